Background: an optimization exercise with open tools, aiming at a short achievable clock period and few clock cycles. Do not read the settings as production practice. Function was checked by simulation only, so behaviour that the tests miss may differ from the original. The runs stand in the order in which they began. Some may have run side by side, so a run need not build on the results above it, and the first need not be the original design. Not every run is shown, and edits may drop behaviour that the tests do not exercise. Power and IR drop assume default switching activity.

==> design.v <==
`timescale 1ns / 1ps
module ALU(
    input [31:0] a,
    input [31:0] b,
    input [31:0] op,
    output [31:0] out
    );
    wire [31:0] sra_ans = $signed($signed(a) >>> b);
    wire [31:0] slt_ans = $signed(a) < $signed(b) ? 32'b1 : 32'b0;
  	assign out =  (op == 4'd0)  ? a + b    :
                  (op == 4'd1)  ? a - b    :
                  (op == 4'd2)  ? a & b    : 
                  (op == 4'd3)   ? a | b    :
                  (op == 4'd4)  ? a ^ b    :
                  (op == 4'd5)  ? ~(a | b) :
                  (op == 4'd6)  ? a << b   :
                  (op == 4'd7)  ? a >> b   :
                  (op == 4'd8)  ? sra_ans  :
                  (op == 4'd9)  ? slt_ans  :
                  (op == 4'd10) ? a < b    :
                  (op == 4'd11)  ? b << 16  :
                  (op == 4'd12) ? b - 4    :
                  0;
endmodule
`timescale 1ns / 1ps
module CU(
    input [31:0] instr,
    input [31:0] a,
    input [31:0] b,  
    input [31:0] DM_write_addr,
    output branch,
    output jump,
    output [31:0] jump_addr,
    output j_r,
    output clear_delay,  
    output bgezal,
    input bgezal_en_in,
    output bgezal_en_out,
    output [4:0] rs,
    output [4:0] rt,
    output [4:0] rd,
    output [15:0] imm,
    output [25:0] addr,
    output load,
    output store,
    output r_cal,
    output i_cal,
    output shift_s,
    output shift_v,
    output branch_ins,
    output jap,
    output lwmx,
    output md,
    output mt,
    output mf,
    output IMM_EXT_TYPE,
    output MemtoReg,
    output MemWrite,
    output [31:0] ALUControl,
    output [2:0] ALUSrcA,
    output [2:0] ALUSrcB,
    output [2:0] RF_data_sel,
    output [4:0] RF_write_addr,
    output RegWrite,
    output [3:0] MDU_type,
    output reg [3:0] DM_data_byteen,
    output reg [3:0] DM_rdata_byteen
	);
    wire [5:0] opcode = instr[31:26],
               func = instr[5:0];
    assign rs = instr[25:21],
           rt = (jap==0) ? instr[20:16] : 29,
           rd = instr[15:11],
           imm = instr[15:0],
           addr = instr[25:0];
    wire lb    = (opcode == 6'b100000   );
    wire lh    = (opcode == 6'b100001   );
    wire lw    = (opcode == 6'b100011   );
    assign lwmx    = (opcode == 6'b101010);
    wire sb    = (opcode == 6'b101000   );
    wire sh    = (opcode == 6'b101001   );
    wire sw    = (opcode == 6'b101011   );
    wire add   = (opcode == 6'b000000 && func == 6'b100000  );
    wire addu  = (opcode == 6'b000000 && func == 6'b100001 );
    wire sub   = (opcode == 6'b000000 && func == 6'b100010  );
    wire subu  = (opcode == 6'b000000 && func == 6'b100011 );
    wire slt   = (opcode == 6'b000000 && func == 6'b101010  );
    wire sltu  = (opcode == 6'b000000 && func == 6'b101011 );
    wire sll   = (opcode == 6'b000000 && func == 6'b000000  );
    wire srl   = (opcode == 6'b000000 && func == 6'b000010  );
    wire sra   = (opcode == 6'b000000 && func == 6'b000011  );
    wire sllv  = (opcode == 6'b000000 && func == 6'b000100 );
    wire srlv  = (opcode == 6'b000000 && func == 6'b000110 );
    wire srav  = (opcode == 6'b000000 && func == 6'b000111 );
    wire And   = (opcode == 6'b000000 && func == 6'b100100  );
    wire Or    = (opcode == 6'b000000 && func == 6'b100101   );
    wire Xor   = (opcode == 6'b000000 && func == 6'b100110  );
    wire Nor   = (opcode == 6'b000000 && func == 6'b100111  );
    wire addi  = (opcode == 6'b001000 );
    wire addiu = (opcode == 6'b001001);
    wire andi  = (opcode == 6'b001100 );
    wire ori   = (opcode == 6'b001101  );
    wire xori  = (opcode == 6'b001110 );
    wire lui   = (opcode == 6'b001111  );
    wire slti  = (opcode == 6'b001010 );
    wire sltiu = (opcode == 6'b001011);
    wire beq   = (opcode == 6'b000100  );
    wire bne   = (opcode == 6'b000101  );
    wire blez  = (opcode == 6'b000110 );
    wire bgtz  = (opcode == 6'b000111 );
    wire bltz  = (opcode == 6'b000001 && rt == 5'b00000);
    wire bgez  = (opcode == 6'b000001 && rt == 5'b00001);
    assign bgezal = (opcode == 6'b000001 && rt == 5'b10001);
    wire j     = (opcode == 6'b000010    );
    wire jal   = (opcode == 6'b000011  );
    wire jalr  = (opcode == 6'b000000 && func == 6'b001001 );
    wire jr    = (opcode == 6'b000000 && func == 6'b001000   );
    assign jap = (opcode == 6'b110110);
    wire mult  = (opcode == 6'b000000 && func == 6'b011000 );
    wire multu = (opcode == 6'b000000 && func == 6'b011001);
    wire div   = (opcode == 6'b000000 && func == 6'b011010  );
    wire divu  = (opcode == 6'b000000 && func == 6'b011011 );
    wire mfhi  = (opcode == 6'b000000 && func == 6'b010000 );
    wire mflo  = (opcode == 6'b000000 && func == 6'b010010 );
    wire mthi  = (opcode == 6'b000000 && func == 6'b010001 );
    wire mtlo  = (opcode == 6'b000000 && func == 6'b010011 );
    assign load   = lw | lh | lb | lwmx;
    assign store  = sw | sh | sb;
    assign r_cal  = add | addu | sub | subu | slt | sltu |
                    sll | sllv | srl | srlv | sra | srav |
                    And | Or | Xor | Nor;  
    assign i_cal = addi | addiu | andi | ori| xori | slti | sltiu | lui ;
    assign shift_s = sll | srl | sra;
    assign shift_v = sllv | srlv | srav;
    assign md = mult | multu | div | divu;
    assign mt = mtlo | mthi;
    assign mf = mflo | mfhi;
    assign branch_ins = beq | bne | blez | bgtz | bgez | bltz;
    assign jump = j | jal | jalr | jr | jap;
    assign j_r = jalr | jr;
    assign branch = beq  ? a==b :
                    bne  ? a!=b :
                    blez ? $signed(a)<=0 :
                    bgtz ? $signed(a)>0 :
                    bltz ? $signed(a)<0 :
                    bgez ? $signed(a)>=0 :
                    bgezal ? $signed(a)>=0 :
                    0;
    assign bgezal_en_out = bgezal && $signed(a)>=0;  
    assign jump_addr = (j|jal|jap) ?    {4'b0,instr[25:0],2'b0} :
                       (jr) ? a :
                       (jalr) ? a :
                       0;
    wire link = (jal | jalr | bgezal_en_in);
    wire [31:0] link_addr = (jal|bgezal_en_in)  ? 31 :
                            (jalr) ? rd :
                             0;
    assign clear_delay = 0;
    assign ALUSrcA = (shift_s | shift_v) ? 3'd1 : 3'd0; 
    assign ALUSrcB = shift_s ? 3'd3  :
                     shift_v ? 3'd4 :
                    (r_cal && !shift_s && !shift_v) ? 3'd1  : 
                    (i_cal | load | store)          ? 3'd2 :
                                                      3'd1  ;
    assign ALUControl = (sub | subu)   ? 4'd1  :
                        (And | andi)   ? 4'd2  :
                        (Or | ori)     ? 4'd3   :
                        (Xor | xori)   ? 4'd4  :
                        (Nor)          ? 4'd5  :
                        (sll | sllv)   ? 4'd6  :
                        (srl | srlv)   ? 4'd7  :
                        (sra | srav)   ? 4'd8  :
                        (slt | slti)   ? 4'd9  :
                        (sltu | sltiu) ? 4'd10 :
                        (lui)          ? 4'd11  :
                        (jap)          ? 4'd12 :
                                         4'd0;
    assign MDU_type  =  (mult)  ? 4'd1     :
                        (multu) ? 4'd2    :
                        (div)   ? 4'd3      :
                        (divu)  ? 4'd4     :
                        (mfhi)  ? 4'd5     :
                        (mflo)  ? 4'd6     :
                        (mthi)  ? 4'd7     :
                        (mtlo)  ? 4'd8     :
                         0;
    assign MemtoReg = load;
    assign MemWrite = store | jap;
    assign RegWrite = load | r_cal | i_cal | mf
                      | jal | jalr | jap;  
    assign RF_write_addr = (r_cal|jalr|mf) ? rd : 
                           (jal) ? 31 :
                           (i_cal|load) ? rt :
                           (jap) ? 29 :
                           0;
    assign RF_data_sel = (jal|jalr|bgezal_en_in) ? 3'd2 :
                         (load)  ?    3'd1 : 
                                      3'd0 ; 
    assign IMM_EXT_TYPE = (lui|ori|andi) ? 0 : 1;
    always @(*) begin
    	if(sw|jap)begin
        	DM_data_byteen <= 4'b1111;
   	 	end
    	else if(sh)begin
        	case(DM_write_addr[1:0])
				0 : DM_data_byteen <= 4'b0011;
				2 : DM_data_byteen <= 4'b1100;
				default : DM_data_byteen <= 4'b0000;
        	endcase
    	end
    	else if(sb)begin
			case(DM_write_addr[1:0])
				0 : DM_data_byteen <= 4'b0001;
				1 : DM_data_byteen <= 4'b0010;
				2 : DM_data_byteen <= 4'b0100;
				3 : DM_data_byteen <= 4'b1000;
				default : DM_data_byteen <= 4'b0000;
        	endcase
    	end
        else DM_data_byteen <= 4'b0000;
    end
    always @(*) begin
    	if(lw|lwmx)begin
        	DM_rdata_byteen <= 4'b1111;
   	 	end
    	else if(lh)begin
        	case(DM_write_addr[1:0])
				0 : DM_rdata_byteen <= 4'b0011;
				2 : DM_rdata_byteen <= 4'b1100;
				default : DM_rdata_byteen <= 4'b0000;
        	endcase
    	end
    	else if(lb)begin
			case(DM_write_addr[1:0])
				0 : DM_rdata_byteen <= 4'b0001;
				1 : DM_rdata_byteen <= 4'b0010;
				2 : DM_rdata_byteen <= 4'b0100;
				3 : DM_rdata_byteen <= 4'b1000;
				default : DM_rdata_byteen <= 4'b0000;
        	endcase
    	end
        else DM_rdata_byteen <= 4'b0000;
    end
endmodule
`timescale 1ns / 1ps
module GRF(
    input clk,
    input rst,
	  input WE,
    input [4:0] aAddr,
    input [4:0] bAddr,
	  input [4:0] wAddr,
    input [31:0] WD,
    input [31:0] PC,
    output [31:0] a,
    output [31:0] b
    );
	reg [31:0] grf[0:31];
  integer i;
  always @(posedge clk) begin
    if (rst)
        for(i=0;i<=31;i=i+1)
            grf[i] <= 0;
    else if(WE) begin
			if(wAddr!=0) begin
        grf[wAddr] <= WD;
      end
    end
  end
  assign a = (wAddr == aAddr && wAddr && WE) ? WD : grf[aAddr];  
  assign b = (wAddr == bAddr && wAddr && WE) ? WD : grf[bAddr];
endmodule
`timescale 1ns / 1ps
module IMM_EXT(
    input [15:0] in,
    input ext_type,
    output [31:0] out
);
    assign out = (ext_type==0) ? {16'h0000,in} :
                (in[15]==0)? {16'h0000,in} : {16'hffff,in};
endmodule
`timescale 1ns / 1ps
module MDU(
	input clk,
	input reset,
    input [31:0] rs_data,
    input [31:0] rt_data,
    input [3:0] MDU_type,
	output ALMD_sel,
    output MDUbusy,
    output [31:0] MDUout
);
	integer cycle;
	reg busy;
    reg [31:0] hi, lo, hi_tmp, lo_tmp;
	wire start = (MDU_type==4'd1) | (MDU_type==4'd2) | 
				 (MDU_type==4'd3)  | (MDU_type==4'd4)  ;
	assign MDUbusy = start | busy;
	assign MDUout = (MDU_type==4'd6) ? lo :
		   			(MDU_type==4'd5) ? hi :
		   							 	    0  ;
  	always @(posedge clk) begin
		if(reset)begin
			hi <= 0;
			lo <= 0;
			busy <= 0;
			cycle <= 0;
		end
		else if(cycle==0) begin
			case (MDU_type)
			4'd7 : hi <= rs_data;
			4'd8 : lo <= rs_data;
			4'd1 : begin
				cycle <= 5;
				busy <= 1;
				{hi_tmp,lo_tmp} <= $signed(rs_data) * $signed(rt_data);
			end
			4'd2: begin
				cycle <= 5;
				busy <= 1;
				{hi_tmp,lo_tmp} <= rs_data * rt_data;
			end
			4'd3  : begin
				cycle <= 10;
				busy <= 1;
				lo_tmp <= $signed(rs_data) / $signed(rt_data);
            	hi_tmp <= $signed(rs_data) % $signed(rt_data);
			end
			4'd4 : begin
				cycle <= 10;
				busy <= 1;
				lo_tmp <= rs_data / rt_data;
            	hi_tmp <= rs_data % rt_data;
			end
    		endcase
		end else if (cycle==1)begin
				busy <= 0;
				cycle <= 0;
				hi <= hi_tmp;
				lo <= lo_tmp;
		end else cycle = cycle - 1;
  	end
	assign ALMD_sel = ((MDU_type==4'd6)||(MDU_type==4'd5)) ? 
											1'd1 :																   
											1'd0 ;
endmodule
`timescale 1ns / 1ps
module PC(
    input clk,
    input rst,
    input branch,
    input jump,
    input stall,
    input [31:0] offset,
    input [31:0] jump_addr,
    output reg [31:0] npc
    );
  always @(posedge clk) begin
    if (rst) npc <= 32'h3000;
      else begin
            if(stall)       npc <= npc;
            else if(branch) npc <= npc + offset;
            else if(jump)   npc <= jump_addr;
            else            npc <= npc + 4;
        end
  end
endmodule
`timescale 1ns / 1ps
module IF2ID(
    input clk,
    input reset,
    input en,
    input [31:0] instr_F,
    output reg [31:0] instr_D,
    input [31:0] pc_in,
    output reg [31:0] pc_out
);
  always @(posedge clk) begin
    if(reset) begin
        instr_D <= 0;
        pc_out <= 16'h3000;
    end
    else if(en) begin
        instr_D <= instr_F;
        pc_out <= pc_in;
    end
  end
endmodule
module ID2EX(
    input clk,
    input reset,
    input en,
    input [31:0] regRD1_in,
    input [31:0] regRD2_in,
    input [31:0] imm_in,
    output reg [31:0] regRD1_out,
    output reg [31:0] regRD2_out,
    output reg [31:0] imm_out,
    input [31:0] instr_in,
    output reg [31:0] instr_out,
    input [31:0] pc_in,
    output reg [31:0] pc_out,
    input bgezal_en_in,
    output reg bgezal_en_out
);
  always @(posedge clk) begin
    if(reset) begin
        regRD1_out <= 0;
        regRD2_out <= 0;
        imm_out <= 0;
        instr_out <= 0;
        pc_out <= 16'h3000;
        bgezal_en_out <= 0;
    end
    else if(en) begin
        regRD1_out <= regRD1_in;
        regRD2_out = regRD2_in;
        imm_out = imm_in;
        instr_out <= instr_in;
        pc_out <= pc_in;
        bgezal_en_out <= bgezal_en_in;
    end
  end
endmodule
module EX2MEM(
    input clk,
    input reset,
    input en,
    input [31:0] regRD2_in,
    input [31:0] ALUout_in,
    output reg [31:0] regRD2_out,
    output reg [31:0] ALUout_out,
    input [31:0] instr_in,
    output reg [31:0] instr_out,
    input [31:0] pc_in,
    output reg [31:0] pc_out,
    input bgezal_en_in,
    output reg bgezal_en_out
);
always @(posedge clk) begin
    if(reset) begin
        regRD2_out <= 0;
        ALUout_out <= 0;
        instr_out <= 0;
        pc_out <= 16'h3000;
        bgezal_en_out <= 0;
    end
    else if(en) begin
        regRD2_out = regRD2_in;
        ALUout_out <= ALUout_in;
        instr_out <= instr_in;
        pc_out <= pc_in;
        bgezal_en_out <= bgezal_en_in;
    end
end
endmodule
module MEM2WB(
    input clk,
    input reset,
    input en,
    input [31:0] DM_out_in,
    input [31:0] ALUout_in,
    output reg [31:0] DM_out_out,
    output reg [31:0] ALUout_out,
    input [31:0] instr_in,
    output reg [31:0] instr_out,
    input [31:0] pc_in,
    output reg [31:0] pc_out,
    input bgezal_en_in,
    output reg bgezal_en_out,
    input lwmx_en_in,
    output reg lwmx_en_out
);
always @(posedge clk) begin
    if(reset) begin
        DM_out_out <= 0;
        ALUout_out <= 0;
        instr_out <= 0;
        pc_out <= 16'h3000;
        bgezal_en_out <= 0;
        lwmx_en_out <= 0;
    end
    else if(en) begin
        DM_out_out <= DM_out_in;
        ALUout_out <= ALUout_in;
        instr_out <= instr_in;
        pc_out <= pc_in;
        bgezal_en_out <= bgezal_en_in;
        lwmx_en_out <= lwmx_en_in;
    end
end
endmodule
`timescale 1ns / 1ps
module SU(
	input [31:0] instr_D,
    input [31:0] instr_E,
    input [31:0] instr_M,
    input busy,
    output stall
    );
    wire [4:0] rs_D, rt_D;
    CU SU_D(
        .instr(instr_D),
        .rs(rs_D),
        .rt(rt_D),
        .load(load_D),
        .store(store_D),
        .r_cal(r_cal_D),
        .i_cal(i_cal_D),
        .branch_ins(branch_D),
        .j_r(j_r_D),
        .md(md_D),
        .mt(mt_D),
        .mf(mf_D),
        .shift_s(shift_s_D),
        .jap(jap_D)
    );
    wire [2:0] rs_Tuse = (branch_D | j_r_D) ? 0 :
                         ((r_cal_D | !shift_s_D)| load_D | store_D | i_cal_D | md_D | mt_D) ? 1 :
                         3,
               rt_Tuse = (branch_D) ? 0 :
                         (r_cal_D|md_D|jap_D) ? 1 :
                         (store_D) ? 2 :
                         3;
    wire [4:0] RF_write_addr_E, RF_write_addr_M;
    CU SU_E(
        .instr(instr_E),
        .load(load_E),
        .r_cal(r_cal_E),
        .i_cal(i_cal_E),
        .branch_ins(branch_E),
        .j_r(j_r_E),
        .RF_write_addr(RF_write_addr_E),
        .mf(mf_E),
        .jap(jap_E),
        .lwmx(lwmx_E)
    );
    wire [2:0] Tnew_E = (load_E) ? 2 :
                        (r_cal_E | i_cal_E | mf_E | jap_E) ? 1:
                        0;
    CU SU_M(
        .instr(instr_M),
        .load(load_M),
        .RF_write_addr(RF_write_addr_M),
        .lwmx(lwmx_M)
    );
    wire [2:0] Tnew_M = (load_M) ? 1 : 0;
    wire rs_stall_e = (rs_Tuse < Tnew_E) && rs_D && (rs_D == RF_write_addr_E);
    wire rs_stall_m = (rs_Tuse < Tnew_M) && rs_D && (rs_D == RF_write_addr_M);
    wire rs_stall = rs_stall_e | rs_stall_m;
    wire rt_stall_e = (rt_Tuse < Tnew_E) && rt_D && (rt_D == RF_write_addr_E);
    wire rt_stall_m = (rt_Tuse < Tnew_M) && rt_D && (rt_D == RF_write_addr_M);
    wire rt_stall = rt_stall_e | rt_stall_m;
    wire MDU_stall = busy & (md_D | mt_D |mf_D);
    assign stall = rs_stall | rt_stall | busy |(lwmx_E|lwmx_M);  
endmodule
`timescale 1ns / 1ps
module mips(
	input clk,
    input reset,
    input [31:0] i_inst_rdata,  
    input [31:0] m_data_rdata,  
    output [31:0] i_inst_addr,  
    output [31:0] m_data_addr,  
    output [31:0] m_data_wdata,
    output [3:0] m_data_byteen,
    output [31:0] m_inst_addr,
    output w_grf_we,
    output [4:0] w_grf_addr,
    output [31:0] w_grf_wdata,
    output [31:0] w_inst_addr
    );
	wire en = 1;
    wire [31:0] offset;
    wire [31:0] PC_F, PC_D, PC_E, PC_M, PC_W;
    wire [31:0] instr_F, instr_D, instr_E, instr_M, instr_W;
    wire [4:0] rs_D, rs_E, rt_D, rt_E, rt_M, rd_D;
    wire [4:0] RF_write_addr_M, RF_write_addr_W;
    wire [31:0] RF_write_data_M, RF_write_data_W;
	wire [31:0] ALMDout_M, rt_data_M, DM_out_M;
	wire [31:0] DM_out_W, ALMDout_W;
	wire [3:0] m_rdata_byteen;
    assign i_inst_addr = PC_F;  
    assign m_data_addr = (jap_M==0) ? ALMDout_M : ALMDout_M + 4;  
    assign m_data_wdata = (m_data_byteen==4'b1111) ? DM_write_data_M        : 
                          (m_data_byteen==4'b0011) ? DM_write_data_M        : 
                          (m_data_byteen==4'b1100) ? DM_write_data_M << 16  : 
                          (m_data_byteen==4'b0001) ? DM_write_data_M        : 
                          (m_data_byteen==4'b0010) ? DM_write_data_M << 8   : 
                          (m_data_byteen==4'b0100) ? DM_write_data_M << 16  : 
                          (m_data_byteen==4'b1000) ? DM_write_data_M << 24  : 
                                                     0;  
    function [31:0] half_signed_ext;
    input [15:0] in;
        half_signed_ext = (in[15]) ? {16'hffff,in}:{16'h0000,in};
    endfunction
    function [31:0] byte_signed_ext;
    input [7:0] in;
        byte_signed_ext = (in[7]) ? {24'hffffff,in}:{24'h000000,in};
    endfunction
   assign DM_out_M = (m_rdata_byteen==4'b1111) ? m_data_rdata                           : 
                     (m_rdata_byteen==4'b0011) ? half_signed_ext(m_data_rdata[15:0])    : 
                     (m_rdata_byteen==4'b1100) ? half_signed_ext(m_data_rdata[31:16])   : 
                     (m_rdata_byteen==4'b0001) ? byte_signed_ext(m_data_rdata[7:0])     :  
                     (m_rdata_byteen==4'b0010) ? byte_signed_ext(m_data_rdata[15:8])    : 
                     (m_rdata_byteen==4'b0100) ? byte_signed_ext(m_data_rdata[23:16])   : 
                     (m_rdata_byteen==4'b1000) ? byte_signed_ext(m_data_rdata[31:24])   : 
                                                     0;  
    assign m_inst_addr = PC_M;
    assign w_grf_we = RegWrite_W;
    assign w_grf_addr = RF_write_addr_W;
    assign w_grf_wdata = RF_write_data_W;
    assign w_inst_addr = PC_W;
    assign instr_F = i_inst_rdata;
    assign RF_write_data_E = (RF_data_sel_E==3'd2) ? PC_E + 8    : 
                              0;
    assign RF_write_data_M = (RF_data_sel_M==3'd0) ? ALMDout_M :
                             (RF_data_sel_M==3'd2) ? PC_M + 8    : 
                              0;  
    assign RF_write_data_W = (RF_data_sel_W==3'd0) ? ALMDout_W :
                             (RF_data_sel_W==3'd1) ? DM_out_W    : 
                             (RF_data_sel_W==3'd2) ? PC_W + 8    :
                              0;  
    SU su(
	    .instr_D(instr_D),
        .instr_E(instr_E),
        .instr_M(instr_M),
        .busy(busy),
        .stall(stall)
    );
    wire [31:0] jump_addr;
    PC pc(
        .clk(clk),
        .rst(reset),
        .stall(stall),
        .branch(branch),
        .offset(offset),
        .jump(jump),
        .jump_addr(jump_addr),
        .npc(PC_F)
    );
    assign offset = (instr_D[15]==0) ? {14'h0000,instr_D[15:0],2'b0} : 
                                       {14'h3fff,instr_D[15:0],2'b0} ;
    IF2ID if2id(
        .clk(clk),
        .reset(reset | (~stall & clear_delay)),
        .en(~stall),
        .instr_F(instr_F),
        .instr_D(instr_D),
        .pc_in(PC_F),
        .pc_out(PC_D)
    );
    wire [31:0] rs_data_D, rt_data_D, IMM_D;
    wire IMM_EXT_TYPE;  
    wire [2:0] RF_data_sel_D;
    IMM_EXT imm_ext(
        .in(instr_D[15:0]),
        .ext_type(IMM_EXT_TYPE),
        .out(IMM_D)
    );
    wire [31:0] RS_FWD_D =  (rs_D==0) ? 0 : 
                            (rs_D==RF_write_addr_E) ? RF_write_data_E : 
                            (rs_D==RF_write_addr_M) ? RF_write_data_M : 
                            (rs_D==RF_write_addr_W) ? RF_write_data_W : 
                            rs_data_D;
    wire [31:0] RT_FWD_D =  (rt_D==0) ? 0 : 
                            (rt_D==RF_write_addr_E) ? RF_write_data_E : 
                            (rt_D==RF_write_addr_M) ? RF_write_data_M : 
                            (rt_D==RF_write_addr_W) ? RF_write_data_W : 
                            rt_data_D;
    CU cu_D(
        .instr(instr_D),
        .a(RS_FWD_D),
        .b(RT_FWD_D),
        .rs(rs_D),
        .rt(rt_D),
        .rd(rd_D),
        .IMM_EXT_TYPE(IMM_EXT_TYPE),
        .MemtoReg(MemtoReg_D),
        .MemWrite(MemWrite_D),
        .RF_data_sel(RF_data_sel_D),
        .RegWrite(RegWrite_D),
        .bgezal_en_out(bgezal_D),
        .bgezal_en_in(bgezal_D),
        .clear_delay(clear_delay),
        .branch(branch),
        .jump(jump),
        .jump_addr(jump_addr)
    );
    GRF grf(
        .clk(clk),
        .rst(reset),
	    .WE(RegWrite_W),
        .aAddr(rs_D),
        .bAddr(rt_D),
	    .wAddr(RF_write_addr_W),
        .WD(RF_write_data_W),
        .PC(PC_W),
        .a(rs_data_D),
        .b(rt_data_D)
    );
    wire [31:0] rs_data_E, rt_data_E, IMM_E, ALUResult_E, ALUControl_E;
    ID2EX id2ex(
        .clk(clk),
        .reset(reset | stall),
        .en(en),
        .regRD1_in(RS_FWD_D), 
        .regRD2_in(RT_FWD_D), 
        .imm_in(IMM_D),
        .regRD1_out(rs_data_E),
        .regRD2_out(rt_data_E),
        .imm_out(IMM_E),
        .instr_in(instr_D),
        .instr_out(instr_E),
        .pc_in(PC_D),
        .pc_out(PC_E),
        .bgezal_en_in(bgezal_D),
        .bgezal_en_out(bgezal_E)
    );
    wire [2:0] ALUSrcA, ALUSrcB;
    wire [31:0] RS_FWD_E =  (rs_E==0) ? 0 : 
                            (rs_E==RF_write_addr_M) ? RF_write_data_M : 
                            (rs_E==RF_write_addr_W) ? RF_write_data_W : 
                            rs_data_E;
    wire [31:0] RT_FWD_E =  (rt_E==0) ? 0 : 
                            (rt_E==RF_write_addr_M) ? RF_write_data_M : 
                            (rt_E==RF_write_addr_W) ? RF_write_data_W : 
                             rt_data_E;
    wire [31:0] ALMD_A = (ALUSrcA==3'd1) ? RT_FWD_E : RS_FWD_E;
    wire [31:0] ALMD_B = (ALUSrcB==3'd3)  ?  {27'b0, instr_E[10:6]} :
                         (ALUSrcB==3'd4) ?  {27'b0, RS_FWD_E[4:0]} :
                         (ALUSrcB==3'd2)    ?   IMM_E    : 
                         (ALUSrcB==3'd1)     ?   RT_FWD_E :
                         0;
	wire [4:0] RF_write_addr_E;
    wire [2:0] RF_data_sel_E;
    wire [3:0] MDU_type;
    CU cu_E(
        .instr(instr_E),
        .rs(rs_E),
        .rt(rt_E),
        .ALUSrcA(ALUSrcA),
        .ALUSrcB(ALUSrcB),
        .ALUControl(ALUControl_E),
        .MDU_type(MDU_type),
        .RF_data_sel(RF_data_sel_E),
        .RF_write_addr(RF_write_addr_E),
        .bgezal_en_in(bgezal_E)
    );
    ALU alu(
        .a(ALMD_A),
        .b(ALMD_B),
        .op(ALUControl_E),
        .out(ALUResult_E)
    );
    wire [31:0] MDUout_E;
    MDU mdu(
        .clk(clk),
        .reset(reset),
        .rs_data(RS_FWD_E),
        .rt_data(RT_FWD_E),
        .MDU_type(MDU_type),
        .ALMD_sel(ALMD_sel),
        .MDUbusy(busy),
        .MDUout(MDUout_E)
    );
    wire[31:0] ALMDout_E = (ALMD_sel==1'd0) ? ALUResult_E : MDUout_E;
    EX2MEM ex2mem(
        .clk(clk),
        .reset(reset),
        .en(en),
        .regRD2_in(RT_FWD_E),
        .ALUout_in(ALMDout_E),
        .regRD2_out(rt_data_M),
        .ALUout_out(ALMDout_M),
        .instr_in(instr_E),
        .instr_out(instr_M),
		.pc_in(PC_E),
        .pc_out(PC_M),
        .bgezal_en_in(bgezal_E),
        .bgezal_en_out(bgezal_M)
    );
    wire [2:0] RF_data_sel_M;
    CU cu_M(
        .instr(instr_M),
        .DM_write_addr(ALMDout_M),
        .rt(rt_M),
        .MemWrite(MemWrite_M),
        .RF_data_sel(RF_data_sel_M),
        .RF_write_addr(RF_write_addr_M),
        .DM_data_byteen(m_data_byteen),
        .DM_rdata_byteen(m_rdata_byteen),
        .bgezal_en_in(bgezal_M),
        .jap(jap_M)
    );
    wire [31:0] DM_write_data_M = 
                            (jap_M) ? PC_M + 8   :
                            (rt_M==0) ? 0 :
                            (rt_M==RF_write_addr_W) ? RF_write_data_W :
                             rt_data_M;
    wire lwmx_en_M = $signed(rt_data_M) < $signed(DM_out_M);
    MEM2WB mem2wb(
        .clk(clk),
        .reset(reset),
        .en(en),
        .DM_out_in(DM_out_M),
        .ALUout_in(ALMDout_M),
        .DM_out_out(DM_out_W),
        .ALUout_out(ALMDout_W),
        .instr_in(instr_M),
        .instr_out(instr_W),
		.pc_in(PC_M),
        .pc_out(PC_W),
        .bgezal_en_in(bgezal_M),
        .bgezal_en_out(bgezal_W),
        .lwmx_en_in(lwmx_en_M),
        .lwmx_en_out(lwmx_en_W)
    );
    wire [2:0] RF_data_sel_W;
    wire [4:0] RF_write_addr_W_;
    wire [4:0] lwmx_addr;
    assign lwmx_addr = (lwmx_en_W) ? 5 : 4;
    assign RF_write_addr_W = (lwmx_W) ? lwmx_addr : 
                              RF_write_addr_W_;
    CU cu_W(
        .instr(instr_W),
        .RF_data_sel(RF_data_sel_W),
        .RF_write_addr(RF_write_addr_W_),
        .RegWrite(RegWrite_W),
        .bgezal_en_in(bgezal_W),
        .lwmx(lwmx_W)
    );
endmodule
==> run.sh <==
#!/bin/bash
# synth_recipe.tcl (not shown) runs the flow's synth.tcl, then flattens the netlist and writes it again
# the make line also repeats each setting of config.mk as NAME=value (left out here)
make -C /OpenROAD-flow-scripts/flow DESIGN_CONFIG=/design/flow/config.mk WORK_HOME=/design/flow/orfs CLKGATE_MAP_FILE= SYNTH_SCRIPT=/design/flow/synth_recipe.tcl finish
==> config.mk <==
export PLATFORM = sky130hd
export DESIGN_NAME = mips
export DESIGN_NICKNAME = mips
export VERILOG_FILES = /design/flow/design.v
export SDC_FILE = /design/flow/constraint.sdc
export NUM_CORES = 8
export LEC_CHECK = 0
export CAP_MARGIN = 20
export CORE_MARGIN = 2
export CORE_UTILIZATION = 40
export SLEW_MARGIN = 20
==> constraint.sdc <==
create_clock -name core_clock -period 98.0 [get_ports {clk}]
set_input_delay 19.6000 -clock core_clock [delete_from_list [all_inputs] [get_ports {clk}]]
set_output_delay 19.6000 -clock core_clock [all_outputs]
set_load 0.01 [all_outputs]
==> metrics.md, run 1 <==
| Metric | Value |
|---|---|
| WP data required | `98.54 ns` |
| 1st-iter DRT viols | `33607` |
| Syn-to-layout area delta | `27.82%` |
| Setup violations, final | `0` |
| Max Slew Vio Count | `0` |
| Worst R2R Setup Slack | `3.39 ns` |
| Post-synth ARST share | `0%` |
| Num CTS Buffers | `189` |
| Mapped Avg Cell Area | `8.419 sq um` |
| Worst slack at placement | `-7.012 ns` |
| Actual slew at the worst max-slew pin | `1.449 ns` |
| Die height | `720.1 um` |
| Die width | `720.1 um` |
| Most instantiated library cell after synthesis | `nor2_1` |
| Slowest stage cell, crit path | `o21ai_0` |
| Area of the mapped netlist | `205100 sq um` |
| Min cycle time layout | `94.61 ns` |
| Total track usage | `44.80%` |
| Slew HR | `3.421%` |
| Worst hold path type | `flop to flop` |
| Core Area | `510100 sq um` |
| Clk buf depth | `4` |
| Share of cells above drive strength 1 | `25.28%` |
| Via/cell ratio | `6.289` |
| Startpoint types | `flop` |
| Worst Setup Slack, final | `3.388 ns` |
| Top delay family on crit path | `compound AO/OA/AOI/OAI gates` |
| Number of fill cells | `48730` |
| Overflow after GRT | `0` |
| Initial antenna violation count | `152` |
| Layout Nets | `31876` |
| Sequential area share after synthesis | `21.46%` |
| Multi-input logic area | `151800 sq um` |
| Finished Cell Area | `262200 sq um` |
| Clock Sinks | `1655` |
| FP Rows | `262` |
| Worst reg2reg path endpoint | `mdu.lo_tmp[19]$_DFFE_PP_` |
| Reg2reg start | `mem2wb.instr_out[29]$_SDFF_PP0_` |
| Vias | `224447` |
| Total routed wirelength | `1205 mm` |
| Number of synthesized flops with an enable pin | `1088` |
| Seq cells post-synth | `1655` |
| Hold Buf Count CTS | `0` |
| FMAX | `10.57 MHz` |
| Worst hold path endpoint | `ex2mem.pc_out[26]$_SDFF_PP0_` |
| Top FF cell, synth | `edfxtp_1` |
| Hold Crit Depth | `1` |
| Status | `complete, no violations` |
| Yosys cell types | `135` |
| Fin. Hold Viols | `0` |
| Worst hold start | `id2ex.pc_out[26]$_SDFF_PP0_` |
| Hpwl dp | `930.6 mm` |
| Clock latency (worst-skew pair) | `0.95 ns` |
| Root Buffer | `clkbuf_16` |
| Largest net degree at the start of global routing | `150` |
| Synth top cells by count | `3384 x nor2_1, 2483 x nand2_1, 2003 x inv_1, 1619 x ha_1, 1490 x a21oi_1` |
| Port Buffers | `267` |
| Drt drc | `0` |
| Critical path launch point | `mem2wb.instr_out[29]$_SDFF_PP0_` |
| CP max FO | `12` |
| Clock Pin Slew Worst Setup and Hold Paths | `0.07 ns` |
| Final ANT Viol Nets | `0` |
| CP Class | `flop to flop` |
| Reg area | `44060 sq um` |
| Area after DPL | `252300 sq um` |
| CP Buf/Inv Count | `73` |
| Vias in the first global route | `213873` |
| Max cap viols | `0` |
| Most repeated library cell on the critical path | `o21a_1` |
| Die ar. | `518500 sq um` |
| Routed WL per cell | `33.77 um` |
| Fin Clk Skew | `0.1128 ns` |
| Worst reg-to-reg path cell count | `500` |
| CTS H-tree lvls | `4` |
| First-pass GRT wire length | `1651 mm` |
| Final worst-path cycle share | `96.54%` |
| Top cell type's share of synthesized area | `15.93%` |
| Pre-Repair DR Iteration Count | `10` |
| Crit. path cell count | `500` |
| Initial Util | `40.21%` |
| GP Congestion | `1.169` |
| Setup crit end kind | `flop` |
| WP data arrival | `95.15 ns` |
| CTS tree | `built` |
| Crit path capture | `mdu.lo_tmp[19]$_DFFE_PP_` |
| Boundary Pins | `268` |
| Top post-synthesis cells by area | `edfxtp_1 16%, fa_1 14%, ha_1 9.9%` |
| Largest area contributor in the netlist | `edfxtp_1` |
| CP max stage delay | `0.88 ns` |
| Ys Warns | `49` |
| Post-synthesis cell count | `24361` |
-- layer usage --
layer | up-vias | part of all wire [%] | global-route usage, %
met1 | 109469 | 38 | 57.19
met2 | 16322 | 39 | 61.81
li1 | 94495 | - | -
met5 | - | 0.087 | 0.3421
met3 | 4082 | 14 | 16.80
met4 | 79 | 8.9 | 31.86
-- through the flow --
| stage | TNS [ns] | util (%) | hold WS [ns] | std cells |
|---|---|---|---|---|
| 2_1_floorplan | 0 | - | 0.3895 | 24393 |
| 3_3_place_gp | -192.84 | 49.45 | 0.4173 | 35124 |
| 3_5_place_dp | -172.77 | 49.46 | 0.4239 | 35125 |
| 4_1_cts | 0 | 50.79 | 0.4331 | 35487 |
| 5_1_grt | -10.45 | 51.35 | 0.4511 | 35595 |
| 6_report | 0 | 51.40 | 0.4295 | 35687 |
-- layout make-up --
class	count	area share, %
Clock buffer	230	1.925
Sequential cell	1655	16.81
Clock inverter	99	0.3837
Multi-Input combinational cell	19254	57.89
Timing Repair Buffer	5560	16.73
Tap cell	6732	3.213
Inverter	2054	2.946
Antenna cell	103	0.09831
-- placed cells by master, fill, tap and decap left out, types with 360 or more instances in the layout --
| master | instances |
|---|---|
| xnor2_1 | 660 |
| o21ai_0 | 961 |
| nor2_1 | 3341 |
| a21oi_1 | 1408 |
| buf_4 | 5161 |
| o21a_1 | 427 |
| inv_1 | 1984 |
| edfxtp_1 | 1088 |
| mux2_2 | 360 |
| dfxtp_1 | 549 |
| fa_1 | 1476 |
| nand3_1 | 374 |
| ha_1 | 1614 |
| nand2_1 | 2431 |
| nor3_1 | 639 |
-- worst min-delay path by stage --
stage,cells after the start,slack [ns],startpoint,endpoint
floorplan,1,0.39,id2ex.pc_out[12]$_SDFF_PP1_,ex2mem.pc_out[12]$_SDFF_PP1_
global placement,1,0.42,id2ex.pc_out[24]$_SDFF_PP0_,ex2mem.pc_out[24]$_SDFF_PP0_
detailed placement,1,0.42,id2ex.pc_out[29]$_SDFF_PP0_,ex2mem.pc_out[29]$_SDFF_PP0_
-- cell families after synthesis --
kind of cell	count (synthesis)	synth area share, %
adder cells (fa/ha/maj)	3096	24.29
XOR/XNOR	1006	4.300
flip-flops	1655	21.46
multiplexers	885	6.559
AO/OA/AOI/OAI	5730	18.45
buffers and inverters	3484	6.490
other	1	0.001828
AND/OR/NAND/NOR	8504	18.44
-- what timing repair did --
action / 4_1_cts / 5_1_grt
cloned: 2 / 2
setup endpoints to repair: 60 / 64
pin swaps: 27 / 251
setup buffers: 31 / 92
resized for setup: 131 / 536
-- state kept, by name, indices dropped and copies added, names as in the netlist, 22 cells and up, named ones only --
signal             cells
ex2mem.ALUout_out     32
ex2mem.instr_out      22
ex2mem.pc_out         32
ex2mem.regRD2_out     32
grf.grf             1024
id2ex.instr_out       32
id2ex.pc_out          32
id2ex.regRD1_out      32
id2ex.regRD2_out      32
if2id.instr_D         32
if2id.pc_out          32
mdu.cycle             32
mdu.hi                32
mdu.hi_tmp            32
mdu.lo                32
mdu.lo_tmp            32
mem2wb.ALUout_out     32
mem2wb.DM_out_out     32
mem2wb.instr_out      22
mem2wb.pc_out         32
pc.npc                32
Testbench counts, summed over its fixed seeds: cycles 93,704.
Power of run 1 is not shown: the default activity estimate is doubtful for this run.
==> run 2: changes to the inputs <==
==> design.v (replaced) <==
`timescale 1ns / 1ps
module ALU(
    input [31:0] a,
    input [31:0] b,
    input [3:0] op,
    output reg [31:0] out
    );
    wire [31:0] sum = a + b;
    wire [31:0] dif = a - b;
    wire lt  = ($signed(a) < $signed(b));
    wire ltu = (a < b);
    always @(*) begin
        case (op)
            4'd0:  out = sum;
            4'd1:  out = dif;
            4'd2:  out = a & b;
            4'd3:   out = a | b;
            4'd4:  out = a ^ b;
            4'd5:  out = ~(a | b);
            4'd6:  out = a << b[4:0];
            4'd7:  out = a >> b[4:0];
            4'd8:  out = $signed(a) >>> b[4:0];
            4'd9:  out = {31'd0, lt};
            4'd10: out = {31'd0, ltu};
            4'd11:  out = {b[15:0], 16'd0};
            default:   out = sum;
        endcase
    end
endmodule
`timescale 1ns / 1ps
module GRF(
    input clk,
    input rst,
    input we,
    input [4:0] waddr,
    input [31:0] wdata,
    input [4:0] raddr_a,
    input [4:0] raddr_b,
    output [31:0] rdata_a,
    output [31:0] rdata_b
    );
    reg [31:0] r [1:31];
    integer i;
    always @(posedge clk) begin
        if (rst) begin
            for (i = 1; i < 32; i = i + 1) r[i] <= 32'd0;
        end else if (we && waddr != 5'd0) begin
            r[waddr] <= wdata;
        end
    end
    assign rdata_a = (raddr_a == 5'd0) ? 32'd0 : r[raddr_a];
    assign rdata_b = (raddr_b == 5'd0) ? 32'd0 : r[raddr_b];
endmodule
`timescale 1ns / 1ps
module MDU(
    input clk,
    input reset,
    input do_mult,
    input do_multu,
    input do_div,
    input do_divu,
    input do_mthi,
    input do_mtlo,
    input [31:0] a,
    input [31:0] b,
    output busy,
    output reg [31:0] hi,
    output reg [31:0] lo
    );
    wire ms = do_mult;
    wire signed [32:0] ma = {ms & a[31], a};
    wire signed [32:0] mb = {ms & b[31], b};
    wire signed [65:0] prod = ma * mb;
    reg        dbusy;
    reg [1:0]  dcnt;
    reg [31:0] drem, dsr, dden;
    reg        dnegq, dnegr;
    wire sa = do_div & a[31];
    wire sb = do_div & b[31];
    wire [31:0] ua = sa ? -a : a;
    wire [31:0] ub = sb ? -b : b;
    wire [1:0] c0 = (ub[31:8]  == 24'd0) ? 2'd3 :
                    (ub[31:16] == 16'd0) ? 2'd2 :
                    (ub[31:24] ==  8'd0) ? 2'd1 : 2'd0;
    reg [31:0] rem_init, sr_init;
    always @(*) begin
        case (c0)
            2'd0: begin rem_init = {8'd0,  ua[31:8]};  sr_init = {ua[7:0],  24'd0}; end
            2'd1: begin rem_init = {16'd0, ua[31:16]}; sr_init = {ua[15:0], 16'd0}; end
            2'd2: begin rem_init = {24'd0, ua[31:24]}; sr_init = {ua[23:0], 8'd0};  end
            default: begin rem_init = 32'd0;           sr_init = ua;            end
        endcase
    end
    reg [31:0] r_s, q_s;
    reg [32:0] t, d;
    integer k;
    always @(*) begin
        r_s = drem;
        q_s = dsr;
        for (k = 0; k < 8; k = k + 1) begin
            t = {r_s, q_s[31]};
            d = t - {1'b0, dden};
            if (!d[32]) begin
                r_s = d[31:0];
                q_s = {q_s[30:0], 1'b1};
            end else begin
                r_s = t[31:0];
                q_s = {q_s[30:0], 1'b0};
            end
        end
    end
    wire [31:0] q_fin = dnegq ? -q_s : q_s;
    wire [31:0] r_fin = dnegr ? -r_s : r_s;
    assign busy = dbusy;
    always @(posedge clk) begin
        if (reset) begin
            hi <= 32'd0;
            lo <= 32'd0;
            dbusy <= 1'b0;
            dcnt <= 2'd0;
        end else begin
            if (dbusy) begin
                drem <= r_s;
                dsr <= q_s;
                dcnt <= dcnt - 2'd1;
                if (dcnt == 2'd0) begin
                    dbusy <= 1'b0;
                    hi <= r_fin;
                    lo <= q_fin;
                end
            end
            if (do_mult | do_multu) begin
                hi <= prod[63:32];
                lo <= prod[31:0];
            end
            if (do_mthi) hi <= a;
            if (do_mtlo) lo <= a;
            if (do_div | do_divu) begin
                dbusy <= 1'b1;
                dcnt <= c0;
                drem <= rem_init;
                dsr <= sr_init;
                dden <= ub;
                dnegq <= sa ^ sb;
                dnegr <= sa;
            end
        end
    end
endmodule
`timescale 1ns / 1ps
module mips(
    input clk,
    input reset,
    input [31:0] i_inst_rdata,
    input [31:0] m_data_rdata,
    output [31:0] i_inst_addr,
    output [31:0] m_data_addr,
    output [31:0] m_data_wdata,
    output [3:0] m_data_byteen,
    output [31:0] m_inst_addr,
    output w_grf_we,
    output [4:0] w_grf_addr,
    output [31:0] w_grf_wdata,
    output [31:0] w_inst_addr
    );
    reg [31:0] pc_f;
    reg [31:0] ir, pc_x;
    reg        v_x;
    reg [31:0] m_addr, m_wdata, m_pc, m_res;
    reg [3:0]  m_be;
    reg        m_we, m_lw, m_lh, m_lb;
    reg [4:0]  m_waddr;
    reg [31:0] w_data, w_pc;
    reg        w_we;
    reg [4:0]  w_addr;
    assign i_inst_addr   = pc_f;
    assign m_data_addr   = m_addr;
    assign m_data_wdata  = m_wdata;
    assign m_data_byteen = m_be;
    assign m_inst_addr   = m_pc;
    assign w_grf_we      = w_we;
    assign w_grf_addr    = w_addr;
    assign w_grf_wdata   = w_data;
    assign w_inst_addr   = w_pc;
    wire [5:0] op = ir[31:26];
    wire [5:0] fn = ir[5:0];
    wire [4:0] rs = ir[25:21];
    wire [4:0] rt = ir[20:16];
    wire [4:0] rd = ir[15:11];
    wire [15:0] imm = ir[15:0];
    wire rtype = (op == 6'b000000);
    wire i_sll  = rtype & (fn == 6'b000000);
    wire i_srl  = rtype & (fn == 6'b000010);
    wire i_sra  = rtype & (fn == 6'b000011);
    wire i_sllv = rtype & (fn == 6'b000100);
    wire i_srlv = rtype & (fn == 6'b000110);
    wire i_srav = rtype & (fn == 6'b000111);
    wire i_jr   = rtype & (fn == 6'b001000);
    wire i_jalr = rtype & (fn == 6'b001001);
    wire i_mfhi = rtype & (fn == 6'b010000);
    wire i_mthi = rtype & (fn == 6'b010001);
    wire i_mflo = rtype & (fn == 6'b010010);
    wire i_mtlo = rtype & (fn == 6'b010011);
    wire i_mult = rtype & (fn == 6'b011000);
    wire i_multu= rtype & (fn == 6'b011001);
    wire i_div  = rtype & (fn == 6'b011010);
    wire i_divu = rtype & (fn == 6'b011011);
    wire i_add  = rtype & (fn == 6'b100000);
    wire i_addu = rtype & (fn == 6'b100001);
    wire i_sub  = rtype & (fn == 6'b100010);
    wire i_subu = rtype & (fn == 6'b100011);
    wire i_and  = rtype & (fn == 6'b100100);
    wire i_or   = rtype & (fn == 6'b100101);
    wire i_xor  = rtype & (fn == 6'b100110);
    wire i_nor  = rtype & (fn == 6'b100111);
    wire i_slt  = rtype & (fn == 6'b101010);
    wire i_sltu = rtype & (fn == 6'b101011);
    wire i_regimm = (op == 6'b000001);
    wire i_bltz = i_regimm & (rt == 5'b00000);
    wire i_bgez = i_regimm & (rt == 5'b00001);
    wire i_beq  = (op == 6'b000100);
    wire i_bne  = (op == 6'b000101);
    wire i_blez = (op == 6'b000110);
    wire i_bgtz = (op == 6'b000111);
    wire i_j    = (op == 6'b000010);
    wire i_jal  = (op == 6'b000011);
    wire i_addi = (op == 6'b001000);
    wire i_addiu= (op == 6'b001001);
    wire i_andi = (op == 6'b001100);
    wire i_ori  = (op == 6'b001101);
    wire i_xori = (op == 6'b001110);
    wire i_lui  = (op == 6'b001111);
    wire i_slti = (op == 6'b001010);
    wire i_sltiu= (op == 6'b001011);
    wire i_lw = (op == 6'b100011);
    wire i_lh = (op == 6'b100001);
    wire i_lb = (op == 6'b100000);
    wire i_sw = (op == 6'b101011);
    wire i_sh = (op == 6'b101001);
    wire i_sb = (op == 6'b101000);
    wire shift_s = i_sll | i_srl | i_sra;
    wire shift_v = i_sllv | i_srlv | i_srav;
    wire r_cal = i_add | i_addu | i_sub | i_subu | i_and | i_or | i_xor | i_nor |
                 i_slt | i_sltu | shift_s | shift_v;
    wire i_cal = i_addi | i_addiu | i_andi | i_ori | i_xori | i_lui | i_slti | i_sltiu;
    wire load  = i_lw | i_lh | i_lb;
    wire store = i_sw | i_sh | i_sb;
    wire md    = i_mult | i_multu | i_div | i_divu;
    wire mdu_op = md | i_mfhi | i_mflo | i_mthi | i_mtlo;
    wire use_rs = ~(i_lui | shift_s | i_mfhi | i_mflo | i_j | i_jal);
    wire use_rt = r_cal | md | i_beq | i_bne | store;
    wire        wr_x = v_x & (r_cal | i_cal | load | i_mfhi | i_mflo | i_jal | i_jalr);
    wire [4:0]  wa_x = (r_cal | i_jalr | i_mfhi | i_mflo) ? rd :
                       i_jal ? 5'd31 : rt;
    wire [31:0] rf_a, rf_b;
    GRF grf(
        .clk(clk), .rst(reset),
        .we(w_we), .waddr(w_addr), .wdata(w_data),
        .raddr_a(rs), .raddr_b(rt),
        .rdata_a(rf_a), .rdata_b(rf_b)
    );
    wire [31:0] va = (rs == 5'd0) ? 32'd0 :
                     (m_we && m_waddr == rs) ? m_res :
                     (w_we && w_addr == rs) ? w_data : rf_a;
    wire [31:0] vb = (rt == 5'd0) ? 32'd0 :
                     (m_we && m_waddr == rt) ? m_res :
                     (w_we && w_addr == rt) ? w_data : rf_b;
    wire mload = m_we & (m_lw | m_lh | m_lb);
    wire load_use = mload & ((use_rs & (m_waddr == rs)) | (use_rt & (m_waddr == rt)));
    wire mdu_busy;
    wire stall = v_x & (load_use | (mdu_op & mdu_busy));
    wire go = v_x & ~stall;
    wire sext = ~(i_andi | i_ori | i_lui);
    wire [31:0] immx = {{16{sext & imm[15]}}, imm};
    reg [3:0] aluop;
    always @(*) begin
        if (i_sub | i_subu)            aluop = 4'd1;
        else if (i_and | i_andi)       aluop = 4'd2;
        else if (i_or | i_ori)         aluop = 4'd3;
        else if (i_xor | i_xori)       aluop = 4'd4;
        else if (i_nor)                aluop = 4'd5;
        else if (i_sll | i_sllv)       aluop = 4'd6;
        else if (i_srl | i_srlv)       aluop = 4'd7;
        else if (i_sra | i_srav)       aluop = 4'd8;
        else if (i_slt | i_slti)       aluop = 4'd9;
        else if (i_sltu | i_sltiu)     aluop = 4'd10;
        else if (i_lui)                aluop = 4'd11;
        else                           aluop = 4'd0;
    end
    wire [31:0] alu_a = (shift_s | shift_v) ? vb : va;
    wire [31:0] alu_b = shift_s ? {27'd0, ir[10:6]} :
                        shift_v ? {27'd0, va[4:0]} :
                        (r_cal) ? vb : immx;
    wire [31:0] alu_out;
    ALU alu(.a(alu_a), .b(alu_b), .op(aluop), .out(alu_out));
    wire [31:0] hi, lo;
    MDU mdu(
        .clk(clk), .reset(reset),
        .do_mult(go & i_mult), .do_multu(go & i_multu),
        .do_div(go & i_div), .do_divu(go & i_divu),
        .do_mthi(go & i_mthi), .do_mtlo(go & i_mtlo),
        .a(va), .b(vb),
        .busy(mdu_busy), .hi(hi), .lo(lo)
    );
    wire [31:0] pc8 = pc_x + 32'd8;
    wire [31:0] res_x = (i_jal | i_jalr) ? pc8 :
                        i_mfhi ? hi :
                        i_mflo ? lo : alu_out;
    wire eq = (va == vb);
    wire taken = i_beq & eq | i_bne & ~eq |
                 i_blez & (va[31] | (va == 32'd0)) |
                 i_bgtz & ~va[31] & (va != 32'd0) |
                 i_bltz & va[31] | i_bgez & ~va[31];
    wire [31:0] br_target = pc_f + {{14{imm[15]}}, imm, 2'b00};
    wire [31:0] pc_next = stall ? pc_f :
                          taken ? br_target :
                          (i_j | i_jal) ? {4'b0, ir[25:0], 2'b00} :
                          (i_jr | i_jalr) ? va :
                          pc_f + 32'd4;
    wire [31:0] maddr = va + immx;
    reg [3:0] be_x;
    reg [31:0] wd_x;
    always @(*) begin
        be_x = 4'b0000;
        wd_x = vb;
        if (i_sw) be_x = 4'b1111;
        else if (i_sh) begin
            case (maddr[1:0])
                2'd0: be_x = 4'b0011;
                2'd2: begin be_x = 4'b1100; wd_x = vb << 16; end
                default: be_x = 4'b0000;
            endcase
        end else if (i_sb) begin
            case (maddr[1:0])
                2'd0: be_x = 4'b0001;
                2'd1: begin be_x = 4'b0010; wd_x = vb << 8; end
                2'd2: begin be_x = 4'b0100; wd_x = vb << 16; end
                default: begin be_x = 4'b1000; wd_x = vb << 24; end
            endcase
        end
    end
    reg [31:0] ld_data;
    always @(*) begin
        if (m_lw) ld_data = m_data_rdata;
        else if (m_lh) ld_data = m_addr[1] ? {{16{m_data_rdata[31]}}, m_data_rdata[31:16]}
                                           : {{16{m_data_rdata[15]}}, m_data_rdata[15:0]};
        else case (m_addr[1:0])
            2'd0: ld_data = {{24{m_data_rdata[7]}},  m_data_rdata[7:0]};
            2'd1: ld_data = {{24{m_data_rdata[15]}}, m_data_rdata[15:8]};
            2'd2: ld_data = {{24{m_data_rdata[23]}}, m_data_rdata[23:16]};
            default: ld_data = {{24{m_data_rdata[31]}}, m_data_rdata[31:24]};
        endcase
    end
    always @(posedge clk) begin
        if (reset) begin
            pc_f <= 32'h3000;
            v_x <= 1'b0;
            ir <= 32'd0;
            pc_x <= 32'd0;
            m_be <= 4'd0;
            m_we <= 1'b0;
            m_lw <= 1'b0; m_lh <= 1'b0; m_lb <= 1'b0;
            m_waddr <= 5'd0;
            m_addr <= 32'd0; m_wdata <= 32'd0; m_pc <= 32'd0; m_res <= 32'd0;
            w_we <= 1'b0;
            w_addr <= 5'd0;
            w_data <= 32'd0;
            w_pc <= 32'd0;
        end else begin
            pc_f <= pc_next;
            if (~stall) begin
                ir <= i_inst_rdata;
                pc_x <= pc_f;
                v_x <= 1'b1;
            end
            m_we <= go & wr_x & (wa_x != 5'd0);
            m_waddr <= wa_x;
            m_lw <= i_lw; m_lh <= i_lh; m_lb <= i_lb;
            m_be <= go ? be_x : 4'd0;
            m_addr <= maddr;
            m_wdata <= wd_x;
            m_pc <= pc_x;
            m_res <= res_x;
            w_we <= m_we;
            w_addr <= m_waddr;
            w_data <= (m_lw | m_lh | m_lb) ? ld_data : m_res;
            w_pc <= m_pc;
        end
    end
endmodule
==> run 2 against run 1 <==
Net effect:
- global-route usage is 12 points lower
- fmax rose to 2.7 times the previous value
- register-to-register slack gained 59 ns
- core utilization decreased by 6.8 points
- clock-buffer cell count down 2
- critical endpoint is now mdu.lo[28]$_SDFFE_PP0P_
- design area decreased by 40%
- non-clock buffer count is 4873 lower
- sequential share of layout area increased by 9.4 points
==> metrics.md, run 2 <==
| Metric | Value |
|---|---|
| Status | `complete, no violations` |
| Post-synth ARST share | `0% (unchanged)` |
| Layout Nets | `16148 (-49%)` |
| Die ar. | `360500 sq um (-30%)` |
| Max Slew Vio Count | `0 (unchanged)` |
| CTS tree | `built` |
| Max cap viols | `0 (unchanged)` |
| GP Congestion | `1.059 (-9.4%)` |
| Clock latency (worst-skew pair) | `0.94 ns (about the same)` |
| Setup TNS Final | `0 ns (unchanged)` |
| FP Rows | `219 (-16%)` |
| Actual slew at the worst max-slew pin | `1.364 ns (-0.08472 ns)` |
| Vias | `118397 (-47%)` |
| Area of the mapped netlist | `142300 sq um (-31%)` |
| Top delay family on crit path | `compound AO/OA/AOI/OAI gates` |
| FMAX | `28.32 MHz (+170%)` |
| Post-synthesis cell count | `14379 (-41%)` |
| RSZ-0062 raised after global routing | `false` |
| Pre-Repair DR Iteration Count | `7 (-3)` |
| Final worst-path cycle share | `36.03% (-61 points)` |
| 1st-iter DRT viols | `15047 (-55%)` |
| Syn-to-layout area delta | `11.12%` |
| Vias in the first global route | `115355 (-46%)` |
| Final ANT Viol Nets | `0 (unchanged)` |
| CP max FO | `45 (+33)` |
| Fin Clk Skew | `0.1091 ns (-0.003641 ns)` |
| Largest net degree at the start of global routing | `107 (-29%)` |
| Share of cells above drive strength 1 | `11.67% (-14 points)` |
| Initial Util | `40.10% (-0.11 points)` |
| Synth top cells by count | `1777 x nand2_1, 1302 x inv_1, 1137 x fa_1, 1122 x edfxtp_1, 1056 x and2_1` |
| Die width | `600.4 um (-17%)` |
| Most repeated library cell on the critical path | `a21oi_1` |
| Drt drc | `0 (unchanged)` |
| Core Area | `354800 sq um (-30%)` |
| Setup repair bufs after CTS | `0 (-100%)` |
| Sequential area share after synthesis | `29.10% (+7.6 points)` |
| Number of fill cells | `33725 (-31%)` |
| Top cell type's share of synthesized area | `23.68% (+7.7 points)` |
| WP data required | `98.80 ns (+0.26 ns)` |
| Slew HR | `8.760% (+5.3 points)` |
| Largest area contributor in the netlist | `edfxtp_1` |
| Seq cells post-synth | `1507 (-8.9%)` |
| Most used cells in the layout excluding fill and tap cells | `1773 x nand2_1, 1301 x inv_1, 1137 x fa_1` |
| Startpoint types | `flop` |
| Multi-input logic area | `94000 sq um (-38%)` |
| Worst hold path type | `flop to flop` |
| Clock Sinks | `1507 (-8.9%)` |
| Setup crit end kind | `flop` |
| Top FF cell, synth | `edfxtp_1` |
| First-pass GRT wire length | `856.0 mm (-48%)` |
| Initial antenna violation count | `67 (-56%)` |
| WP data arrival | `36.11 ns (-59.04 ns)` |
| Clk buf depth | `4 (unchanged)` |
| Total routed wirelength | `604.5 mm (-50%)` |
| Reg area | `41430 sq um (-6.0%)` |
| Hpwl dp | `430.5 mm (-54%)` |
| CP max stage delay | `0.69 ns (-0.19 ns)` |
| Boundary Pins | `268 (unchanged)` |
| CP Buf/Inv Count | `14 (-81%)` |
| Ys Warns | `4 (-92%)` |
| Max FFs per register | `1024 (unchanged)` |
| CTS H-tree lvls | `4 (unchanged)` |
| Die height | `600.4 um (-17%)` |
| Num CTS Buffers | `175 (-7.4%)` |
| Top post-synthesis cells by area | `edfxtp_1 24%, fa_1 16%, mux4_2 10%` |
| Root Buffer | `clkbuf_16` |
| Total track usage | `32.90% (-12 points)` |
| Yosys cell types | `106 (-21%)` |
| Resize count post-CTS | `0 (-100%)` |
| Number of synthesized flops with an enable pin | `1122 (+3.1%)` |
| Via/cell ratio | `6.162 (-2.0%)` |
| Clock Pin Slew Worst Setup and Hold Paths | `0.06 ns (about the same)` |
| Overflow after GRT | `0 (unchanged)` |
| Commonest non-fill, non-tap cell in the layout | `nand2_1` |
| Min cycle time layout | `35.31 ns (-59.30 ns)` |
| Mapped Avg Cell Area | `9.896 sq um (+18%)` |
| CP Class | `flop to flop` |
| Port Buffers | `267 (unchanged)` |
| Most flops, register | `grf.r` |
| Routed WL per cell | `31.46 um (-6.8%)` |
| Most instantiated library cell after synthesis | `nand2_1` |
| Fin. Hold Viols | `0 (unchanged)` |
| Setup violations, final | `0 (unchanged)` |
| Slowest stage cell, crit path | `edfxtp_1` |
| Hold Buf Count CTS | `0 (unchanged)` |
==> run 2: cell count changes in the layout (fill, tap and decap cells not counted), moves of 485 or more <==
| cell | change |
|---|---|
| nor3_1 | -485 |
| ha_1 | -950 |
| a21oi_1 | -639 |
| inv_1 | -683 |
| and2_1 | +899 |
| buf_4 | -4749 |
| nor2_1 | -2528 |
| nand2_1 | -658 |
==> run 2: kinds of logic after synthesis <==
kind of cell / Yosys count / synth area share (%)
buf+inv: 2309 / 6.102
other cells: 1 / 0.002635
mux: 905 / 12.10
compound gates: 2631 / 11.69
flops: 1507 / 29.10
xor+xnor: 551 / 3.407
simple gates: 4674 / 15.77
fa+ha+maj: 1801 / 21.84
==> run 2: stage by stage <==
step / util, % / worst slack (ns) / area, sq um / instances / hold slack [ns]
floorplan: - / 65.55 / 142400 / 14410 / 0.4371
global placement: 42.87 / 63.23 / 152100 / 18852 / 0.4416
detailed placement: 42.88 / 62.93 / 152200 / 18853 / 0.4574
CTS: 44.50 / 62.72 / 157900 / 19170 / 0.4660
global route: 44.53 / 59.79 / 158000 / 19182 / 0.4768
finish: 44.56 / 62.69 / 158100 / 19215 / 0.4483
==> run 2: area by class of cell <==
class / count / share of cell area, %
Clock buffer: 228 / 3.098
Sequential cell: 1507 / 26.21
Inverter: 1316 / 3.127
Clock inverter: 89 / 0.5334
Antenna cell: 43 / 0.06806
Multi-Input combinational cell: 10594 / 59.46
Tap cell: 4751 / 3.760
Timing Repair Buffer: 687 / 3.751
==> run 2: metal layers <==
| metal | GRT usage, % | up-vias | share of wire (%) |
|---|---|---|---|
| li1 | - | 49743 | - |
| met1 | 40.27 | 58893 | 36 |
| met2 | 49.57 | 7592 | 43 |
| met3 | 9.214 | 2133 | 12 |
| met4 | 24.39 | 36 | 9.2 |
| met5 | 0.01321 | - | 0.039 |
==> run 2: worst paths after layout <==
path,startpoint,endpoint,slack (ns),cells after the start
setup / recovery,mdu.dden[1]$_DFFE_PP_,mdu.lo[28]$_SDFFE_PP0P_,62.69,126
hold / removal,m_pc[2]$_SDFF_PP0_,w_pc[2]$_SDFF_PP0_,0.45,1
setup reg to reg,mdu.dden[1]$_DFFE_PP_,mdu.lo[28]$_SDFFE_PP0P_,62.69,126
hold reg to reg,m_pc[2]$_SDFF_PP0_,w_pc[2]$_SDFF_PP0_,0.45,1
Testbench counts for the RTL of run 2, summed over its fixed seeds: cycles 72,867.
Power of run 2 is not shown: the default activity estimate is doubtful for this run.
==> run 3: changes to the inputs <==
==> design.v (replaced) <==
`timescale 1ns / 1ps
module ALU(
    input [31:0] a,
    input [31:0] b,
    input [3:0] op,
    output reg [31:0] out
    );
    wire [31:0] sum = a + b;
    wire [31:0] dif = a - b;
    wire lt  = ($signed(a) < $signed(b));
    wire ltu = (a < b);
    always @(*) begin
        case (op)
            4'd0:  out = sum;
            4'd1:  out = dif;
            4'd2:  out = a & b;
            4'd3:   out = a | b;
            4'd4:  out = a ^ b;
            4'd5:  out = ~(a | b);
            4'd6:  out = a << b[4:0];
            4'd7:  out = a >> b[4:0];
            4'd8:  out = $signed(a) >>> b[4:0];
            4'd9:  out = {31'd0, lt};
            4'd10: out = {31'd0, ltu};
            4'd11:  out = {b[15:0], 16'd0};
            default:   out = sum;
        endcase
    end
endmodule
`timescale 1ns / 1ps
module CU(
    input [31:0] instr,
    output [4:0] rs,
    output [4:0] rt,
    output use_rs,           
    output use_rt,           
    output wr,               
    output [4:0] waddr,      
    output link,             
    output mf_hi,
    output mf_lo,
    output load,
    output ld_w,
    output ld_h,
    output ld_b,
    output store,
    output st_w,
    output st_h,
    output st_b,
    output mdu,              
    output md_mult,
    output md_multu,
    output md_div,
    output md_divu,
    output md_mthi,
    output md_mtlo,
    output ctl,              
    output br_beq,
    output br_bne,
    output br_blez,
    output br_bgtz,
    output br_bltz,
    output br_bgez,
    output jmp_imm,          
    output jmp_reg,          
    output reg [3:0] aluop,
    output alu_a_rt,         
    output alu_b_sa,         
    output alu_b_rs,         
    output alu_b_imm,        
    output [31:0] immx       
    );
    wire [5:0] op = instr[31:26];
    wire [5:0] fn = instr[5:0];
    assign rs = instr[25:21];
    assign rt = instr[20:16];
    wire [4:0] rd = instr[15:11];
    wire [15:0] imm = instr[15:0];
    wire rtype = (op == 6'b000000);
    wire i_sll  = rtype & (fn == 6'b000000);
    wire i_srl  = rtype & (fn == 6'b000010);
    wire i_sra  = rtype & (fn == 6'b000011);
    wire i_sllv = rtype & (fn == 6'b000100);
    wire i_srlv = rtype & (fn == 6'b000110);
    wire i_srav = rtype & (fn == 6'b000111);
    wire i_jr   = rtype & (fn == 6'b001000);
    wire i_jalr = rtype & (fn == 6'b001001);
    wire i_mfhi = rtype & (fn == 6'b010000);
    wire i_mthi = rtype & (fn == 6'b010001);
    wire i_mflo = rtype & (fn == 6'b010010);
    wire i_mtlo = rtype & (fn == 6'b010011);
    wire i_mult = rtype & (fn == 6'b011000);
    wire i_multu= rtype & (fn == 6'b011001);
    wire i_div  = rtype & (fn == 6'b011010);
    wire i_divu = rtype & (fn == 6'b011011);
    wire i_add  = rtype & (fn == 6'b100000);
    wire i_addu = rtype & (fn == 6'b100001);
    wire i_sub  = rtype & (fn == 6'b100010);
    wire i_subu = rtype & (fn == 6'b100011);
    wire i_and  = rtype & (fn == 6'b100100);
    wire i_or   = rtype & (fn == 6'b100101);
    wire i_xor  = rtype & (fn == 6'b100110);
    wire i_nor  = rtype & (fn == 6'b100111);
    wire i_slt  = rtype & (fn == 6'b101010);
    wire i_sltu = rtype & (fn == 6'b101011);
    wire i_regimm = (op == 6'b000001);
    assign br_bltz = i_regimm & (rt == 5'b00000);
    assign br_bgez = i_regimm & (rt == 5'b00001);
    assign br_beq  = (op == 6'b000100);
    assign br_bne  = (op == 6'b000101);
    assign br_blez = (op == 6'b000110);
    assign br_bgtz = (op == 6'b000111);
    wire i_j    = (op == 6'b000010);
    wire i_jal  = (op == 6'b000011);
    wire i_addi = (op == 6'b001000);
    wire i_addiu= (op == 6'b001001);
    wire i_andi = (op == 6'b001100);
    wire i_ori  = (op == 6'b001101);
    wire i_xori = (op == 6'b001110);
    wire i_lui  = (op == 6'b001111);
    wire i_slti = (op == 6'b001010);
    wire i_sltiu= (op == 6'b001011);
    assign ld_w = (op == 6'b100011);
    assign ld_h = (op == 6'b100001);
    assign ld_b = (op == 6'b100000);
    assign st_w = (op == 6'b101011);
    assign st_h = (op == 6'b101001);
    assign st_b = (op == 6'b101000);
    assign load  = ld_w | ld_h | ld_b;
    assign store = st_w | st_h | st_b;
    wire shift_s = i_sll | i_srl | i_sra;
    wire shift_v = i_sllv | i_srlv | i_srav;
    wire r_cal = i_add | i_addu | i_sub | i_subu | i_and | i_or | i_xor | i_nor |
                 i_slt | i_sltu | shift_s | shift_v;
    wire i_cal = i_addi | i_addiu | i_andi | i_ori | i_xori | i_lui | i_slti | i_sltiu;
    assign md_mult  = i_mult;
    assign md_multu = i_multu;
    assign md_div   = i_div;
    assign md_divu  = i_divu;
    assign md_mthi  = i_mthi;
    assign md_mtlo  = i_mtlo;
    assign mf_hi = i_mfhi;
    assign mf_lo = i_mflo;
    assign mdu = i_mult | i_multu | i_div | i_divu | i_mthi | i_mtlo | i_mfhi | i_mflo;
    assign jmp_imm = i_j | i_jal;
    assign jmp_reg = i_jr | i_jalr;
    assign ctl = br_beq | br_bne | br_blez | br_bgtz | br_bltz | br_bgez | jmp_imm | jmp_reg;
    assign link = i_jal | i_jalr;
    assign use_rs = ~(i_lui | shift_s | i_mfhi | i_mflo | i_j | i_jal);
    assign use_rt = r_cal | i_mult | i_multu | i_div | i_divu | br_beq | br_bne | store;
    wire wr_any = r_cal | i_cal | load | i_mfhi | i_mflo | i_jal | i_jalr;
    assign waddr = (r_cal | i_jalr | i_mfhi | i_mflo) ? rd :
                   i_jal ? 5'd31 : rt;
    assign wr = wr_any & (waddr != 5'd0);
    always @(*) begin
        if (i_sub | i_subu)            aluop = 4'd1;
        else if (i_and | i_andi)       aluop = 4'd2;
        else if (i_or | i_ori)         aluop = 4'd3;
        else if (i_xor | i_xori)       aluop = 4'd4;
        else if (i_nor)                aluop = 4'd5;
        else if (i_sll | i_sllv)       aluop = 4'd6;
        else if (i_srl | i_srlv)       aluop = 4'd7;
        else if (i_sra | i_srav)       aluop = 4'd8;
        else if (i_slt | i_slti)       aluop = 4'd9;
        else if (i_sltu | i_sltiu)     aluop = 4'd10;
        else if (i_lui)                aluop = 4'd11;
        else                           aluop = 4'd0;
    end
    assign alu_a_rt  = shift_s | shift_v;
    assign alu_b_sa  = shift_s;
    assign alu_b_rs  = shift_v;
    assign alu_b_imm = ~r_cal;
    wire sext = ~(i_andi | i_ori | i_lui);
    assign immx = {{16{sext & imm[15]}}, imm};
endmodule
`timescale 1ns / 1ps
module GRF(
    input clk,
    input rst,
    input we,
    input [4:0] waddr,
    input [31:0] wdata,
    input [4:0] ra0,
    input [4:0] ra1,
    input [4:0] ra2,
    input [4:0] ra3,
    output [31:0] rd0,
    output [31:0] rd1,
    output [31:0] rd2,
    output [31:0] rd3
    );
    reg [31:0] r [1:31];
    integer i;
    always @(posedge clk) begin
        if (rst) begin
            for (i = 1; i < 32; i = i + 1) r[i] <= 32'd0;
        end else if (we && waddr != 5'd0) begin
            r[waddr] <= wdata;
        end
    end
    assign rd0 = (ra0 == 5'd0) ? 32'd0 : r[ra0];
    assign rd1 = (ra1 == 5'd0) ? 32'd0 : r[ra1];
    assign rd2 = (ra2 == 5'd0) ? 32'd0 : r[ra2];
    assign rd3 = (ra3 == 5'd0) ? 32'd0 : r[ra3];
endmodule
`timescale 1ns / 1ps
module IM #(parameter NQ = 8) (
    input clk,
    input rst,
    input fill,
    input [31:0] fill_a,
    input [31:0] fill_d,
    input [31:0] ra,             
    output [31:0] rd0,
    output [31:0] rd1,
    input [NQ*32-1:0] qa,
    output [NQ-1:0] qhit
    );
    reg        cv [0:127];
    reg [5:0]  ct [0:127];
    reg [31:0] cd0 [0:63];
    reg [31:0] cd1 [0:63];
    wire fill_ok = fill & (fill_a[31:15] == 17'd0);
    integer i;
    always @(posedge clk) begin
        if (rst) begin
            for (i = 0; i < 128; i = i + 1) cv[i] <= 1'b0;
        end else if (fill_ok) begin
            cv[fill_a[8:2]] <= 1'b1;
        end
    end
    always @(posedge clk) begin
        if (fill_ok) begin
            ct[fill_a[8:2]] <= fill_a[14:9];
            if (fill_a[2]) cd1[fill_a[8:3]] <= fill_d;
            else           cd0[fill_a[8:3]] <= fill_d;
        end
    end
    wire [5:0] ra_n = ra[8:3] + 6'd1;
    assign rd0 = ra[2] ? cd1[ra[8:3]] : cd0[ra[8:3]];
    assign rd1 = ra[2] ? cd0[ra_n] : cd1[ra[8:3]];
    genvar g;
    generate
        for (g = 0; g < NQ; g = g + 1) begin : q
            wire [31:0] a = qa[g*32 +: 32];
            assign qhit[g] = (a[31:15] == 17'd0) & cv[a[8:2]] & (ct[a[8:2]] == a[14:9]);
        end
    endgenerate
endmodule
`timescale 1ns / 1ps
module MDU(
    input clk,
    input reset,
    input do_mult,
    input do_multu,
    input do_div,
    input do_divu,
    input do_mthi,
    input do_mtlo,
    input [31:0] a,
    input [31:0] b,
    output busy,
    output [31:0] hi,
    output [31:0] lo
    );
    reg [31:0] hi_r, lo_r;
    reg        hi_neg, lo_neg;
    assign hi = hi_neg ? -hi_r : hi_r;
    assign lo = lo_neg ? -lo_r : lo_r;
    wire ms = do_mult;
    wire signed [32:0] ma = {ms & a[31], a};
    wire signed [32:0] mb = {ms & b[31], b};
    wire signed [65:0] prod = ma * mb;
    reg        dbusy;
    reg [2:0]  dcnt;
    reg [31:0] drem, dsr, dden;
    reg        dnegq, dnegr;
    wire sa = do_div & a[31];
    wire sb = do_div & b[31];
    wire [31:0] ua = sa ? -a : a;
    wire [31:0] ub = sb ? -b : b;
    reg [2:0] c0;
    always @(*) begin
        if (ub[31:28] != 4'd0)      c0 = 3'd0;
        else if (ub[27:24] != 4'd0) c0 = 3'd1;
        else if (ub[23:20] != 4'd0) c0 = 3'd2;
        else if (ub[19:16] != 4'd0) c0 = 3'd3;
        else if (ub[15:12] != 4'd0) c0 = 3'd4;
        else if (ub[11:8] != 4'd0)  c0 = 3'd5;
        else if (ub[7:4] != 4'd0)   c0 = 3'd6;
        else                        c0 = 3'd7;
    end
    reg [31:0] rem_init, sr_init;
    always @(*) begin
        case (c0)
            3'd0: begin rem_init = {4'd0,  ua[31:4]};  sr_init = {ua[3:0],  28'd0}; end
            3'd1: begin rem_init = {8'd0,  ua[31:8]};  sr_init = {ua[7:0],  24'd0}; end
            3'd2: begin rem_init = {12'd0, ua[31:12]}; sr_init = {ua[11:0], 20'd0}; end
            3'd3: begin rem_init = {16'd0, ua[31:16]}; sr_init = {ua[15:0], 16'd0}; end
            3'd4: begin rem_init = {20'd0, ua[31:20]}; sr_init = {ua[19:0], 12'd0}; end
            3'd5: begin rem_init = {24'd0, ua[31:24]}; sr_init = {ua[23:0], 8'd0};  end
            3'd6: begin rem_init = {28'd0, ua[31:28]}; sr_init = {ua[27:0], 4'd0};  end
            default: begin rem_init = 32'd0;           sr_init = ua;            end
        endcase
    end
    reg [31:0] r_s, q_s;
    reg [32:0] t, d;
    integer k;
    always @(*) begin
        r_s = drem;
        q_s = dsr;
        for (k = 0; k < 4; k = k + 1) begin
            t = {r_s, q_s[31]};
            d = t - {1'b0, dden};
            if (!d[32]) begin
                r_s = d[31:0];
                q_s = {q_s[30:0], 1'b1};
            end else begin
                r_s = t[31:0];
                q_s = {q_s[30:0], 1'b0};
            end
        end
    end
    assign busy = dbusy;
    always @(posedge clk) begin
        if (reset) begin
            hi_r <= 32'd0;
            lo_r <= 32'd0;
            hi_neg <= 1'b0;
            lo_neg <= 1'b0;
            dbusy <= 1'b0;
            dcnt <= 3'd0;
        end else begin
            if (dbusy) begin
                drem <= r_s;
                dsr <= q_s;
                dcnt <= dcnt - 3'd1;
                if (dcnt == 3'd0) begin
                    dbusy <= 1'b0;
                    hi_r <= r_s;
                    lo_r <= q_s;
                    hi_neg <= dnegr;
                    lo_neg <= dnegq;
                end
            end
            if (do_mult | do_multu) begin
                hi_r <= prod[63:32];
                lo_r <= prod[31:0];
                hi_neg <= 1'b0;
                lo_neg <= 1'b0;
            end
            if (do_mthi) begin hi_r <= a; hi_neg <= 1'b0; end
            if (do_mtlo) begin lo_r <= a; lo_neg <= 1'b0; end
            if (do_div | do_divu) begin
                dbusy <= 1'b1;
                dcnt <= c0;
                drem <= rem_init;
                dsr <= sr_init;
                dden <= ub;
                dnegq <= sa ^ sb;
                dnegr <= sa;
            end
        end
    end
endmodule
`timescale 1ns / 1ps
module mips(
    input clk,
    input reset,
    input [31:0] i_inst_rdata,
    input [31:0] m_data_rdata,
    output [31:0] i_inst_addr,
    output [31:0] m_data_addr,
    output [31:0] m_data_wdata,
    output [3:0] m_data_byteen,
    output [31:0] m_inst_addr,
    output w_grf_we,
    output [4:0] w_grf_addr,
    output [31:0] w_grf_wdata,
    output [31:0] w_inst_addr
    );
    reg rst_r;
    always @(posedge clk) rst_r <= reset;
    wire rst_q = reset | rst_r;
    reg [31:0] pc;               
    reg        pend_v;           
    reg [31:0] pend_t;
    reg        mb_v;             
    reg [31:0] mb_a, mb_d;
    reg [31:0] pf;               
    reg [31:0] pfp;              
    reg [31:0] m_addr, m_wdata, m_spc, m_res, m_wpc;
    reg [3:0]  m_be;
    reg        m_we, m_ld, m_lw, m_lh, m_lb;
    reg [4:0]  m_waddr;
    reg [31:0] w_data, w_pc;
    reg        w_we;
    reg [4:0]  w_addr;
    assign i_inst_addr   = pf;
    assign m_data_addr   = m_addr;
    assign m_data_wdata  = m_wdata;
    assign m_data_byteen = m_be;
    assign m_inst_addr   = m_spc;
    assign w_grf_we      = w_we;
    assign w_grf_addr    = w_addr;
    assign w_grf_wdata   = w_data;
    assign w_inst_addr   = w_pc;
    wire [31:0] pc4 = pc + 32'd4;
    wire [31:0] pc8 = pc + 32'd8;
    wire [31:0] pc12 = pc + 32'd12;
    wire [31:0] pend_t4 = pend_t + 32'd4;
    wire [31:0] tgt0;
    wire [31:0] tgt0_4 = tgt0 + 32'd4;
    wire [31:0] pfp4 = pfp + 32'd4;
    wire [31:0] pfp8 = pfp + 32'd8;
    wire [31:0] pfp12 = pfp + 32'd12;
    wire [31:0] pfp16 = pfp + 32'd16;
    wire [31:0] c_rd0, c_rd1;
    wire [11:0] qhit;
    IM #(.NQ(12)) icache(
        .clk(clk), .rst(rst_r),
        .fill(mb_v), .fill_a(mb_a), .fill_d(mb_d),
        .ra(pc), .rd0(c_rd0), .rd1(c_rd1),
        .qa({pfp12, pfp8, pfp4, pfp, tgt0_4, tgt0, pend_t4, pend_t, pc12, pc8, pc4, pc}),
        .qhit(qhit)
    );
    function have;
        input hit;
        input [31:0] a;
        input bv;
        input [31:0] ba;
        input [31:0] fa;
        have = hit | (bv & (ba == a)) | (fa == a);
    endfunction
    wire h_pc    = have(qhit[0], pc, mb_v, mb_a, pf);
    wire h_pc4   = have(qhit[1], pc4, mb_v, mb_a, pf);
    wire h_pc8   = have(qhit[2], pc8, mb_v, mb_a, pf);
    wire h_pc12  = have(qhit[3], pc12, mb_v, mb_a, pf);
    wire h_pt    = have(qhit[4], pend_t, mb_v, mb_a, pf);
    wire h_pt4   = have(qhit[5], pend_t4, mb_v, mb_a, pf);
    wire h_t0    = have(qhit[6], tgt0, mb_v, mb_a, pf);
    wire h_t04   = have(qhit[7], tgt0_4, mb_v, mb_a, pf);
    wire h_p0    = have(qhit[8], pfp, mb_v, mb_a, pf);
    wire h_p4    = have(qhit[9], pfp4, mb_v, mb_a, pf);
    wire h_p8    = have(qhit[10], pfp8, mb_v, mb_a, pf);
    wire h_p12   = have(qhit[11], pfp12, mb_v, mb_a, pf);
    wire mb0 = mb_v & (mb_a == pc);
    wire mb1 = mb_v & (mb_a == pc4);
    wire av0 = mb0 | qhit[0];
    wire av1 = mb1 | qhit[1];
    wire [31:0] ir0 = mb0 ? mb_d : c_rd0;
    wire [31:0] ir1 = mb1 ? mb_d : c_rd1;
    wire [4:0] rs0, rt0, wa0, rs1, rt1, wa1;
    wire ur0s, ur0t, wr0, link0, mfhi0, mflo0, ld0, lw0, lh0, lb0, st0, sw0, sh0, sb0;
    wire mdu0, mult0, multu0, div0, divu0, mthi0, mtlo0, ctl0, beq0, bne0, blez0, bgtz0, bltz0, bgez0, ji0, jr0;
    wire ar0, bsa0, brs0, bim0;
    wire [3:0] aop0;
    wire [31:0] imm0;
    CU dec0(
        .instr(ir0), .rs(rs0), .rt(rt0), .use_rs(ur0s), .use_rt(ur0t), .wr(wr0), .waddr(wa0),
        .link(link0), .mf_hi(mfhi0), .mf_lo(mflo0),
        .load(ld0), .ld_w(lw0), .ld_h(lh0), .ld_b(lb0), .store(st0), .st_w(sw0), .st_h(sh0), .st_b(sb0),
        .mdu(mdu0), .md_mult(mult0), .md_multu(multu0), .md_div(div0), .md_divu(divu0),
        .md_mthi(mthi0), .md_mtlo(mtlo0),
        .ctl(ctl0), .br_beq(beq0), .br_bne(bne0), .br_blez(blez0), .br_bgtz(bgtz0),
        .br_bltz(bltz0), .br_bgez(bgez0), .jmp_imm(ji0), .jmp_reg(jr0),
        .aluop(aop0), .alu_a_rt(ar0), .alu_b_sa(bsa0), .alu_b_rs(brs0), .alu_b_imm(bim0), .immx(imm0)
    );
    wire ur1s, ur1t, wr1, link1, mfhi1, mflo1, ld1, lw1, lh1, lb1, st1, sw1, sh1, sb1;
    wire mdu1, mult1, multu1, div1, divu1, mthi1, mtlo1, ctl1, beq1, bne1, blez1, bgtz1, bltz1, bgez1, ji1, jr1;
    wire ar1, bsa1, brs1, bim1;
    wire [3:0] aop1;
    wire [31:0] imm1;
    CU dec1(
        .instr(ir1), .rs(rs1), .rt(rt1), .use_rs(ur1s), .use_rt(ur1t), .wr(wr1), .waddr(wa1),
        .link(link1), .mf_hi(mfhi1), .mf_lo(mflo1),
        .load(ld1), .ld_w(lw1), .ld_h(lh1), .ld_b(lb1), .store(st1), .st_w(sw1), .st_h(sh1), .st_b(sb1),
        .mdu(mdu1), .md_mult(mult1), .md_multu(multu1), .md_div(div1), .md_divu(divu1),
        .md_mthi(mthi1), .md_mtlo(mtlo1),
        .ctl(ctl1), .br_beq(beq1), .br_bne(bne1), .br_blez(blez1), .br_bgtz(bgtz1),
        .br_bltz(bltz1), .br_bgez(bgez1), .jmp_imm(ji1), .jmp_reg(jr1),
        .aluop(aop1), .alu_a_rt(ar1), .alu_b_sa(bsa1), .alu_b_rs(brs1), .alu_b_imm(bim1), .immx(imm1)
    );
    wire mem0 = ld0 | st0;
    wire mem1 = ld1 | st1;
    wire [31:0] rf0s, rf0t, rf1s, rf1t;
    GRF grf(
        .clk(clk), .rst(rst_r),
        .we(w_we), .waddr(w_addr), .wdata(w_data),
        .ra0(rs0), .ra1(rt0), .ra2(rs1), .ra3(rt1),
        .rd0(rf0s), .rd1(rf0t), .rd2(rf1s), .rd3(rf1t)
    );
    function [31:0] fwd;
        input [4:0] r;
        input [31:0] rfv;
        input mw;
        input [4:0] ma;
        input [31:0] mv;
        input ww;
        input [4:0] wa;
        input [31:0] wv;
        fwd = (r == 5'd0) ? 32'd0 :
              (mw && ma == r) ? mv :
              (ww && wa == r) ? wv : rfv;
    endfunction
    wire [31:0] va0 = fwd(rs0, rf0s, m_we, m_waddr, m_res, w_we, w_addr, w_data);
    wire [31:0] vb0 = fwd(rt0, rf0t, m_we, m_waddr, m_res, w_we, w_addr, w_data);
    wire [31:0] va1 = fwd(rs1, rf1s, m_we, m_waddr, m_res, w_we, w_addr, w_data);
    wire [31:0] vb1 = fwd(rt1, rf1t, m_we, m_waddr, m_res, w_we, w_addr, w_data);
    wire mdu_busy;
    wire mload = m_we & m_ld;
    wire haz0 = (mload & ((ur0s & (m_waddr == rs0)) | (ur0t & (m_waddr == rt0)))) | (mdu0 & mdu_busy);
    wire haz1 = (mload & ((ur1s & (m_waddr == rs1)) | (ur1t & (m_waddr == rt1)))) | (mdu1 & mdu_busy);
    wire dep10 = wr0 & ((ur1s & (rs1 == wa0)) | (ur1t & (rt1 == wa0)));
    wire go0 = av0 & ~haz0;
    wire go1 = go0 & av1 & ~haz1 & ~pend_v & ~ctl1 & ~dep10 &
               ~(wr0 & wr1) & ~(wr0 & st1) & ~(mem0 & mem1) & ~(mdu0 & mdu1);
    wire eq0 = (va0 == vb0);
    wire taken0 = beq0 & eq0 | bne0 & ~eq0 |
                  blez0 & (va0[31] | (va0 == 32'd0)) |
                  bgtz0 & ~va0[31] & (va0 != 32'd0) |
                  bltz0 & va0[31] | bgez0 & ~va0[31] | ji0 | jr0;
    assign tgt0 = ji0 ? {4'b0, ir0[25:0], 2'b00} :
                  jr0 ? va0 :
                  pc4 + {imm0[29:0], 2'b00};
    reg [31:0] pc_n, pend_t_n;
    reg pend_v_n;
    always @(*) begin
        pc_n = pc;
        pend_v_n = pend_v;
        pend_t_n = pend_t;
        if (go0) begin
            if (pend_v) begin
                pc_n = pend_t;
                pend_v_n = 1'b0;
            end else if (ctl0) begin
                if (go1) pc_n = taken0 ? tgt0 : pc8;
                else begin
                    pc_n = pc4;
                    pend_v_n = taken0;
                    pend_t_n = tgt0;
                end
            end else begin
                pc_n = go1 ? pc8 : pc4;
            end
        end
    end
    reg [31:0] np1, np2;
    reg hn1, hn2;
    always @(*) begin
        if (!go0) begin
            np1 = pc; hn1 = h_pc;
            if (pend_v) begin np2 = pend_t; hn2 = h_pt; end
            else begin np2 = pc4; hn2 = h_pc4; end
        end else if (pend_v) begin
            np1 = pend_t; hn1 = h_pt;
            np2 = pend_t4; hn2 = h_pt4;
        end else if (ctl0 & go1) begin
            if (taken0) begin np1 = tgt0; hn1 = h_t0; np2 = tgt0_4; hn2 = h_t04; end
            else begin np1 = pc8; hn1 = h_pc8; np2 = pc12; hn2 = h_pc12; end
        end else if (ctl0) begin
            np1 = pc4; hn1 = h_pc4;
            if (taken0) begin np2 = tgt0; hn2 = h_t0; end
            else begin np2 = pc8; hn2 = h_pc8; end
        end else if (go1) begin
            np1 = pc8; hn1 = h_pc8; np2 = pc12; hn2 = h_pc12;
        end else begin
            np1 = pc4; hn1 = h_pc4; np2 = pc8; hn2 = h_pc8;
        end
    end
    wire [31:0] win = pfp - pc;
    wire in_win = (win[31:8] == 24'd0);
    reg [31:0] pf_n, pfp_n;
    always @(*) begin
        if (!hn1) begin
            pf_n = np1; pfp_n = np1 + 32'd4;
        end else if (!hn2) begin
            pf_n = np2; pfp_n = np2 + 32'd4;
        end else if (!in_win) begin
            pf_n = np2 + 32'd4; pfp_n = np2 + 32'd8;
        end else if (!h_p0) begin
            pf_n = pfp; pfp_n = pfp4;
        end else if (!h_p4) begin
            pf_n = pfp4; pfp_n = pfp8;
        end else if (!h_p8) begin
            pf_n = pfp8; pfp_n = pfp12;
        end else if (!h_p12) begin
            pf_n = pfp12; pfp_n = pfp16;
        end else begin
            pf_n = pfp16; pfp_n = pfp16 + 32'd4;
        end
    end
    wire [31:0] alu0_a = ar0 ? vb0 : va0;
    wire [31:0] alu0_b = bsa0 ? {27'd0, ir0[10:6]} : brs0 ? {27'd0, va0[4:0]} : bim0 ? imm0 : vb0;
    wire [31:0] alu1_a = ar1 ? vb1 : va1;
    wire [31:0] alu1_b = bsa1 ? {27'd0, ir1[10:6]} : brs1 ? {27'd0, va1[4:0]} : bim1 ? imm1 : vb1;
    wire [31:0] alu0_o, alu1_o;
    ALU alu0(.a(alu0_a), .b(alu0_b), .op(aop0), .out(alu0_o));
    ALU alu1(.a(alu1_a), .b(alu1_b), .op(aop1), .out(alu1_o));
    wire [31:0] hi, lo;
    wire m_s1 = ~mdu0;
    MDU mdu(
        .clk(clk), .reset(rst_r),
        .do_mult(go0 & mult0 | go1 & mult1), .do_multu(go0 & multu0 | go1 & multu1),
        .do_div(go0 & div0 | go1 & div1), .do_divu(go0 & divu0 | go1 & divu1),
        .do_mthi(go0 & mthi0 | go1 & mthi1), .do_mtlo(go0 & mtlo0 | go1 & mtlo1),
        .a(m_s1 ? va1 : va0), .b(m_s1 ? vb1 : vb0),
        .busy(mdu_busy), .hi(hi), .lo(lo)
    );
    wire [31:0] res0 = link0 ? pc8 : mfhi0 ? hi : mflo0 ? lo : alu0_o;
    wire [31:0] res1 = mfhi1 ? hi : mflo1 ? lo : alu1_o;
    wire ms1 = ~mem0;                        
    wire [31:0] maddr = ms1 ? (va1 + imm1) : (va0 + imm0);
    wire [31:0] sdata = ms1 ? vb1 : vb0;
    wire s_w = ms1 ? sw1 : sw0;
    wire s_h = ms1 ? sh1 : sh0;
    wire s_b = ms1 ? sb1 : sb0;
    wire s_go = ms1 ? (go1 & st1) : (go0 & st0);
    reg [3:0] be_x;
    reg [31:0] wd_x;
    always @(*) begin
        be_x = 4'b0000;
        wd_x = sdata;
        if (s_w) be_x = 4'b1111;
        else if (s_h) begin
            case (maddr[1:0])
                2'd0: be_x = 4'b0011;
                2'd2: begin be_x = 4'b1100; wd_x = sdata << 16; end
                default: be_x = 4'b0000;
            endcase
        end else if (s_b) begin
            case (maddr[1:0])
                2'd0: be_x = 4'b0001;
                2'd1: begin be_x = 4'b0010; wd_x = sdata << 8; end
                2'd2: begin be_x = 4'b0100; wd_x = sdata << 16; end
                default: begin be_x = 4'b1000; wd_x = sdata << 24; end
            endcase
        end
    end
    wire ws1 = ~(go0 & wr0);
    wire we_x = (go0 & wr0) | (go1 & wr1);
    reg [31:0] ld_data;
    always @(*) begin
        if (m_lw) ld_data = m_data_rdata;
        else if (m_lh) ld_data = m_addr[1] ? {{16{m_data_rdata[31]}}, m_data_rdata[31:16]}
                                           : {{16{m_data_rdata[15]}}, m_data_rdata[15:0]};
        else case (m_addr[1:0])
            2'd0: ld_data = {{24{m_data_rdata[7]}},  m_data_rdata[7:0]};
            2'd1: ld_data = {{24{m_data_rdata[15]}}, m_data_rdata[15:8]};
            2'd2: ld_data = {{24{m_data_rdata[23]}}, m_data_rdata[23:16]};
            default: ld_data = {{24{m_data_rdata[31]}}, m_data_rdata[31:24]};
        endcase
    end
    always @(posedge clk) begin
        if (rst_q) begin
            m_be <= 4'd0;
            w_we <= 1'b0;
        end else begin
            m_be <= s_go ? be_x : 4'd0;
            w_we <= m_we;
        end
    end
    always @(posedge clk) begin
        if (rst_r) begin
            pc <= 32'h3000;
            pend_v <= 1'b0;
            pend_t <= 32'd0;
            mb_v <= 1'b0;
            mb_a <= 32'd0;
            mb_d <= 32'd0;
            pf <= 32'h3000;
            pfp <= 32'h3004;
            m_we <= 1'b0;
            m_ld <= 1'b0;
            m_lw <= 1'b0; m_lh <= 1'b0; m_lb <= 1'b0;
            m_waddr <= 5'd0;
            m_addr <= 32'd0; m_wdata <= 32'd0; m_spc <= 32'd0; m_res <= 32'd0; m_wpc <= 32'd0;
            w_addr <= 5'd0;
            w_data <= 32'd0;
            w_pc <= 32'd0;
        end else begin
            pc <= pc_n;
            pend_v <= pend_v_n;
            pend_t <= pend_t_n;
            mb_v <= 1'b1;
            mb_a <= pf;
            mb_d <= i_inst_rdata;
            pf <= pf_n;
            pfp <= pfp_n;
            m_we <= we_x;
            m_waddr <= ws1 ? wa1 : wa0;
            m_res <= ws1 ? res1 : res0;
            m_wpc <= ws1 ? pc4 : pc;
            m_ld <= ws1 ? ld1 : ld0;
            m_lw <= ws1 ? lw1 : lw0;
            m_lh <= ws1 ? lh1 : lh0;
            m_lb <= ws1 ? lb1 : lb0;
            m_addr <= maddr;
            m_wdata <= wd_x;
            m_spc <= ms1 ? pc4 : pc;
            w_addr <= m_waddr;
            w_data <= m_ld ? ld_data : m_res;
            w_pc <= m_wpc;
        end
    end
endmodule
==> run 3 against run 2 <==
Net effect:
- the layout now fails its checks (antenna violations, max-capacitance violations, max-slew violations)
- via count rose to 3.9 times the previous value
- global-route usage up 15 points
- clock skew up 0.16 ns
- sequential share of layout area up 8.3 points
- final cell count rose to 3.1 times the previous value
- die area rose to 3.5 times the previous value
- sequential cell count up 5127
- hold slack worse by 0.0062 ns
- first-iteration DRC count rose to 6.1 times the previous value
- non-clock buffer count up 1926
- register-to-register slack better by 10 ns
- highest routed layer unchanged
==> metrics.md, run 3 <==
| Metric | Value |
|---|---|
| FP Rows | `411 (+88%)` |
| Total routed wirelength | `3134 mm (+420%)` |
| Reg2reg start | `mdu.dden[1]$_DFFE_PP_` |
| Final worst-path cycle share | `25.80% (-10 points)` |
| Clock Pin Slew Worst Setup and Hold Paths | `0.06 ns (about the same)` |
| Clock Sinks | `6634 (+340%)` |
| Fin Clk Skew | `0.2740 ns (+0.1649 ns)` |
| Critical path launch point | `mdu.dden[1]$_DFFE_PP_` |
| Slew HR | `-2.336% (-11 points)` |
| Largest area contributor in the netlist | `edfxtp_1` |
| Port Buffers | `267 (unchanged)` |
| Hpwl dp | `2131 mm (+400%)` |
| Setup TNS Final | `0 ns (unchanged)` |
| Top post-synthesis cells by area | `edfxtp_1 36%, mux4_2 21%, fa_1 4.5%` |
| First-pass GRT wire length | `4090 mm (+380%)` |
| Post-synth ARST share | `0% (unchanged)` |
| CP Class | `flop to flop` |
| CP max FO | `39 (-13%)` |
| Post-synthesis cell count | `43675 (+200%)` |
| Total track usage | `47.85% (+15 points)` |
| Actual slew at the worst max-slew pin | `1.535 ns (+0.1711 ns)` |
| Top cell type's share of synthesized area | `35.74% (+12 points)` |
| Ys Warns | `6 (+2)` |
| Layout Nets | `44280 (+170%)` |
| 1st-iter DRT viols | `91445 (+510%)` |
| Largest net degree at the start of global routing | `138 (+29%)` |
| Resize count post-CTS | `0 (unchanged)` |
| Syn-to-layout area delta | `11.12% (about the same)` |
| Fin. Hold Viols | `0 (unchanged)` |
| Core Area | `1253000 sq um (+250%)` |
| Most used cells in the layout excluding fill and tap cells | `5986 x edfxtp_1, 4904 x nand2_1, 4643 x mux4_2` |
| Max Slew Vio Count | `12 (+12)` |
| Clk buf depth | `5 (+1)` |
| Seq cells post-synth | `6634 (+340%)` |
| CTS H-tree lvls | `6 (+2)` |
| FMAX | `39.55 MHz (+40%)` |
| Startpoint types | `flop` |
| CTS tree | `built` |
| Die ar. | `1266000 sq um (+250%)` |
| Via/cell ratio | `7.581 (+23%)` |
| Share of cells above drive strength 1 | `22.55% (+11 points)` |
| CP max stage delay | `0.65 ns (-0.04 ns)` |
| Status | `failed layout checks` |
| Initial Util | `40.15% (+0.047 points)` |
| RSZ-0062 raised after global routing | `false` |
| Sequential area share after synthesis | `38.32% (+9.2 points)` |
| Final ANT Viol Nets | `2 (+2)` |
| Setup violations, final | `0 (unchanged)` |
| Min cycle time layout | `25.29 ns (-10.02 ns)` |
| Mapped Avg Cell Area | `11.51 sq um (+16%)` |
| Synth top cells by count | `5986 x edfxtp_1, 4951 x nand2_1, 4643 x mux4_2, 2978 x clkbuf_1, 2314 x nor2_1` |
| Drt drc | `0 (unchanged)` |
| Initial antenna violation count | `511 (+660%)` |
| Setup repair bufs after CTS | `0 (unchanged)` |
| Vias in the first global route | `419127 (+260%)` |
| Num CTS Buffers | `771 (+340%)` |
| Boundary Pins | `268 (unchanged)` |
| Most repeated library cell on the critical path | `o21ai_0` |
| Die height | `1.125 mm (+87%)` |
| Number of fill cells | `114512 (+240%)` |
| Clock latency (worst-skew pair) | `1.42 ns (+0.48 ns)` |
| Number of synthesized flops with an enable pin | `5986 (+430%)` |
| Die width | `1.125 mm (+87%)` |
| Max cap viols | `2 (+2)` |
| Setup crit end kind | `flop` |
| Slowest stage cell, crit path | `a2111oi_0` |
| Hold Buf Count CTS | `0 (unchanged)` |
| Vias | `458554 (+290%)` |
| Root Buffer | `clkbuf_16` |
| GP Congestion | `1.071 (+1.2%)` |
| SO Viols | `antenna violations, max-capacitance violations, max-slew violations` |
| Pre-Repair DR Iteration Count | `13 (+6)` |
| Commonest non-fill, non-tap cell in the layout | `edfxtp_1` |
| Area of the mapped netlist | `502900 sq um (+250%)` |
| Most instantiated library cell after synthesis | `edfxtp_1` |
| Routed WL per cell | `51.82 um (+65%)` |
| WP data required | `99.00 ns (+0.20 ns)` |
| Top FF cell, synth | `edfxtp_1` |
| Overflow after GRT | `0 (unchanged)` |
| Worst hold path type | `flop to flop` |
| WP data arrival | `26.29 ns (-9.82 ns)` |
| Worst hold start | `m_wpc[5]$_SDFF_PP0_` |
| Yosys cell types | `139 (+31%)` |
run 3: cell types whose count changed in the layout (fill, tap and decap cells not counted), moves of 1214 or more:
cell	delta
edfxtp_1	+4864
nand2_1	+3131
mux4_2	+4000
buf_4	+1815
nand3_1	+1214
mux2i_1	+1741
run 3: area by class of cell:
class	count	area, sq um	area share, %
Inverter	1871	7084	1.268
Antenna cell	726	1817	0.3251
Timing Repair Buffer	2613	21610	3.867
Clock buffer	937	20280	3.629
Multi-Input combinational cell	30510	289000	51.72
Tap cell	16726	20930	3.745
Sequential cell	6634	193000	34.54
Clock inverter	472	5066	0.9066
run 3: routing by layer:
| metal | wire length, um | vias to the layer above | GRT usage [%] |
|---|---|---|---|
| met5 | 2438 | - | 0.7140 |
| met4 | 310700 | 197 | 36.89 |
| met3 | 494800 | 11964 | 22.24 |
| met2 | 1238000 | 47629 | 64.52 |
| met1 | 1088000 | 234006 | 58.97 |
| li1 | - | 164758 | - |
run 3: cell families after synthesis:
| group | share of synthesized area [%] |
|---|---|
| fa+ha+maj | 6.205 |
| buf+inv | 5.438 |
| compound gates | 10.18 |
| simple gates | 11.69 |
| flops | 38.32 |
| mux | 25.34 |
| other cells | 0.0007457 |
| xor+xnor | 2.831 |
run 3: worst paths after layout:
kind                              endpoint  slack [ns]  cells after the start
setup reg to reg  mdu.hi_r[2]$_SDFFE_PP0P_       72.71                     94
hold reg to reg         w_pc[5]$_SDFF_PP0_        0.44                      1
setup / recovery  mdu.hi_r[2]$_SDFFE_PP0P_       72.71                     94
hold / removal          w_pc[5]$_SDFF_PP0_        0.44                      1
run 3: critical path: cells and delay by family (launching register included):
family | cells | cell delay [ns]
AOI/OAI and AO/OA | 64 | 15.88
xor gates and xnor gates | 4 | 1.43
adders and majority gates | 4 | 1.44
buffers and inverters | 5 | 2.07
DFF | 1 | 0.49
muxes | 4 | 1.45
and+or+nand+nor | 13 | 2.19
run 3: per-stage QoR:
step	utilization [%]	area (sq um)	worst slack, ns	std cells	hold slack [ns]
finish	44.61	558800	72.71	60489	0.4421
floorplan	-	503000	77.12	43706	0.4138
global route	44.51	557500	70.60	59972	0.4531
CTS	44.43	556500	73.39	59747	0.4436
detailed placement	42.40	531200	73.51	58338	0.4278
global placement	42.34	530400	71.75	58314	0.4216
Testbench counts for the RTL of run 3, summed over its fixed seeds: cycles 62,100.
Power of run 3 is left out: the tool's default activity adds up to more than one toggle a clock period on the data nets, which glitch-free logic cannot reach.
==> run 4: changes to the inputs <==
==> design.v (replaced) <==
`timescale 1ns / 1ps
module ALU(
    input [31:0] a,
    input [31:0] b,
    input [3:0] op,
    output reg [31:0] out
    );
    wire [31:0] sum = a + b;
    wire [31:0] dif = a - b;
    wire lt  = ($signed(a) < $signed(b));
    wire ltu = (a < b);
    always @(*) begin
        case (op)
            4'd0:  out = sum;
            4'd1:  out = dif;
            4'd2:  out = a & b;
            4'd3:   out = a | b;
            4'd4:  out = a ^ b;
            4'd5:  out = ~(a | b);
            4'd6:  out = a << b[4:0];
            4'd7:  out = a >> b[4:0];
            4'd8:  out = $signed(a) >>> b[4:0];
            4'd9:  out = {31'd0, lt};
            4'd10: out = {31'd0, ltu};
            4'd11:  out = {b[15:0], 16'd0};
            default:   out = sum;
        endcase
    end
endmodule
`timescale 1ns / 1ps
module GRF(
    input clk,
    input rst,
    input we,
    input [4:0] waddr,
    input [31:0] wdata,
    input [4:0] raddr_a,
    input [4:0] raddr_b,
    output [31:0] rdata_a,
    output [31:0] rdata_b
    );
    reg [31:0] r [1:31];
    integer i;
    always @(posedge clk) begin
        if (rst) begin
            for (i = 1; i < 32; i = i + 1) r[i] <= 32'd0;
        end else if (we && waddr != 5'd0) begin
            r[waddr] <= wdata;
        end
    end
    assign rdata_a = (raddr_a == 5'd0) ? 32'd0 : r[raddr_a];
    assign rdata_b = (raddr_b == 5'd0) ? 32'd0 : r[raddr_b];
endmodule
`timescale 1ns / 1ps
module MDU(
    input clk,
    input reset,
    input do_mult,
    input do_multu,
    input do_div,
    input do_divu,
    input do_mthi,
    input do_mtlo,
    input [31:0] a,
    input [31:0] b,
    output busy,
    output [31:0] hi,
    output [31:0] lo
    );
    reg [31:0] hi_r, lo_r;
    reg        hi_neg, lo_neg;
    assign hi = hi_neg ? -hi_r : hi_r;
    assign lo = lo_neg ? -lo_r : lo_r;
    wire ms = do_mult;
    wire signed [32:0] ma = {ms & a[31], a};
    wire signed [32:0] mb = {ms & b[31], b};
    wire signed [65:0] prod = ma * mb;
    reg        dbusy;
    reg [2:0]  dcnt;
    reg [31:0] drem, dsr, dden;
    reg        dnegq, dnegr;
    wire sa = do_div & a[31];
    wire sb = do_div & b[31];
    wire [31:0] ua = sa ? -a : a;
    wire [31:0] ub = sb ? -b : b;
    reg [2:0] c0;
    always @(*) begin
        if (ub[31:28] != 4'd0)      c0 = 3'd0;
        else if (ub[27:24] != 4'd0) c0 = 3'd1;
        else if (ub[23:20] != 4'd0) c0 = 3'd2;
        else if (ub[19:16] != 4'd0) c0 = 3'd3;
        else if (ub[15:12] != 4'd0) c0 = 3'd4;
        else if (ub[11:8] != 4'd0)  c0 = 3'd5;
        else if (ub[7:4] != 4'd0)   c0 = 3'd6;
        else                        c0 = 3'd7;
    end
    reg [31:0] rem_init, sr_init;
    always @(*) begin
        case (c0)
            3'd0: begin rem_init = {4'd0,  ua[31:4]};  sr_init = {ua[3:0],  28'd0}; end
            3'd1: begin rem_init = {8'd0,  ua[31:8]};  sr_init = {ua[7:0],  24'd0}; end
            3'd2: begin rem_init = {12'd0, ua[31:12]}; sr_init = {ua[11:0], 20'd0}; end
            3'd3: begin rem_init = {16'd0, ua[31:16]}; sr_init = {ua[15:0], 16'd0}; end
            3'd4: begin rem_init = {20'd0, ua[31:20]}; sr_init = {ua[19:0], 12'd0}; end
            3'd5: begin rem_init = {24'd0, ua[31:24]}; sr_init = {ua[23:0], 8'd0};  end
            3'd6: begin rem_init = {28'd0, ua[31:28]}; sr_init = {ua[27:0], 4'd0};  end
            default: begin rem_init = 32'd0;           sr_init = ua;            end
        endcase
    end
    reg [31:0] r_s, q_s;
    reg [32:0] t, d;
    integer k;
    always @(*) begin
        r_s = drem;
        q_s = dsr;
        for (k = 0; k < 4; k = k + 1) begin
            t = {r_s, q_s[31]};
            d = t - {1'b0, dden};
            if (!d[32]) begin
                r_s = d[31:0];
                q_s = {q_s[30:0], 1'b1};
            end else begin
                r_s = t[31:0];
                q_s = {q_s[30:0], 1'b0};
            end
        end
    end
    assign busy = dbusy;
    always @(posedge clk) begin
        if (reset) begin
            hi_r <= 32'd0;
            lo_r <= 32'd0;
            hi_neg <= 1'b0;
            lo_neg <= 1'b0;
            dbusy <= 1'b0;
            dcnt <= 3'd0;
        end else begin
            if (dbusy) begin
                drem <= r_s;
                dsr <= q_s;
                dcnt <= dcnt - 3'd1;
                if (dcnt == 3'd0) begin
                    dbusy <= 1'b0;
                    hi_r <= r_s;
                    lo_r <= q_s;
                    hi_neg <= dnegr;
                    lo_neg <= dnegq;
                end
            end
            if (do_mult | do_multu) begin
                hi_r <= prod[63:32];
                lo_r <= prod[31:0];
                hi_neg <= 1'b0;
                lo_neg <= 1'b0;
            end
            if (do_mthi) begin hi_r <= a; hi_neg <= 1'b0; end
            if (do_mtlo) begin lo_r <= a; lo_neg <= 1'b0; end
            if (do_div | do_divu) begin
                dbusy <= 1'b1;
                dcnt <= c0;
                drem <= rem_init;
                dsr <= sr_init;
                dden <= ub;
                dnegq <= sa ^ sb;
                dnegr <= sa;
            end
        end
    end
endmodule
`timescale 1ns / 1ps
module mips(
    input clk,
    input reset,
    input [31:0] i_inst_rdata,
    input [31:0] m_data_rdata,
    output [31:0] i_inst_addr,
    output [31:0] m_data_addr,
    output [31:0] m_data_wdata,
    output [3:0] m_data_byteen,
    output [31:0] m_inst_addr,
    output w_grf_we,
    output [4:0] w_grf_addr,
    output [31:0] w_grf_wdata,
    output [31:0] w_inst_addr
    );
    reg rst_r;
    always @(posedge clk) rst_r <= reset;
    wire rst_q = reset | rst_r;
    reg [31:0] pc_f;
    reg [31:0] ir, pc_x;
    reg        v_x;
    reg [31:0] m_addr, m_wdata, m_pc, m_res;
    reg [3:0]  m_be;
    reg        m_we, m_lw, m_lh, m_lb;
    reg [4:0]  m_waddr;
    reg [31:0] w_data, w_pc;
    reg        w_we;
    reg [4:0]  w_addr;
    assign i_inst_addr   = pc_f;
    assign m_data_addr   = m_addr;
    assign m_data_wdata  = m_wdata;
    assign m_data_byteen = m_be;
    assign m_inst_addr   = m_pc;
    assign w_grf_we      = w_we;
    assign w_grf_addr    = w_addr;
    assign w_grf_wdata   = w_data;
    assign w_inst_addr   = w_pc;
    wire [5:0] op = ir[31:26];
    wire [5:0] fn = ir[5:0];
    wire [4:0] rs = ir[25:21];
    wire [4:0] rt = ir[20:16];
    wire [4:0] rd = ir[15:11];
    wire [15:0] imm = ir[15:0];
    wire rtype = (op == 6'b000000);
    wire i_sll  = rtype & (fn == 6'b000000);
    wire i_srl  = rtype & (fn == 6'b000010);
    wire i_sra  = rtype & (fn == 6'b000011);
    wire i_sllv = rtype & (fn == 6'b000100);
    wire i_srlv = rtype & (fn == 6'b000110);
    wire i_srav = rtype & (fn == 6'b000111);
    wire i_jr   = rtype & (fn == 6'b001000);
    wire i_jalr = rtype & (fn == 6'b001001);
    wire i_mfhi = rtype & (fn == 6'b010000);
    wire i_mthi = rtype & (fn == 6'b010001);
    wire i_mflo = rtype & (fn == 6'b010010);
    wire i_mtlo = rtype & (fn == 6'b010011);
    wire i_mult = rtype & (fn == 6'b011000);
    wire i_multu= rtype & (fn == 6'b011001);
    wire i_div  = rtype & (fn == 6'b011010);
    wire i_divu = rtype & (fn == 6'b011011);
    wire i_add  = rtype & (fn == 6'b100000);
    wire i_addu = rtype & (fn == 6'b100001);
    wire i_sub  = rtype & (fn == 6'b100010);
    wire i_subu = rtype & (fn == 6'b100011);
    wire i_and  = rtype & (fn == 6'b100100);
    wire i_or   = rtype & (fn == 6'b100101);
    wire i_xor  = rtype & (fn == 6'b100110);
    wire i_nor  = rtype & (fn == 6'b100111);
    wire i_slt  = rtype & (fn == 6'b101010);
    wire i_sltu = rtype & (fn == 6'b101011);
    wire i_regimm = (op == 6'b000001);
    wire i_bltz = i_regimm & (rt == 5'b00000);
    wire i_bgez = i_regimm & (rt == 5'b00001);
    wire i_beq  = (op == 6'b000100);
    wire i_bne  = (op == 6'b000101);
    wire i_blez = (op == 6'b000110);
    wire i_bgtz = (op == 6'b000111);
    wire i_j    = (op == 6'b000010);
    wire i_jal  = (op == 6'b000011);
    wire i_addi = (op == 6'b001000);
    wire i_addiu= (op == 6'b001001);
    wire i_andi = (op == 6'b001100);
    wire i_ori  = (op == 6'b001101);
    wire i_xori = (op == 6'b001110);
    wire i_lui  = (op == 6'b001111);
    wire i_slti = (op == 6'b001010);
    wire i_sltiu= (op == 6'b001011);
    wire i_lw = (op == 6'b100011);
    wire i_lh = (op == 6'b100001);
    wire i_lb = (op == 6'b100000);
    wire i_sw = (op == 6'b101011);
    wire i_sh = (op == 6'b101001);
    wire i_sb = (op == 6'b101000);
    wire shift_s = i_sll | i_srl | i_sra;
    wire shift_v = i_sllv | i_srlv | i_srav;
    wire r_cal = i_add | i_addu | i_sub | i_subu | i_and | i_or | i_xor | i_nor |
                 i_slt | i_sltu | shift_s | shift_v;
    wire i_cal = i_addi | i_addiu | i_andi | i_ori | i_xori | i_lui | i_slti | i_sltiu;
    wire load  = i_lw | i_lh | i_lb;
    wire store = i_sw | i_sh | i_sb;
    wire md    = i_mult | i_multu | i_div | i_divu;
    wire mdu_op = md | i_mfhi | i_mflo | i_mthi | i_mtlo;
    wire use_rs = ~(i_lui | shift_s | i_mfhi | i_mflo | i_j | i_jal);
    wire use_rt = r_cal | md | i_beq | i_bne | store;
    wire        wr_x = v_x & (r_cal | i_cal | load | i_mfhi | i_mflo | i_jal | i_jalr);
    wire [4:0]  wa_x = (r_cal | i_jalr | i_mfhi | i_mflo) ? rd :
                       i_jal ? 5'd31 : rt;
    wire [31:0] rf_a, rf_b;
    GRF grf(
        .clk(clk), .rst(rst_r),
        .we(w_we), .waddr(w_addr), .wdata(w_data),
        .raddr_a(rs), .raddr_b(rt),
        .rdata_a(rf_a), .rdata_b(rf_b)
    );
    wire [31:0] va = (rs == 5'd0) ? 32'd0 :
                     (m_we && m_waddr == rs) ? m_res :
                     (w_we && w_addr == rs) ? w_data : rf_a;
    wire [31:0] vb = (rt == 5'd0) ? 32'd0 :
                     (m_we && m_waddr == rt) ? m_res :
                     (w_we && w_addr == rt) ? w_data : rf_b;
    wire mload = m_we & (m_lw | m_lh | m_lb);
    wire load_use = mload & ((use_rs & (m_waddr == rs)) | (use_rt & (m_waddr == rt)));
    wire mdu_busy;
    wire stall = v_x & (load_use | (mdu_op & mdu_busy));
    wire go = v_x & ~stall;
    wire sext = ~(i_andi | i_ori | i_lui);
    wire [31:0] immx = {{16{sext & imm[15]}}, imm};
    reg [3:0] aluop;
    always @(*) begin
        if (i_sub | i_subu)            aluop = 4'd1;
        else if (i_and | i_andi)       aluop = 4'd2;
        else if (i_or | i_ori)         aluop = 4'd3;
        else if (i_xor | i_xori)       aluop = 4'd4;
        else if (i_nor)                aluop = 4'd5;
        else if (i_sll | i_sllv)       aluop = 4'd6;
        else if (i_srl | i_srlv)       aluop = 4'd7;
        else if (i_sra | i_srav)       aluop = 4'd8;
        else if (i_slt | i_slti)       aluop = 4'd9;
        else if (i_sltu | i_sltiu)     aluop = 4'd10;
        else if (i_lui)                aluop = 4'd11;
        else                           aluop = 4'd0;
    end
    wire [31:0] alu_a = (shift_s | shift_v) ? vb : va;
    wire [31:0] alu_b = shift_s ? {27'd0, ir[10:6]} :
                        shift_v ? {27'd0, va[4:0]} :
                        (r_cal) ? vb : immx;
    wire [31:0] alu_out;
    ALU alu(.a(alu_a), .b(alu_b), .op(aluop), .out(alu_out));
    wire [31:0] hi, lo;
    MDU mdu(
        .clk(clk), .reset(rst_r),
        .do_mult(go & i_mult), .do_multu(go & i_multu),
        .do_div(go & i_div), .do_divu(go & i_divu),
        .do_mthi(go & i_mthi), .do_mtlo(go & i_mtlo),
        .a(va), .b(vb),
        .busy(mdu_busy), .hi(hi), .lo(lo)
    );
    wire [31:0] pc8 = pc_x + 32'd8;
    wire [31:0] res_x = (i_jal | i_jalr) ? pc8 :
                        i_mfhi ? hi :
                        i_mflo ? lo : alu_out;
    wire eq = (va == vb);
    wire taken = i_beq & eq | i_bne & ~eq |
                 i_blez & (va[31] | (va == 32'd0)) |
                 i_bgtz & ~va[31] & (va != 32'd0) |
                 i_bltz & va[31] | i_bgez & ~va[31];
    wire [31:0] br_target = pc_f + {{14{imm[15]}}, imm, 2'b00};
    wire [31:0] pc_next = stall ? pc_f :
                          taken ? br_target :
                          (i_j | i_jal) ? {4'b0, ir[25:0], 2'b00} :
                          (i_jr | i_jalr) ? va :
                          pc_f + 32'd4;
    wire [31:0] maddr = va + immx;
    reg [3:0] be_x;
    reg [31:0] wd_x;
    always @(*) begin
        be_x = 4'b0000;
        wd_x = vb;
        if (i_sw) be_x = 4'b1111;
        else if (i_sh) begin
            case (maddr[1:0])
                2'd0: be_x = 4'b0011;
                2'd2: begin be_x = 4'b1100; wd_x = vb << 16; end
                default: be_x = 4'b0000;
            endcase
        end else if (i_sb) begin
            case (maddr[1:0])
                2'd0: be_x = 4'b0001;
                2'd1: begin be_x = 4'b0010; wd_x = vb << 8; end
                2'd2: begin be_x = 4'b0100; wd_x = vb << 16; end
                default: begin be_x = 4'b1000; wd_x = vb << 24; end
            endcase
        end
    end
    reg [31:0] ld_data;
    always @(*) begin
        if (m_lw) ld_data = m_data_rdata;
        else if (m_lh) ld_data = m_addr[1] ? {{16{m_data_rdata[31]}}, m_data_rdata[31:16]}
                                           : {{16{m_data_rdata[15]}}, m_data_rdata[15:0]};
        else case (m_addr[1:0])
            2'd0: ld_data = {{24{m_data_rdata[7]}},  m_data_rdata[7:0]};
            2'd1: ld_data = {{24{m_data_rdata[15]}}, m_data_rdata[15:8]};
            2'd2: ld_data = {{24{m_data_rdata[23]}}, m_data_rdata[23:16]};
            default: ld_data = {{24{m_data_rdata[31]}}, m_data_rdata[31:24]};
        endcase
    end
    always @(posedge clk) begin
        if (rst_q) begin
            m_be <= 4'd0;
            w_we <= 1'b0;
        end else begin
            m_be <= go ? be_x : 4'd0;
            w_we <= m_we;
        end
    end
    always @(posedge clk) begin
        if (rst_r) begin
            pc_f <= 32'h3000;
            v_x <= 1'b0;
            ir <= 32'd0;
            pc_x <= 32'd0;
            m_we <= 1'b0;
            m_lw <= 1'b0; m_lh <= 1'b0; m_lb <= 1'b0;
            m_waddr <= 5'd0;
            m_addr <= 32'd0; m_wdata <= 32'd0; m_pc <= 32'd0; m_res <= 32'd0;
            w_addr <= 5'd0;
            w_data <= 32'd0;
            w_pc <= 32'd0;
        end else begin
            pc_f <= pc_next;
            if (~stall) begin
                ir <= i_inst_rdata;
                pc_x <= pc_f;
                v_x <= 1'b1;
            end
            m_we <= go & wr_x & (wa_x != 5'd0);
            m_waddr <= wa_x;
            m_lw <= i_lw; m_lh <= i_lh; m_lb <= i_lb;
            m_addr <= maddr;
            m_wdata <= wd_x;
            m_pc <= pc_x;
            m_res <= res_x;
            w_addr <= m_waddr;
            w_data <= (m_lw | m_lh | m_lb) ? ld_data : m_res;
            w_pc <= m_pc;
        end
    end
endmodule
==> flow/run.sh (new file) <==
#!/bin/bash
set -euo pipefail
MARGIN=$(cat flow/margin.txt)
bash standard.sh SETUP_SLACK_MARGIN=$MARGIN finish > flow_standard.log 2>&1
==> flow/margin.txt (new file) <==
77
==> standard.sh (new file) <==
#!/bin/bash
# synth_recipe.tcl (not shown) runs the flow's synth.tcl, then flattens the netlist and writes it again
# the make line also repeats each setting of config.mk as NAME=value (left out here)
make -C /OpenROAD-flow-scripts/flow DESIGN_CONFIG=/design/flow/config.mk WORK_HOME=/design/flow/orfs CLKGATE_MAP_FILE= SYNTH_SCRIPT=/design/flow/synth_recipe.tcl "${@:-finish}"
removed: run.sh
==> run 4 against run 3 <==
Net effect:
- now clean on timing, DRC and antenna
- first-iteration DRC count shrank 80%
- final cell count shrank 70%
- area after synthesis shrank 73%
- die area shrank 73%
- sequential cell count shrank 5123
==> metrics.md, run 4 <==
| Metric | Value |
|---|---|
| Status | `complete, no violations` |
| WP data required | `78.40 ns (-20.60 ns)` |
| Die width | `589.7 um (-48%)` |
| Final worst-path cycle share | `21.64% (-4.2 points)` |
| Overflow after GRT | `0 (unchanged)` |
| Vias | `116435 (-75%)` |
| Core Area | `342200 sq um (-73%)` |
| Boundary Pins | `268 (unchanged)` |
| Slowest stage cell, crit path | `dfxtp_4` |
| Min cycle time layout | `21.21 ns (-4.076 ns)` |
| Clk buf depth | `4 (-1)` |
| Die height | `589.7 um (-48%)` |
| Number of fill cells | `32313 (-72%)` |
| Num CTS Buffers | `178 (-77%)` |
| Slew HR | `9.108% (+11 points)` |
| Layout Nets | `15293 (-65%)` |
| Actual slew at the worst max-slew pin | `1.352 ns (-0.1829 ns)` |
| Area of the mapped netlist | `137200 sq um (-73%)` |
| Root Buffer | `clkbuf_16` |
| Routed WL per cell | `34.49 um (-33%)` |
| Mapped Avg Cell Area | `10.11 sq um (-12%)` |
| Critical path, cell by cell | `buf_6` |
| Syn-to-layout area delta | `12.08%` |
| Seq cells post-synth | `1511 (-77%)` |
| Via/cell ratio | `6.350 (-16%)` |
| Die ar. | `347700 sq um (-73%)` |
| Largest area contributor in the netlist | `edfxtp_1` |
| Synth top cells by count | `1571 x nand2_1, 1360 x inv_1, 1133 x fa_1, 1122 x edfxtp_1, 1078 x and2_1` |
| CP Buf/Inv Count | `1 (-4)` |
| Pre-Repair DR Iteration Count | `10 (-3)` |
| Fin. Hold Viols | `0 (unchanged)` |
| Total routed wirelength | `632.4 mm (-80%)` |
| Initial Util | `40.09% (-0.052 points)` |
| Yosys cell types | `100 (-28%)` |
| Top post-synthesis cells by area | `edfxtp_1 25%, fa_1 17%, mux4_2 9.7%` |
| WP data arrival | `1.61 ns (-24.68 ns)` |
| RSZ-0062 raised after global routing | `true` |
| Fin Clk Skew | `0.2110 ns (-0.06300 ns)` |
| Port Buffers | `267 (unchanged)` |
| CP max FO | `2 (-95%)` |
| Clock Sinks | `1511 (-77%)` |
| Max cap viols | `0 (-2)` |
| CTS H-tree lvls | `4 (-2)` |
| Largest net degree at the start of global routing | `151 (+9.4%)` |
| Worst hold path type | `flop to flop` |
| Commonest non-fill, non-tap cell in the layout | `nand2_1` |
| Setup violations, final | `0 (unchanged)` |
| Clock latency (worst-skew pair) | `1.02 ns (-0.40 ns)` |
| Clock Pin Slew Worst Setup and Hold Paths | `0.06 ns (about the same)` |
| Most flops, register | `grf.r` |
| 1st-iter DRT viols | `17858 (-80%)` |
| Setup TNS Final | `0 ns (unchanged)` |
| CP max stage delay | `0.51 ns (-0.14 ns)` |
| Sequential area share after synthesis | `30.23% (-8.1 points)` |
| Total track usage | `35.84% (-12 points)` |
| CTS tree | `built` |
| Worst Setup Slack, final | `76.79 ns (+4.076 ns)` |
| Startpoint types | `flop` |
| FP Rows | `215 (-48%)` |
| Post-synth ARST share | `0% (unchanged)` |
| Vias in the first global route | `111819 (-73%)` |
| GP Congestion | `1.061 (-0.92%)` |
| Number of synthesized flops with an enable pin | `1122 (-81%)` |
| Hpwl dp | `426.9 mm (-80%)` |
| Setup crit end kind | `output pin` |
| Top cell type's share of synthesized area | `24.56% (-11 points)` |
| Drt drc | `0 (unchanged)` |
| Initial antenna violation count | `107 (-79%)` |
| Max FFs per register | `1024` |
| First-pass GRT wire length | `878.9 mm (-79%)` |
| Most instantiated library cell after synthesis | `nand2_1` |
| CP Class | `flop to output pin` |
| Max Slew Vio Count | `0 (-12)` |
| Fin Hold WS | `0.4591 ns (+0.01705 ns)` |
| Top FF cell, synth | `edfxtp_1` |
| FMAX | `47.15 MHz (+19%)` |
| Ys Warns | `4 (-2)` |
| Final ANT Viol Nets | `0 (-2)` |
| Share of cells above drive strength 1 | `14.66% (-7.9 points)` |
| Worst slack at placement | `76.41 ns (+2.897 ns)` |
| Top delay family on crit path | `flip-flops` |
| Most used cells in the layout excluding fill and tap cells | `1564 x nand2_1, 1355 x inv_1, 1132 x fa_1` |
| Post-synthesis cell count | `13572 (-69%)` |
[run 4: final cells by class]
cell class	instances	area (sq um)	share of cell area (%)
multi-input cells	9685	87820	57.11
flip-flops and latches	1511	41770	27.16
repair buffers	812	7208	4.688
well taps	4557	5702	3.708
inverters	1369	5146	3.347
clock buffers	219	4795	3.118
clock inverters	105	1131	0.7356
diodes	79	197.7	0.1286
[run 4: through the flow]
| stage | area, sq um | utilization [%] | std cells |
|---|---|---|---|
| after detailed placement | 146100 | 42.69 | 17812 |
| final | 153800 | 44.94 | 18337 |
| after floorplan | 137300 | - | 13603 |
| after CTS | 153500 | 44.87 | 18247 |
| after global placement | 146100 | 42.69 | 17812 |
| after global routing | 153600 | 44.90 | 18287 |
[run 4: cell families (layout without fill, tap and decap cells)]
kind of cell / Yosys count / count (layout) / share of synthesized area, %
adder cells (fa/ha/maj): 1670 / 1670 / 21.43
other: 1 / 111 / 0.002733
AO/OA/AOI/OAI: 2263 / 2263 / 10.75
buffers and inverters: 2407 / 2505 / 6.863
flip-flops: 1511 / 1511 / 30.23
multiplexers: 948 / 948 / 12.37
AND/OR/NAND/NOR: 4311 / 4311 / 15.40
XOR/XNOR: 461 / 461 / 2.943
[run 4: worst paths after layout]
| kind | startpoint | endpoint | slack, ns | cells past startpoint |
|---|---|---|---|---|
| setup / recovery | w_data[7]$_SDFF_PP0_ | w_grf_wdata[7] | 76.79 | 1 |
| hold / removal | m_pc[31]$_SDFF_PP0_ | w_pc[31]$_SDFF_PP0_ | 0.46 | 1 |
| setup reg to reg | mdu.dden[1]$_DFFE_PP_ | mdu.drem[26]$_DFFE_PP_ | 80.06 | 59 |
| hold reg to reg | m_pc[31]$_SDFF_PP0_ | w_pc[31]$_SDFF_PP0_ | 0.46 | 1 |
[run 4: metal layers]
| layer | vias to the layer above | track usage (%) | routed length (um) |
|---|---|---|---|
| li1 | 47083 | - | - |
| met1 | 57913 | 43.97 | 222000 |
| met2 | 8886 | 50.53 | 258900 |
| met3 | 2467 | 13.58 | 88970 |
| met4 | 86 | 28.08 | 61840 |
| met5 | - | 0.4379 | 756 |
[run 4: worst register-to-register path, delay by kind of cell, from the launching register on]
family	cells	cell delay (ns)
flops	1	0.49
compound gates	34	9.52
xor+xnor	3	0.48
simple gates	7	1.47
mux	4	1.83
fa+ha+maj	4	1.51
buf+inv	7	2.34
[run 4: what timing repair did]
action / in CTS / in global routing
setup buffers: 90 / 7
pin swaps: 0 / 0
hold buffers: 0 / 0
hold endpoints to repair: 0 / 0
endpoints found under the setup margin: 202 / 51
gates cloned: 21 / 0
gates resized for setup: 1033 / 20
Testbench counts for the RTL of run 4, summed over its fixed seeds: cycles 73,465.
Power of run 4 is not shown: the default activity estimate is doubtful for this run.
==> run 5: changes to the inputs <==
--- a/design.v
+++ b/design.v
@@ -196,14 +196,17 @@
     reg [31:0] w_data, w_pc;
     reg        w_we;
     reg [4:0]  w_addr;
+    reg [31:0] wo_data;
+    reg        wo_we;
+    reg [4:0]  wo_addr;
     assign i_inst_addr   = pc_f;
     assign m_data_addr   = m_addr;
     assign m_data_wdata  = m_wdata;
     assign m_data_byteen = m_be;
     assign m_inst_addr   = m_pc;
-    assign w_grf_we      = w_we;
-    assign w_grf_addr    = w_addr;
-    assign w_grf_wdata   = w_data;
+    assign w_grf_we      = wo_we;
+    assign w_grf_addr    = wo_addr;
+    assign w_grf_wdata   = wo_data;
     assign w_inst_addr   = w_pc;
     wire [5:0] op = ir[31:26];
     wire [5:0] fn = ir[5:0];
@@ -378,9 +381,11 @@
         if (rst_q) begin
             m_be <= 4'd0;
             w_we <= 1'b0;
+            wo_we <= 1'b0;
         end else begin
             m_be <= go ? be_x : 4'd0;
             w_we <= m_we;
+            wo_we <= m_we;
         end
     end
     always @(posedge clk) begin
@@ -395,6 +400,8 @@
             m_addr <= 32'd0; m_wdata <= 32'd0; m_pc <= 32'd0; m_res <= 32'd0;
             w_addr <= 5'd0;
             w_data <= 32'd0;
+            wo_addr <= 5'd0;
+            wo_data <= 32'd0;
             w_pc <= 32'd0;
         end else begin
             pc_f <= pc_next;
@@ -412,6 +419,8 @@
             m_res <= res_x;
             w_addr <= m_waddr;
             w_data <= (m_lw | m_lh | m_lb) ? ld_data : m_res;
+            wo_addr <= m_waddr;
+            wo_data <= (m_lw | m_lh | m_lb) ? ld_data : m_res;
             w_pc <= m_pc;
         end
     end
==> run 5 against run 4 <==
Net effect:
- hold slack got worse by 0.0028 ns
- still clean
- design area rose by 0.55%
- critical path depth rose by 1
- clock-buffer cell count rose by 15
- critical path type unchanged
==> metrics.md, run 5 <==
| Metric | Value |
|---|---|
| Status | `complete, no violations` |
| Most flops, register | `grf.r` |
| GR Util met2 | `52.55% (+2.0 points)` |
| Clock Pin Slew Worst Setup and Hold Paths | `0.06 ns (about the same)` |
| Vias in the first global route | `111946 (+0.11%)` |
| CTS tree | `built` |
| CP Class | `flop to output pin` |
| Seq cells post-synth | `1511 (unchanged)` |
| Sequential area share after synthesis | `30.16% (-0.079 points)` |
| Synth Area in Simple Gates | `15.38% (-0.028 points)` |
| CP max FO | `2 (unchanged)` |
| Ys Warns | `4 (unchanged)` |
| Setup violations, final | `0 (unchanged)` |
| Sequential share of power | `18.9%` |
| Min cycle time layout | `21.19 ns (-0.01600 ns)` |
| Number of synthesized flops with an enable pin | `1122 (unchanged)` |
| FMAX | `47.18 MHz (about the same)` |
| Top FF cell, synth | `edfxtp_1` |
| Routed WL per cell | `34.16 um (-0.96%)` |
| Overflow after GRT | `0 (unchanged)` |
| Pre-Repair DR Iteration Count | `9 (-1)` |
| Mapped Avg Cell Area | `10.16 sq um (+0.54%)` |
| Post-synthesis cell count | `13535 (-0.27%)` |
| Leakage Power | `61.60 nW` |
| Total track usage | `35.52% (-0.32 points)` |
| Layout Nets | `15309 (+0.10%)` |
| Startpoint types | `flop` |
| WP data arrival | `1.59 ns (-0.02 ns)` |
| Clock Sinks | `1511 (unchanged)` |
| Share of cells above drive strength 1 | `15.71% (+1.1 points)` |
| Core Area | `342700 sq um (+0.16%)` |
| Die width | `590.4 um (+0.13%)` |
| Core Util, Final | `45.12% (+0.18 points)` |
| Largest family of logic cells by synthesized area | `adder cells` |
| Clk buf depth | `4 (unchanged)` |
| Setup crit end kind | `output pin` |
| Worst hold path type | `flop to flop` |
| Post-synthesis adder-cell area fraction | `21.37% (-0.056 points)` |
| Top post-synthesis cells by area | `edfxtp_1 24%, fa_1 16%, mux4_2 10%` |
| Gate power share | `63.3%` |
| Worst R2R Setup Slack | `79.67 ns (-0.39 ns)` |
| Max cap viols | `0 (unchanged)` |
| Initial Util | `40.14% (+0.042 points)` |
| CTS H-tree lvls | `4 (unchanged)` |
| Fin. Hold Viols | `0 (unchanged)` |
| Clock latency (worst-skew pair) | `0.97 ns (-0.05 ns)` |
| Drt drc | `0 (unchanged)` |
| GRT met1 Usage | `41.84% (-2.1 points)` |
| Final ANT Viol Nets | `0 (unchanged)` |
| FP Rows | `215 (unchanged)` |
| Switching part of the total | `48.89%` |
| Port Buffers | `267 (unchanged)` |
| Largest area contributor in the netlist | `edfxtp_1` |
| Total power | `0.003907 W` |
| Area of the mapped netlist | `137600 sq um (+0.26%)` |
| Top cell type's share of synthesized area | `24.49% (-0.064 points)` |
| Max FFs per register | `1024 (unchanged)` |
| Compound-Gate Fraction of Synth Area | `10.78% (+0.023 points)` |
| GR Util met3 | `11.37% (-2.2 points)` |
| Multiplexer share of the synthesized area | `12.75% (+0.38 points)` |
| Slowest stage cell, crit path | `dfxtp_4` |
| 1st-iter DRT viols | `15767 (-12%)` |
| Total routed wirelength | `626.5 mm (-0.94%)` |
| Pwr Density | `25.27 nW/um^2` |
| Switching pwr | `0.001910 W` |
| Worst Setup Slack, final | `76.81 ns (+0.01600 ns)` |
| Vias | `115205 (-1.1%)` |
| Boundary Pins | `268 (unchanged)` |
| Max Slew Vio Count | `0 (unchanged)` |
| Critical path, cell by cell | `buf_12, buf_8` |
| Setup TNS Final | `0 ns (unchanged)` |
| Hold Buf Count CTS | `0 (unchanged)` |
| Largest net degree at the start of global routing | `110 (-27%)` |
| GP Congestion | `1.083 (+2.1%)` |
| Die ar. | `348600 sq um (+0.26%)` |
| GR peak layer | `met2` |
| WP data required | `78.40 ns (about the same)` |
| Most used cells in the layout excluding fill and tap cells | `1484 x nand2_1, 1377 x inv_1, 1135 x and2_1` |
| Syn-to-layout area delta | `12.41%` |
| Number of fill cells | `32469 (+0.48%)` |
| Fin Clk Skew | `0.1160 ns (-0.09500 ns)` |
| Internal power | `0.001997 W` |
| Yosys cell types | `106 (+6.0%)` |
| IR drop worst, VDD | `88.45 uV` |
| RSZ-0062 raised after global routing | `true` |
| Most instantiated library cell after synthesis | `nand2_1` |
| Post-synth ARST share | `0% (unchanged)` |
| Post-Synth XOR/XNOR Area | `2.863% (-0.080 points)` |
| CP max stage delay | `0.36 ns (-0.15 ns)` |
| Via/cell ratio | `6.281 (-1.1%)` |
| Clk pwr share | `17.8%` |
| Root Buffer | `clkbuf_16` |
| Final worst-path cycle share | `21.63% (about the same)` |
| Commonest non-fill, non-tap cell in the layout | `nand2_1` |
| Die height | `590.4 um (+0.13%)` |
| Hpwl dp | `435.8 mm (+2.1%)` |
| Initial antenna violation count | `88 (-18%)` |
| Synth top cells by count | `1488 x nand2_1, 1381 x inv_1, 1139 x and2_1, 1133 x fa_1, 1122 x edfxtp_1` |
| Actual slew at the worst max-slew pin | `1.426 ns (+0.07356 ns)` |
| Num CTS Buffers | `179 (+0.56%)` |
| Worst slack at placement | `76.50 ns (+0.09260 ns)` |
| First-pass GRT wire length | `872.3 mm (-0.75%)` |
| Slew HR | `4.223% (-4.9 points)` |
## run 5: kinds of logic after synthesis
family | count (synthesis)
flip-flops | 1511
AND/OR/NAND/NOR | 4309
multiplexers | 940
buffers and inverters | 2390
other | 1
AO/OA/AOI/OAI | 2266
adder cells (fa/ha/maj) | 1670
XOR/XNOR | 448
## run 5: cell type report
class,count,area [sq um],area share [%]
clock buffer,234,4954,3.204
sequential,1511,41800,27.03
inverter,1389,5219,3.375
antenna,66,165.2,0.1068
tap,4557,5702,3.688
timing repair buffer,827,7551,4.884
clock inverter,93,935.9,0.6053
multi-input combinational,9665,88300,57.11
## run 5: timing repair
action / in CTS / in global routing
buffers inserted: 94 / 6
resized for setup: 1128 / 29
gates cloned: 29 / 0
endpoints found under the setup margin: 202 / 64
## run 5: path summary, 6_finish.rpt
check | end | cells after the start | startpoint
min reg2reg | w_pc[4]$_SDFF_PP0_ | 1 | m_pc[4]$_SDFF_PP0_
min | w_pc[4]$_SDFF_PP0_ | 1 | m_pc[4]$_SDFF_PP0_
max | w_grf_wdata[30] | 2 | wo_data[30]$_SDFF_PP0_
max reg2reg | mdu.drem[2]$_DFFE_PP_ | 58 | mdu.dden[0]$_DFFE_PP_
## run 5: layer usage
layer	share of wire, %	wire length (um)
met5	0.061	384
met4	11	66480
met3	12	77510
met2	43	267700
met1	34	214500
## run 5: per-stage QoR
stage | hold slack, ns | cell area [sq um] | cells
global route | 0.4656 | 154500 | 18299
detailed placement | 0.4532 | 146600 | 17816
CTS | 0.4592 | 154300 | 18266
floorplan | 0.4404 | 137700 | 13566
finish | 0.4563 | 154600 | 18342
global placement | 0.4500 | 146600 | 17813
## run 5: critical path: cells and delay by family (launching register included)
family,cells,cell delay [ns]
DFF,1,0.36
buffers and inverters,2,0.27
## run 5: power by group through the flow
stage	Clock, W	Sequential (W)	Combinational, W
after floorplan	0	0.000744	0.00154
after global placement	0	0.000750	0.00235
after detailed placement	0	0.000752	0.00236
after CTS	0.000696	0.000738	0.00240
after global routing	0.000719	0.000741	0.00266
final	0.000696	0.000740	0.00247
Testbench counts for the RTL of run 5, summed over its fixed seeds: cycles 73,465.

[re-timing with driven ports]
Ports are ideal in the flow. The routed layouts listed here were re-timed in OpenROAD. Step 1 sets driving cells, clkbuf_16 on the clock port and buf_2 on the other inputs (assumed; they add their load-dependent delay and slew). Step 2 also shifts input and output timing later by t, the mid clock arrival at the registers, as if the neighbouring blocks saw the same clock. a / b / c = ideal / step 1 / step 2; a / b = the first two.
| run | t (ns) | setup slack, ns | worst register clock-pin slew, ns |
|---|---|---|---|
| run 1 | 0.998 | 3.388 / 3.388 / 3.388 | 0.08 / 0.08 |
| run 2 | 0.964 | 62.690 / 62.690 / 62.690 | 0.08 / 0.08 |
| run 3 | 1.472 | 72.714 / 72.714 / 72.714 | 0.08 / 0.08 |
| run 4 | 0.994 | 76.789 / 76.706 / 76.303 | 0.07 / 0.07 |
| run 5 | 0.995 | 76.806 / 76.720 / 76.459 | 0.09 / 0.09 |
The setup slack of run 4, which loses most, moves by -0.083 ns with the drivers and by -0.486 ns with both steps.
